What follows belongs to an exercise in optimizing a design on an open flow for small area; a production flow would make more cautious choices.
At most, simulation tests tie the RTL to the original design; equivalence was not proved.
Order is by start time. A run may have started before the one above it ended, and the first run may already hold edits.
Not every run is shown, and edits may drop behaviour that the tests do not exercise.
Only the layout flow was run in runs 5, 6 and 10; the RTL was not checked for function there.
The clock input has no modelled driver; a real chip could not lean on it and would need a root buffer or a full tree.
No activity file was given, so power comes from the tool's default toggle rates.

$ cat flow/run.sh
#!/bin/bash
# synth_recipe.tcl (not shown) runs the flow's synth.tcl, then flattens the netlist and writes it again
# the make line also repeats each setting of config.mk as NAME=value (left out here)
make -C /OpenROAD-flow-scripts/flow DESIGN_CONFIG=/design/flow/config.mk WORK_HOME=/design/flow/orfs CLKGATE_MAP_FILE= SYNTH_SCRIPT=/design/flow/synth_recipe.tcl finish
$ cat flow/constraint.sdc
create_clock -name core_clock -period 12.0 [get_ports {clock}]
set_input_delay 2.4000 -clock core_clock [delete_from_list [all_inputs] [get_ports {clock}]]
set_output_delay 2.4000 -clock core_clock [all_outputs]
set_load 0.01 [all_outputs]
$ cat flow/config.mk
export PLATFORM = sky130hd
export DESIGN_NAME = my_chip
export DESIGN_NICKNAME = my_chip
export VERILOG_FILES = /design/flow/design.v
export SDC_FILE = /design/flow/constraint.sdc
export NUM_CORES = 4
export LEC_CHECK = 0
export CAP_MARGIN = 20
export CORE_MARGIN = 2
export CORE_UTILIZATION = 40
export SLEW_MARGIN = 20
$ cat flow/design.v
module huff_encoder (
	clk,
	reset,
	io_in,
	io_out
);
	input wire clk;
	input wire reset;
	input wire [11:0] io_in;
	output reg [11:0] io_out;
	reg [23:0] data_in;
	reg [8:0] freq_in;
	reg [1:0] count;
	reg [3:0] odd_idx;
	reg [3:0] even_idx;
	wire [56:0] initial_node;
	reg [2:0] state;
	reg [19:0] huff_tree [0:5];
	reg [56:0] in_huff_tree;
	reg [2:0] in_pad;
	wire [2:0] out_pad;
	wire [75:0] out_huff_tree;
	wire [18:0] merged_node;
	reg [8:0] encoded_value;
	reg [8:0] encoded_mask;
	reg done;
	reg [14:0] character;
	reg [2:0] encoded_value_h [0:5];
	reg [2:0] a;
	reg [2:0] b;
	reg [2:0] c;
	reg [2:0] encoded_value_l;
	reg [2:0] encoded_value_r;
	reg is_n_odd;
	freq_calc freq_calc_ins(
		.data_in(data_in),
		.freq_in(freq_in),
		.node(initial_node)
	);
	node_sorter node_sorter_ins(
		.clk(clk),
		.input_node(in_huff_tree[0+:57]),
		.input_pad(in_pad),
		.output_node(out_huff_tree[19+:57]),
		.output_pad(out_pad)
	);
	assign out_huff_tree[0+:19] = 19'b0;
	merge_nodes merge_nodes_ins(
		.min_node(out_huff_tree[57+:19]),
		.second_min_node(out_huff_tree[38+:19]),
		.merged_node(merged_node)
	);
	always @(posedge clk) begin : huffman_enc
		if (reset) begin
			state <= 3'b001;
			a <= 3'd0;
			b <= 3'b000;
			c <= 3'b000;
			done = 'b0;
			in_pad <= 3'b000;
			begin : sv2v_autoblock_1
				reg signed [31:0] i;
				for (i = 0; i < 3; i = i + 1)
					begin
						encoded_value[(2 - i) * 3+:3] = 'b0;
						encoded_mask[(2 - i) * 3+:3] = 'b0;
						in_huff_tree[((2 - i) * 19) + 18-:5] <= 'b0;
						in_huff_tree[((2 - i) * 19) + 13-:3] <= 'b0;
						in_huff_tree[((2 - i) * 19) + 10] <= 'b0;
						in_huff_tree[((2 - i) * 19) + 9-:5] <= 'b0;
						in_huff_tree[((2 - i) * 19) + 4-:5] <= 'b0;
						character[(2 - i) * 5+:5] = 'b0;
					end
			end
			begin : sv2v_autoblock_2
				reg signed [31:0] i;
				for (i = 0; i < 6; i = i + 1)
					begin
						encoded_value_h[i] = 'b0;
						huff_tree[i][19-:5] = 'b0;
						huff_tree[i][14] = 1'b0;
						huff_tree[i][3-:2] = 'b0;
						huff_tree[i][13-:5] = 'b0;
						huff_tree[i][8-:5] = 'b0;
						huff_tree[i][1-:2] = 'b0;
					end
			end
			encoded_value_l = 'b0;
			encoded_value_r = 'b0;
		end
		else
			case (state)
				3'b001: begin
					done = 'b0;
					io_out <= 'b0;
					a <= 'b0;
					b <= 'b0;
					if (io_in[11] == 1'b1) begin
						if (c < 3) begin
							data_in[(2 - c) * 8+:8] <= io_in[7:0];
							freq_in[(2 - c) * 3+:3] <= io_in[10:8];
						end
						c <= c + 1'b1;
					end
					state <= (c == 3 ? 3'b010 : 3'b001);
				end
				3'b010: begin
					count = 3;
					begin : sv2v_autoblock_3
						reg signed [31:0] i;
						for (i = 0; i < 3; i = i + 1)
							in_huff_tree[(2 - i) * 19+:19] <= initial_node[(2 - i) * 19+:19];
					end
					in_pad <= 3'b000;
					state <= 3'b011;
				end
				3'b011: state <= 3'b100;
				3'b100: begin
					in_huff_tree[38+:19] <= merged_node;
					in_huff_tree[0+:38] <= out_huff_tree[0+:38];
					in_pad <= {out_pad[2] | out_pad[1], out_pad[0], 1'b1};
					count = count - 1'b1;
					even_idx = count << 1'b1;
					odd_idx = even_idx + 1'b1;
					huff_tree[even_idx][19-:5] = out_huff_tree[75-:5];
					huff_tree[odd_idx][19-:5] = out_huff_tree[56-:5];
					huff_tree[even_idx][14] = out_huff_tree[67];
					huff_tree[odd_idx][14] = out_huff_tree[48];
					huff_tree[even_idx][13-:5] = out_huff_tree[66-:5];
					huff_tree[odd_idx][13-:5] = out_huff_tree[47-:5];
					huff_tree[even_idx][8-:5] = out_huff_tree[61-:5];
					huff_tree[odd_idx][8-:5] = out_huff_tree[42-:5];
					huff_tree[1][19-:5] = out_huff_tree[75-:5];
					huff_tree[1][14] = out_huff_tree[67];
					huff_tree[1][13-:5] = out_huff_tree[66-:5];
					huff_tree[1][8-:5] = out_huff_tree[61-:5];
					if (!(count[0] | count[1]))
						state <= 3'b101;
					else
						state <= 3'b011;
				end
				3'b101: begin
					begin : sv2v_autoblock_4
						reg signed [31:0] l;
						for (l = 5; l > 1; l = l - 1)
							begin : sv2v_autoblock_5
								reg signed [31:0] n;
								for (n = 1; n < 6; n = n + 1)
									if ((huff_tree[n][14] == 'b0) && ((huff_tree[n][13-:5] == huff_tree[l][19-:5]) || (huff_tree[n][8-:5] == huff_tree[l][19-:5])))
										huff_tree[l][3-:2] = n;
							end
					end
					begin : sv2v_autoblock_6
						reg signed [31:0] n;
						for (n = 2; n < 6; n = n + 1)
							huff_tree[n][1-:2] = huff_tree[huff_tree[n][3-:2]][1-:2] + 1'b1;
					end
					state <= 3'b110;
				end
				3'b110: begin
					begin : sv2v_autoblock_7
						reg signed [31:0] n;
						for (n = 2; n < 6; n = n + 1)
							begin
								encoded_value_l = encoded_value_h[huff_tree[n][3-:2]] << 1'b1;
								encoded_value_r = (encoded_value_h[huff_tree[n][3-:2]] << 1'b1) | 1'b1;
								is_n_odd = n[0];
								if (huff_tree[n][3-:2] != 1'b1)
									encoded_value_h[n] = (is_n_odd ? encoded_value_r : encoded_value_l);
								else if (huff_tree[n][3-:2] == 1'b1)
									encoded_value_h[n][0] = (is_n_odd ? 1'b1 : 1'b0);
							end
					end
					begin : sv2v_autoblock_8
						integer i;
						for (i = 0; i <= 2; i = i + 1)
							begin : sv2v_autoblock_9
								reg signed [31:0] n;
								for (n = 1; n < 6; n = n + 1)
									if ((huff_tree[n][19-:5] == data_in[((2 - i) * 8) + 3-:4]) && (huff_tree[n][14] == 'b1)) begin
										encoded_mask[(2 - i) * 3+:3] = (1'b1 << huff_tree[n][1-:2]) - 1'b1;
										encoded_value[(2 - i) * 3+:3] = encoded_value_h[n];
										character[(2 - i) * 5+:5] = huff_tree[n][19-:5];
									end
							end
					end
					state <= 3'b111;
				end
				3'b111: begin
					c <= 'b0;
					done = 1'b1;
					io_out[8:0] <= (b[0] == 1'b0 ? {done, 3'b011, (a > 2 ? 5'b00000 : character[(2 - a) * 5+:5])} : {done, 2'b00, encoded_mask[(2 - a) * 3+:3], encoded_value[(2 - a) * 3+:3]});
					b <= b + 1'b1;
					a <= (b[0] == 1'b1 ? a + 1 : a);
					state <= (a > 2 ? 3'b001 : 3'b111);
				end
				default: state <= 3'b001;
			endcase
	end
endmodule
module freq_calc (
	data_in,
	freq_in,
	node
);
	input wire [23:0] data_in;
	input wire [8:0] freq_in;
	output reg [56:0] node;
	always @(*) begin : sv2v_autoblock_1
		reg signed [31:0] i;
		for (i = 0; i < 3; i = i + 1)
			begin
				node[((2 - i) * 19) + 18-:5] = data_in[(2 - i) * 8+:8];
				node[((2 - i) * 19) + 13-:3] = freq_in[(2 - i) * 3+:3];
				node[((2 - i) * 19) + 9-:5] = 'b0;
				node[((2 - i) * 19) + 4-:5] = 'b0;
				node[((2 - i) * 19) + 10] = 1'b1;
			end
	end
endmodule
module node_sorter (
	clk,
	input_node,
	input_pad,
	output_node,
	output_pad
);
	input wire clk;
	input wire [56:0] input_node;
	input wire [2:0] input_pad;
	output reg [56:0] output_node;
	output reg [2:0] output_pad;
	reg [18:0] temp_node;
	reg [56:0] sort_tmp;
	reg [2:0] pad_tmp;
	always @(posedge clk) begin
		begin : sv2v_autoblock_1
			reg signed [31:0] i;
			for (i = 0; i < 3; i = i + 1)
				sort_tmp = input_node;
		end
		pad_tmp = input_pad;
		begin : sv2v_autoblock_2
			reg signed [31:0] j;
			for (j = 0; j < 2; j = j + 1)
				begin : sv2v_autoblock_3
					reg signed [31:0] k;
					for (k = 0; k < 2; k = k + 1)
						if (!(pad_tmp[2 - k] | pad_tmp[2 - (k + 1)]) && (((sort_tmp[((2 - k) * 19) + 13-:3] == sort_tmp[((2 - (k + 1)) * 19) + 13-:3]) && (sort_tmp[((2 - k) * 19) + 18-:5] > sort_tmp[((2 - (k + 1)) * 19) + 18-:5])) || (sort_tmp[((2 - k) * 19) + 13-:3] > sort_tmp[((2 - (k + 1)) * 19) + 13-:3]))) begin
							temp_node = sort_tmp[(2 - k) * 19+:19];
							sort_tmp[(2 - k) * 19+:19] = sort_tmp[(2 - (k + 1)) * 19+:19];
							sort_tmp[(2 - (k + 1)) * 19+:19] = temp_node;
							pad_tmp[2 - k] = 1'b0;
							pad_tmp[2 - (k + 1)] = 1'b0;
						end
				end
		end
		output_node <= sort_tmp;
		output_pad <= pad_tmp;
	end
endmodule
module merge_nodes (
	min_node,
	second_min_node,
	merged_node
);
	input wire [18:0] min_node;
	input wire [18:0] second_min_node;
	output wire [18:0] merged_node;
	assign merged_node[18-:5] = min_node[18-:5] + second_min_node[18-:5];
	assign merged_node[13-:3] = min_node[13-:3] + second_min_node[13-:3];
	assign merged_node[9-:5] = min_node[18-:5];
	assign merged_node[4-:5] = second_min_node[18-:5];
	assign merged_node[10] = 1'b0;
endmodule
`default_nettype none
module my_chip (
    input logic [11:0] io_in,  
    output logic [11:0] io_out,  
    input logic clock,
    input logic reset  
);
    huff_encoder DUT(.clk(clock), .reset(reset), .io_in(io_in), .io_out(io_out));  
endmodule
==> results of run 1 <==
-- stage by stage --
stage	cell area (µm²)	setup WS (ns)	hold WS, ns	instances	util (%)
after floorplan	19000	3.58	0.421	2306	-
after global placement	19200	1.75	0.399	2746	41.1
after detailed placement	19200	1.66	0.398	2746	41.1
after CTS	20300	1.60	0.403	2808	43.5
after global routing	20400	0.956	0.417	2809	43.5
final	20400	1.64	0.411	2809	43.5
-- cell usage after synthesis, types with 12 or more instances --
cell	count	area (µm²)
sky130_fd_sc_hd__nand2_1	265	995
sky130_fd_sc_hd__dfxtp_1	258	5160
sky130_fd_sc_hd__nor2_1	199	747
sky130_fd_sc_hd__a21oi_1	179	896
sky130_fd_sc_hd__xor2_1	161	1410
sky130_fd_sc_hd__clkbuf_1	120	450
sky130_fd_sc_hd__mux2i_1	105	1050
sky130_fd_sc_hd__xnor2_1	103	902
sky130_fd_sc_hd__nor3_1	73	365
sky130_fd_sc_hd__inv_1	72	270
sky130_fd_sc_hd__ha_1	67	838
sky130_fd_sc_hd__o22ai_1	67	419
sky130_fd_sc_hd__nand3_1	57	285
sky130_fd_sc_hd__buf_2	53	265
sky130_fd_sc_hd__o21ai_0	47	235
sky130_fd_sc_hd__mux2_2	46	518
sky130_fd_sc_hd__a22oi_1	34	255
sky130_fd_sc_hd__edfxtp_1	34	1020
sky130_fd_sc_hd__a211oi_1	31	233
sky130_fd_sc_hd__nor2b_1	26	163
sky130_fd_sc_hd__buf_1	22	82.6
sky130_fd_sc_hd__a221oi_1	21	184
sky130_fd_sc_hd__a22o_1	20	175
sky130_fd_sc_hd__o211ai_1	17	128
sky130_fd_sc_hd__buf_4	16	120
sky130_fd_sc_hd__nand2b_1	16	100
sky130_fd_sc_hd__a31oi_1	14	87.6
sky130_fd_sc_hd__nand4_1	12	75.1
sky130_fd_sc_hd__o21a_1	12	90.1
-- state kept, by name (all words and copies together), names as in the netlist --
register	flops
DUT.in_pad	3
DUT.node_sorter_ins.output_pad	3
DUT.character	15
DUT.encoded_value_h	10
DUT.huff_tree	96
DUT.state	3
DUT.data_in	15
DUT.io_out	8
DUT.freq_in	9
DUT.encoded_mask	9
DUT.b	1
DUT.encoded_value	9
DUT.c	3
DUT.in_huff_tree	46
DUT.a	3
DUT.count	2
DUT.node_sorter_ins.output_node	57
-- power groups by stage --
stage / Clock [mW] / Combinational, mW / Sequential, mW
detailed placement: 0 / 2.10 / 1.26
finish: 1.03 / 2.11 / 1.24
CTS: 1.06 / 2.11 / 1.24
global placement: 0 / 2.07 / 1.26
global route: 1.09 / 2.32 / 1.26
floorplan: 0 / 1.69 / 1.18
-- final cells by class --
type / instances / area (µm²) / area share, %
Clock buffer: 53 / 1040 / 5.13
Clock inverter: 9 / 68.8 / 0.338
Inverter: 75 / 282 / 1.38
Multi-Input combinational cell: 1718 / 11600 / 56.7
Sequential cell: 292 / 6190 / 30.4
Tap cell: 607 / 759 / 3.73
Timing Repair Buffer: 55 / 467 / 2.29
-- routing by layer --
metal,track usage (%),up-vias
met2,35.4,569
met3,2.39,117
met5,0,-
met1,29.8,7769
met4,8.04,0
li1,-,7769
-- worst register-to-register path: cells and delay by family (launching register included) --
kind | cells | cell delay (ns)
flip-flops | 1 | 0.32
AO/OA/AOI/OAI | 23 | 6.13
multiplexers | 3 | 1.17
buffers and inverters | 4 | 0.97
AND/OR/NAND/NOR | 4 | 0.55
adder cells (fa/ha/maj) | 4 | 1.16
-- path summary, 6_finish.rpt --
path	start	to	cells after the start
worst max register to register	DUT.in_huff_tree[34]	DUT.node_sorter_ins.output_node[10]	38
worst max-delay path	DUT.in_huff_tree[34]	DUT.node_sorter_ins.output_node[10]	38
worst min-delay path	DUT.in_pad[2]	DUT.node_sorter_ins.output_pad[2]	0
worst min register to register	DUT.in_pad[2]	DUT.node_sorter_ins.output_pad[2]	0
-- logic make-up (layout without fill, tap and decap cells) --
| family | after synthesis | count (layout) | share of synthesized area [%] |
|---|---|---|---|
| flops | 292 | 292 | 32.5 |
| other cells | 1 | 4 | 0.0197 |
| xor+xnor | 264 | 264 | 12.2 |
| mux | 157 | 157 | 8.89 |
| fa+ha+maj | 72 | 72 | 4.94 |
| buf+inv | 296 | 192 | 6.89 |
| simple gates | 709 | 709 | 17.0 |
| compound gates | 512 | 512 | 17.6 |
==> run notes, run 1 <==
- The flow ran to the end and the layout has no timing, DRC or antenna violations.
- The portion of total power attributed to combinational logic is roughly 48%.
- The routed design uses 25,300 µm of met2 wire.
- The internal power contribution is around 2.5 mW.
- Synthesis inferred ~290 register bits.
- After routing, the total negative slack on setup checks comes to 0 ns.
- The count of input and output buffers is 18.
- The uppermost signal routing layer after detailed routing is met4.
- The global-route wire length before repair is between 80,000 and 90,000 µm.
- During synthesis, Yosys emitted a total of 5 warnings.
- The sequential fraction of the synthesis area is 32.5%.
- The clock passes through at most 3 buffers.
- The worst slew slack as a fraction of its limit is between 10% and 20%.
- In this run the mean area of a mapped cell was roughly 8.3 µm².
- The floorplan step defined a core boundary enclosing roughly 47,000 µm².
- The count of pins over their slew limit came to 0.
- The clock net in this run drives a total of roughly 290 sinks.
- The netlist uses between 80 and 90 different library cells.
- The analysis attributes to net switching a power of roughly 1.9 mW.
- The number of DRC violations after detailed-routing iteration 0 is approximately 1,200.
- The category of the critical setup timing path is reg2reg.
- Using the TritonRoute via totals, the vias-per-cell ratio works out to 5.78.
- By instance count, the cell type seen most on the critical path is sky130_fd_sc_hd__o21a_1.
- The number of buffers inserted for hold repair after clock tree synthesis is 0.
- The residual antenna-violating net count after detailed routing is 0.
- After clock tree synthesis, the clock-pin slew on the worst setup and hold paths is around 0.060 ns.
- The dominant register cell in the synthesized netlist is sky130_fd_sc_hd__dfxtp_1.
- In the finished design, the share of the clock period the worst path needs comes to approximately 86%.
- On the critical path the largest part of the delay comes from compound AO/OA/AOI/OAI gates.
- The share of post-route cells with drive strength above 1 is ~8.0%.
- The per-cell routed wire length is ~20 µm.
- The library cells used most frequently in the layout, excluding fill and tap cells, are sky130_fd_sc_hd__nand2_1 (263), sky130_fd_sc_hd__dfxtp_1 (257), sky130_fd_sc_hd__nor2_1 (197), sky130_fd_sc_hd__a21oi_1 (179), sky130_fd_sc_hd__xor2_1 (161).
- Derived from the worst setup path, the maximum achievable clock frequency is 0.0965 GHz.
- The number of global-route vias before repair is approximately 15,000.
- Before antenna repair, the detailed router went through 6 iterations.
- The total of cells resized after clock tree synthesis is 0.
- For this run, the post-layout net count is around 2,300.
- Summed over all nets, the half-perimeter wirelength after detailed placement is around 38,000 µm.
- The layout has 4,512 filler cells.
- The net switching fraction of the power is roughly 42%.
- Setup violations remaining at the end of the flow were counted as 0.
- The transition time of the tightest slew-check pin is between 1 and 1.5 ns.
- The total length of routed met3 wires is around 3300 µm.
- STA classifies the critical path endpoint as a flip-flop.
- The maximum number of pins on one net before global-route repair is 86.
- The routed design has around 55,000 µm of wire.
- For this run, design rule violations remaining after detail routing come to 0.
- The number of enable flip-flop cells after synthesis is 34.
- Once the floorplan was initialized, standard cells occupied between 40% and 50% of the core.
- TritonCTS built the clock tree.
- The worst setup path is launched from a flip-flop.
- Of all nets on the critical path, the largest fanout is 31.
- In this run the worst hold path is classified as reg2reg.
- The clock period minus final worst setup slack is a little over 10 ns.
- The total die area is around 49,000 µm².
- IR analysis of the VDD net gives a maximum drop of approximately 500 µV.
- Row generation in the floorplan step produced 79 rows.
- At the worst endpoint, the arrival time is approximately 11 ns.
- Measured along the y axis, the die boundary spans approximately 220 µm.
- The H-tree depth is 2.
- Of all flip-flops after synthesis, the portion carrying an async set or reset was 0%.
- The sequential share of power is between 20% and 30%.
- The total vias in the final route is 16,200.
- The cell count after synthesis came out at approximately 2,300.
- The overall power after layout is 4.39 mW.
- The number of antenna violations at the first check in global routing is 0.
- For this run, the total global-route usage over all layers was measured as approximately 22%.
- The count of boundary I/O pins is 26.
- The relative area change from synthesis to final layout is 7.12%.
- The library cell used most frequently in the layout, excluding fill and tap cells, is sky130_fd_sc_hd__nand2_1.
- In this run the clock root is driven by a sky130_fd_sc_hd__clkbuf_16.
- The leakage component of the power is between 8 and 9 nW.
- The cell area that synthesis handed to floorplanning was approximately 19,000 µm².
- The clock network accounts for between 20% and 30% of the total power.
- The required time at the endpoint of the critical path is 12.47 ns.
- The number of clock buffers added by TritonCTS is 35.
- Setup repair after global routing left no endpoint under its margin.
- The later pin in the worst-skew pair is clocked with a latency of between 0.5 and 0.6 ns.
- The final global-route overflow total is 0.
- The number of setup buffers added after CTS is 0.
- The die is 222 µm wide.
- The met1 layer wirelength in the final routing is between 20,000 and 25,000 µm.
- The count of buffering cells on the critical path with inverters included is 4.
- The global placement routability congestion is 0.886.
- For this run, the slowest stage of the critical path takes 0.79 ns.
- The cell at the slowest stage of the critical path is sky130_fd_sc_hd__a21oi_1.
- The final antenna diode count is 0.
- The clock tree skew after final layout is between 0.02 and 0.025 ns.
- The slack of the worst reg-to-reg path is roughly 1.6 ns.
- Max-cap violations in this run came to 0.
- The total power divided by cell area is approximately 220 nW/µm².
- The final number of hold-violating endpoints is 0.
==> run 2, diff against run 1 <==
==> flow/design.v (replaced) <==
module huff_encoder (
	clk,
	reset,
	io_in,
	io_out
);
	input wire clk;
	input wire reset;
	input wire [11:0] io_in;
	output wire [11:0] io_out;
	reg [5:0] s0, s1, s2;    
	reg [4:0] cnt;           
	reg nsw;                 
	reg c2a;                 
	reg [1:0] lvl;           
	wire en = io_in[11];
	wire collect = (cnt < 5'd3) | (cnt == 5'd20);
	wire load = collect & en;
	wire rot = (cnt == 5'd3) | (cnt == 5'd4) | (cnt == 5'd5) | (cnt == 5'd15) | (cnt == 5'd17);
	always @(posedge clk)
		if (load | rot) begin
			s0 <= s1;
			s1 <= s2;
			s2 <= load ? {io_in[9:8], io_in[3:0]} : s0;
		end
	always @(posedge clk)
		if (reset)
			cnt <= 5'd0;
		else if (cnt == 5'd20)
			cnt <= {4'd0, en};
		else if (cnt < 5'd3)
			cnt <= cnt + {4'd0, en};
		else
			cnt <= cnt + 5'd1;
	wire [1:0] f0 = s0[5:4], f1 = s1[5:4], f2 = s2[5:4];
	wire [3:0] x0 = s0[3:0], x1 = s1[3:0], x2 = s2[3:0];
	wire eq1 = x0 == x1;
	wire eq2 = x0 == x2;
	wire xg1 = x0 > x1;
	wire xg2 = x0 > x2;
	wire gt1 = (f0 > f1) | ((f0 == f1) & xg1);
	wire gt2 = (f0 > f2) | ((f0 == f2) & xg2);
	wire c2 = gt1 & gt2 & ~eq1 & ~eq2;
	wire c12 = (f1 > f2) | ((f1 == f2) & (eq1 ? xg2 : ~xg1));
	wire med = eq1 ? (eq2 | ~(gt2 ^ c12)) : (eq2 ? (gt1 ^ c12) : (gt1 ^ gt2));
	wire [2:0] fs = f1 + f2;
	wire [4:0] xs = x1 + x2;
	wire term = ({1'b0, f0} > fs) | (({1'b0, f0} == fs) & (xs <= {1'b0, x0}));
	always @(posedge clk) begin
		if (cnt == 5'd3) begin
			nsw <= term;
			c2a <= c2;
		end else if ((cnt == 5'd4) | (cnt == 5'd5)) begin
			nsw <= nsw | term;
			c2a <= c2a | c2;
		end
	end
	wire dup = ~c2a;
	wire a1 = lvl[1];
	wire b2 = lvl[1] & lvl[0];
	always @(posedge clk)
		if (reset)
			lvl <= 2'd0;
		else if (cnt == 5'd19)
			case (lvl)
				2'd0: lvl <= 2'd1;
				2'd1: lvl <= (~nsw & dup) ? 2'd2 : 2'd1;
				2'd2: lvl <= (nsw & dup) ? 2'd3 : 2'd2;
				default: lvl <= 2'd3;
			endcase
	wire active = (cnt >= 5'd14) & (cnt <= 5'd20);
	wire charw = active & ~cnt[0];
	wire maskw = active & cnt[0];
	wire showc = charw & (cnt != 5'd20);
	wire [2:0] value = {nsw & (c2 ? b2 : a1), ~nsw & (~c2 | a1), c2 ? nsw : med};
	assign io_out[11:9] = 3'b000;
	assign io_out[8] = active;
	assign io_out[7] = 1'b0;
	assign io_out[6] = charw;
	assign io_out[5] = charw;
	assign io_out[4] = maskw & ~c2;
	assign io_out[3] = (showc & x0[3]) | maskw;
	assign io_out[2:0] = showc ? x0[2:0] : (maskw ? value : 3'b000);
endmodule
`default_nettype none
module my_chip (
    input logic [11:0] io_in,  
    output logic [11:0] io_out,  
    input logic clock,
    input logic reset  
);
    huff_encoder DUT(.clk(clock), .reset(reset), .io_in(io_in), .io_out(io_out));
endmodule
==> run 2 against run 1 <==
  * Worst setup slack improved by 5.2 ns
  * Area after synthesis fell by 89%
  * First-iteration DRC count fell by 93%
  * Final area down 88%
  * Sequential share of layout area up 0.51 points
  * Clock-buffer cell count decreased by 50
  * Non-clock buffer count down 38
  * Critical endpoint is now io_out[0]
  * Largest cell class unchanged
  * Largest power group is now sequential cells
==> run notes, run 2 <==
- Counting instances, the worst hold path has a depth of 0.
- After filler insertion, the fill cell instance count of the layout stands at 514.
- The worst hold path begins at DUT.s1[2].
- The reg-to-reg critical path startpoint is DUT.s1[0].
- The portion of total power attributed to combinational logic is approximately a third.
- From bottom edge to top edge, the die measures about 78 µm.
- The number of gates resized after CTS was 0.
- The gate count of the mapped netlist is around 220.
- The library cells used most frequently in the layout, excluding fill and tap cells, are sky130_fd_sc_hd__ha_1 (27), sky130_fd_sc_hd__inv_1 (26), sky130_fd_sc_hd__edfxtp_1 (20), sky130_fd_sc_hd__clkdlybuf4s50_1 (16).
- 0 antenna diodes ended up in the layout.
- Setup repair after global routing left no endpoint under its margin.
- Across the routed clock network, the largest skew measured is 0.00309 ns.
- The area used by multi-input combinational logic is 1260 µm².
- After clock tree synthesis, the flow added hold-fix buffers numbering 0.
- Setup violations remaining at the end of the flow were counted as 0.
- The maximum number of pins on one net before global-route repair is 19.
- The switching power is 88.3 µW.
- Clock tree synthesis selected as its root buffer the cell sky130_fd_sc_hd__clkbuf_8.
- The total number of yosys warnings is 1.
- The overall power after layout is 263 µW.
- At the pin with the least slew margin, the transition time is between 0.5 and 0.6 ns.
- The power share of the clock group is approximately a fifth.
- The mean area per synthesized cell is around 10 µm².
- The maximum ir drop on the vdd rail is 50.8 µV.
- Yosys attributes the largest share of cell area to sky130_fd_sc_hd__edfxtp_1 (28%), sky130_fd_sc_hd__ha_1 (16%), sky130_fd_sc_hd__dfxtp_1 (6.5%), sky130_fd_sc_hd__inv_1 (4.5%), sky130_fd_sc_hd__a21oi_1 (3.5%).
- The count of input and output buffers is 16.
- The number of antenna violations at the first check in global routing is 0.
- The final number of hold-violating endpoints is 0.
- The x dimension of the die is 77.6 µm.
- Relative to the synthesized area, the layout overhead comes to 10.6%.
- The number of global-route vias before repair is roughly 1,500.
- The count of pins over their slew limit is 0.
- The clock passes through at most 2 buffers.
- In this run, flip-flops and latches consume a little under half of the power.
- The biggest area contributor in the post-synthesis netlist is sky130_fd_sc_hd__edfxtp_1.
- The largest fanout of any net on the critical path is 5.
- The worst setup path is captured at an output port.
- The largest stage delay on the critical path is 0.53 ns.
- The run finished with no timing, DRC or antenna violations.
- The H-tree depth is 1.
- The per-cell routed wire length is about 14 µm.
- The worst setup path is launched from a flip-flop.
- After synthesis, flip-flops and latches occupy approximately a third of the total area.
- The later pin in the worst-skew pair is clocked with a latency of approximately 0.27 ns.
- In the synthesized netlist the async set-or-reset flop fraction comes to 0%.
- STA puts the critical path data required time at 9.60 ns.
- The signal on the critical path passes through ha_1, a21oi_1, a41oi_2, nand4_1, o31ai_1, a31o_1, clkdlybuf4s50_1.
- The final layout contains routed wiring with a total length of between 4000 and 5000 µm.
- Once placement completed, the tool counted placed cells totaling 295.
- TritonCTS built the clock tree.
- Setup slack on the worst reg-to-reg path comes out at between 9 and 10 ns.
- For the worst setup path, the data arrival time is around 2.7 ns.
- By instance count, the leading cell after synthesis is sky130_fd_sc_hd__ha_1.
- The initial utilization of the core area, before any placement, comes to between 40% and 50%.
- The pre-antenna-repair detailed-routing pass consisted of 4 iterations.
- Dividing total power by cell area gives a power density of between 100 and 150 nW/µm².
- The via-per-instance ratio is between 5 and 6.
- The worst register-to-register path ends at DUT.nsw.
- Hold is met by ~0.5 ns.
- After clock tree synthesis, the clock-pin slew on the worst setup and hold paths is approximately 0.1 ns.
- The total overflow left after global routing is 0.
- The global placement routability congestion is 0.760.
- The total DRC errors in the routed layout is 0.
- The non-filler instance count after layout is ~300.
- Buffers inserted during clock tree synthesis total 3.
- The post-route fraction of the period consumed by the critical path is between 40% and 50%.
- The combined global-route utilization of all metal layers is 14.9%.
- The net count of the finished layout is between 200 and 300.
- The cell area after technology mapping is ~2200 µm².
- The category of the critical setup timing path is reg2out.
- The path with the worst hold slack has its endpoint at DUT.s0[2].
- The dominant register cell in the synthesized netlist is sky130_fd_sc_hd__edfxtp_1.
- The leakage component of the power is just over 1 nW.
- The depth of the most critical reg-to-reg path is 11.
- The setup TNS after final layout is 0 ns.
- The number of rows created at floorplan is 26.
- The detailed router placed around 1,500 vias in this run.
- The count of boundary I/O pins is 26.
- The number of setup buffers added after CTS is 0.
- In the final layout, flip-flops and latches occupy roughly 740 µm².
- The clock period minus final worst setup slack is a little over 5 ns.
- On the critical path, the stage with the largest delay is an instance of sky130_fd_sc_hd__clkdlybuf4s50_1.
- Cells with a size suffix above 1 make up between 8 and 9% of the layout.
- In this run the biggest area consumer among cell types represents roughly 28% of the synthesized area.
- Headroom to the max-slew limit came out at between 60% and 70%.
- The half-perimeter wire length of the detailed placement result is ~3200 µm.
- The number of max-capacitance violations reported is 0.
- Once detail routing completed, the nets flagged for antenna violations numbered 0.
- The region available for standard cell placement spans around 5200 µm².
- The internal power of the cells totals 174 µW.
- The clock net in this run drives a total of 27 sinks.
- Based on the critical path, the design can be clocked at up to a little under 0.2 GHz.
- The number of enable flip-flop cells after synthesis is 20.
- Sorting the synthesized cells by how often they occur yields sky130_fd_sc_hd__ha_1 (27), sky130_fd_sc_hd__inv_1 (26), sky130_fd_sc_hd__edfxtp_1 (20), sky130_fd_sc_hd__a21oi_1 (15), sky130_fd_sc_hd__nor2_1 (15).
- The first global-routing pass estimated around 7200 µm of wire.
- The detailed router finished its first iteration with 84 violations.
- The die covers 6020 µm².
- The number of register bits inferred by synthesis is 27.
- The count of distinct cell types in the synthesized netlist is between 50 and 60.
- In this run the worst hold path is classified as reg2reg.
- The library cell used most frequently in the layout, excluding fill and tap cells, is sky130_fd_sc_hd__ha_1.
- The net switching fraction of the power is approximately 34%.
run 2: changes by cell type after synthesis, moves of 46 or more:
cell | previous run | this run
sky130_fd_sc_hd__a21oi_1 | 179 | 15
sky130_fd_sc_hd__buf_2 | 53 | 3
sky130_fd_sc_hd__clkbuf_1 | 120 | 0
sky130_fd_sc_hd__dfxtp_1 | 258 | 7
sky130_fd_sc_hd__inv_1 | 72 | 26
sky130_fd_sc_hd__mux2i_1 | 105 | 3
sky130_fd_sc_hd__nand2_1 | 265 | 8
sky130_fd_sc_hd__nand3_1 | 57 | 5
sky130_fd_sc_hd__nor2_1 | 199 | 15
sky130_fd_sc_hd__nor3_1 | 73 | 4
sky130_fd_sc_hd__o22ai_1 | 67 | 0
sky130_fd_sc_hd__xnor2_1 | 103 | 3
sky130_fd_sc_hd__xor2_1 | 161 | 2
run 2: critical path, delay by kind of cell (launching register included):
kind / cells / cell delay [ns]
AOI/OAI and AO/OA: 4 / 0.80
buffers and inverters: 1 / 0.53
DFF: 1 / 0.52
adders and majority gates: 1 / 0.38
and+or+nand+nor: 1 / 0.22
run 2: worst max-delay path by stage:
stage	endpoint	cells after the start	slack, ns	from
2_1_floorplan	io_out[0]	8	7.88	DUT.s2[5]
3_3_place_gp	io_out[0]	8	7.20	DUT.s0[1]
4_1_cts	io_out[0]	8	6.87	DUT.s0[1]
6_report	io_out[0]	7	6.87	DUT.s0[3]
5_1_grt	io_out[0]	8	6.63	DUT.s0[1]
3_5_place_dp	io_out[0]	7	7.17	DUT.s0[3]
run 2: power by group through the flow:
stage / Clock (mW) / Combinational [mW] / Sequential, mW
5_1_grt: 0.0581 / 0.101 / 0.124
4_1_cts: 0.0555 / 0.0881 / 0.122
2_1_floorplan: 0 / 0.0714 / 0.118
6_report: 0.0531 / 0.0880 / 0.121
3_3_place_gp: 0 / 0.0852 / 0.124
3_5_place_dp: 0 / 0.0875 / 0.124
run 2: per-layer routing:
metal  wire (µm)  part of all wire (%)  GRT usage, %  vias up
met5           0                     0             0        -
met1        2100                    52          21.5      719
met2        1810                    44          23.1       27
met3         106                   2.6          1.86        4
li1            -                     -             -      796
met4          59                   1.4          4.82        0
run 2: through the flow:
stage | util, % | worst slack, ns | area (µm²)
6_report | 46.3 | 6.87 | 2400
5_1_grt | 46.3 | 6.63 | 2400
4_1_cts | 46.3 | 6.87 | 2400
3_5_place_dp | 45.5 | 7.17 | 2350
3_3_place_gp | 45.5 | 7.20 | 2350
2_1_floorplan | - | 7.88 | 2180
run 2: cell families (layout without fill, tap and decap cells):
kind of cell | Yosys count | count (layout) | share of synthesized area, %
XOR/XNOR | 5 | 5 | 2.02
multiplexers | 10 | 10 | 5.02
AO/OA/AOI/OAI | 46 | 46 | 15.0
AND/OR/NAND/NOR | 61 | 61 | 17.5
other | 1 | 4 | 0.173
adder cells (fa/ha/maj) | 29 | 29 | 17.4
buffers and inverters | 38 | 47 | 8.66
flip-flops | 27 | 27 | 34.2
run 2: area by class of cell:
| type | instances | area share (%) |
|---|---|---|
| Multi-Input combinational cell | 155 | 52.5 |
| Timing Repair Buffer | 17 | 6.99 |
| Tap cell | 70 | 3.65 |
| Clock inverter | 1 | 0.209 |
| Sequential cell | 27 | 30.9 |
| Inverter | 26 | 4.07 |
| Clock buffer | 3 | 1.72 |
==> run 3, diff against run 2 <==
--- a/flow/design.v
+++ b/flow/design.v
@@ -16,7 +16,7 @@
 	wire en = io_in[11];
 	wire collect = (cnt < 5'd3) | (cnt == 5'd20);
 	wire load = collect & en;
-	wire rot = (cnt == 5'd3) | (cnt == 5'd4) | (cnt == 5'd5) | (cnt == 5'd15) | (cnt == 5'd17);
+	wire rot = ((cnt >= 5'd8) & (cnt <= 5'd13)) | (cnt == 5'd15) | (cnt == 5'd17);
 	always @(posedge clk)
 		if (load | rot) begin
 			s0 <= s1;
@@ -26,34 +26,59 @@
 	always @(posedge clk)
 		if (reset)
 			cnt <= 5'd0;
-		else if (cnt == 5'd20)
-			cnt <= {4'd0, en};
-		else if (cnt < 5'd3)
-			cnt <= cnt + {4'd0, en};
 		else
-			cnt <= cnt + 5'd1;
+			case (cnt)
+				5'd0: cnt <= en ? 5'd1 : 5'd0;
+				5'd1: cnt <= en ? 5'd2 : 5'd1;
+				5'd2: cnt <= en ? 5'd3 : 5'd2;
+				5'd3: cnt <= 5'd4;
+				5'd4: cnt <= 5'd5;
+				5'd5: cnt <= 5'd6;
+				5'd6: cnt <= 5'd7;
+				5'd7: cnt <= 5'd8;
+				5'd8: cnt <= 5'd9;
+				5'd9: cnt <= 5'd10;
+				5'd10: cnt <= 5'd11;
+				5'd11: cnt <= 5'd12;
+				5'd12: cnt <= 5'd13;
+				5'd13: cnt <= 5'd14;
+				5'd14: cnt <= 5'd15;
+				5'd15: cnt <= 5'd16;
+				5'd16: cnt <= 5'd17;
+				5'd17: cnt <= 5'd18;
+				5'd18: cnt <= 5'd19;
+				5'd19: cnt <= 5'd20;
+				5'd20: cnt <= en ? 5'd1 : 5'd0;
+				default: cnt <= 5'd0;
+			endcase
 	wire [1:0] f0 = s0[5:4], f1 = s1[5:4], f2 = s2[5:4];
 	wire [3:0] x0 = s0[3:0], x1 = s1[3:0], x2 = s2[3:0];
-	wire eq1 = x0 == x1;
-	wire eq2 = x0 == x2;
-	wire xg1 = x0 > x1;
-	wire xg2 = x0 > x2;
-	wire gt1 = (f0 > f1) | ((f0 == f1) & xg1);
-	wire gt2 = (f0 > f2) | ((f0 == f2) & xg2);
-	wire c2 = gt1 & gt2 & ~eq1 & ~eq2;
-	wire c12 = (f1 > f2) | ((f1 == f2) & (eq1 ? xg2 : ~xg1));
-	wire med = eq1 ? (eq2 | ~(gt2 ^ c12)) : (eq2 ? (gt1 ^ c12) : (gt1 ^ gt2));
-	wire [2:0] fs = f1 + f2;
+	function gt4(input [3:0] a, input [3:0] b);
+		gt4 = (a[3] & ~b[3]) | ((a[3] | ~b[3]) & ((a[2] & ~b[2]) | ((a[2] | ~b[2]) &
+		      ((a[1] & ~b[1]) | ((a[1] | ~b[1]) & a[0] & ~b[0])))));
+	endfunction
+	function gt2(input [1:0] a, input [1:0] b);
+		gt2 = (a[1] & ~b[1]) | ((a[1] | ~b[1]) & a[0] & ~b[0]);
+	endfunction
+	wire xg1 = gt4(x0, x1), xl1 = gt4(x1, x0);
+	wire xg2 = gt4(x0, x2), xl2 = gt4(x2, x0);
+	wire eq1 = ~xg1 & ~xl1;
+	wire eq2 = ~xg2 & ~xl2;
+	wire fg1 = gt2(f0, f1), fl1 = gt2(f1, f0);
+	wire fg2 = gt2(f0, f2), fl2 = gt2(f2, f0);
+	wire fg12 = gt2(f1, f2), fl12 = gt2(f2, f1);
+	wire gt1 = fg1 | (~fl1 & xg1);
+	wire gt2_ = fg2 | (~fl2 & xg2);
+	wire c2 = gt1 & gt2_ & ~eq1 & ~eq2;
+	wire c12 = fg12 | (~fl12 & (eq1 ? xg2 : xl1));
+	wire med = eq1 ? (eq2 | ~(gt2_ ^ c12)) : (eq2 ? (gt1 ^ c12) : (gt1 ^ gt2_));
+	wire f11 = (f1 == 2'd1) & (f2 == 2'd1);
+	wire fsum = (f0 == 2'd3) ? (((f1 == 2'd1) & (f2 == 2'd2)) | ((f1 == 2'd2) & (f2 == 2'd1))) : ((f0 == 2'd2) & f11);
 	wire [4:0] xs = x1 + x2;
-	wire term = ({1'b0, f0} > fs) | (({1'b0, f0} == fs) & (xs <= {1'b0, x0}));
+	wire term = ((f0 == 2'd3) & f11) | (fsum & (xs <= {1'b0, x0}));
 	always @(posedge clk) begin
-		if (cnt == 5'd3) begin
-			nsw <= term;
-			c2a <= c2;
-		end else if ((cnt == 5'd4) | (cnt == 5'd5)) begin
-			nsw <= nsw | term;
-			c2a <= c2a | c2;
-		end
+		nsw <= ~collect & (nsw | term);
+		c2a <= ~collect & (c2a | c2);
 	end
 	wire dup = ~c2a;
 	wire a1 = lvl[1];
==> flow/flow/run.sh (new file) <==
#!/bin/bash
# Standard ORFS layout with two changes:
#  - synthesis maps the logic with an area-oriented ABC script (flow/abc_area.script)
#    and without the adder extraction pass; registers are mapped as in the standard flow;
#  - ports are buffered with the smallest buffer cell.
set -euo pipefail
HERE=$(pwd)
cp -r "$FLOW_HOME/scripts" "$HERE/scripts_mod"
cp "$HERE/flow/abc_area.script" "$HERE/scripts_mod/abc_area.script"
bash standard.sh SCRIPTS_DIR="$HERE/scripts_mod" ABC_AREA=1 ADDER_MAP_FILE= synth > "$HERE/synth.log" 2>&1
bash standard.sh "BUFFER_PORTS_ARGS=-buffer_cell sky130_fd_sc_hd__buf_1" CTS_BUF_LIST=sky130_fd_sc_hd__clkbuf_16 CTS_CLUSTER_SIZE=30 CTS_CLUSTER_DIAMETER=200 finish > "$HERE/finish.log" 2>&1
==> flow/flow/abc_area.script (new file) <==
strash
&get -n
&deepsyn -T 60
&put
dch -f
map -a
strash
dch -f
map -a
topo
==> flow/standard.sh (new file) <==
#!/bin/bash
# synth_recipe.tcl (not shown) runs the flow's synth.tcl, then flattens the netlist and writes it again
# the make line also repeats each setting of config.mk as NAME=value (left out here)
make -C /OpenROAD-flow-scripts/flow DESIGN_CONFIG=/design/flow/config.mk WORK_HOME=/design/flow/orfs CLKGATE_MAP_FILE= SYNTH_SCRIPT=/design/flow/synth_recipe.tcl "${@:-finish}"
removed: flow/run.sh
==> run 3 against run 2 <==
  * Sequential power decreased by 3%
  * Clock skew rose by 0.0024 ns
  * Highest routed layer unchanged
  * First-iteration DRC count down 63%
  * Global-route usage grew 0.57 points
  * Worst setup slack got worse by 0.10 ns
  * Hold slack worse by 0.040 ns
  * Critical path type unchanged
  * Largest power group unchanged
  * Fmax is 1.9% lower
  * Synthesized cell count decreased by 18%
  * Largest cell class is now sequential cells
  * Non-clock buffer count did not move
  * Still clean
  * Sequential share of layout area grew 14 points
==> run notes, run 3 <==
- The flow ran to the end and the layout has no timing, DRC or antenna violations.
- Data arrives at the worst endpoint at about 2.8 ns.
- The number of rows created at floorplan is 21.
- Setup repair after global routing left no endpoint under its margin.
- In the global route stage, overall resource usage came out at 15.5%.
- Routability-driven placement finished with a final weighted congestion of 0.828.
- The count of nets after finishing is 211.
- The number of clock buffers added by TritonCTS is 3.
- The leakage component of the power is ~0.55 nW.
- In this run the tool buffered the top-level ports with 16 buffer cells.
- Along the worst path, the maximum fanout reaches 6.
- The total length of routed met3 wires is just over 90 µm.
- The post-route fraction of the period consumed by the critical path is between 40% and 50%.
- The number of register bits inferred by synthesis is 27.
- The residual antenna-violating net count after detailed routing is 0.
- After detailed routing, the number of remaining DRC violations is 0.
- Traced cell by cell, the critical path runs through clkinv_1, nand2_1, clkinv_1, a211oi_1, o21ai_0, o211ai_1, a21oi_1, o21bai_1, nor2_1, a21oi_1, o21ai_0, nor2_1, clkinv_1, o21ai_0, o32ai_1, buf_1.
- The master cell of the clock root buffer is sky130_fd_sc_hd__clkbuf_16.
- The met1 layer wirelength in the final routing is between 1000 and 1500 µm.
- The number of sinks handled by clock tree synthesis is 27.
- From synthesis to final layout, the design area changed by 11.2%.
- Hold repair after CTS inserted 0 buffers.
- The fill cell instance count of the final layout is 339.
- The overall power after layout is between 200 and 250 µW.
- Setup total negative slack on the finished layout was measured at 0 ns.
- The minimum setup slack after placement is roughly 7 ns.
- In this run the register-to-register setup slack is approximately 9.7 ns.
- Yosys mapped a number of flops with a built-in enable equal to 18.
- The total of cells resized after clock tree synthesis is 0.
- The maximum ir drop on the vdd rail is about 66 µV.
- The clock period minus final worst setup slack is 5.23 ns.
- The longest clock path from root to sink contains 2 buffers.
- After detailed routing, no signal wire sits above met4.
- The total power divided by cell area is 147 nW/µm².
- The maximum number of pins on one net before global-route repair is 19.
- Wires add up to between 2000 and 3000 µm.
- The HPWL after detailed placement is ~2300 µm.
- The share of post-route cells with drive strength above 1 is 2.04%.
- For this run, asynchronously set or reset flops after synthesis account for 0%.
- The x dimension of the die is 64.2 µm.
- The count of pins over their slew limit is 0.
- After routing the design area is 1610 µm².
- The final number of hold-violating endpoints is 0.
- The core region area is 3420 µm².
- The number of antenna violations at the first check in global routing is 0.
- The worst hold path was traced through 2 stages.
- The cell taking the most area after synthesis is sky130_fd_sc_hd__edfxtp_1.
- Summing over every cut layer, the via total after detailed routing is 1,241.
- In the layout the commonest cells are sky130_fd_sc_hd__clkinv_1 (31), sky130_fd_sc_hd__a21oi_1 (26), sky130_fd_sc_hd__nor2_1 (24), sky130_fd_sc_hd__nand2_1 (20), sky130_fd_sc_hd__edfxtp_1 (18).
- The non-filler instance count after layout is between 200 and 250.
- Across the run, the number of max-cap violations was 0.
- The cell area after placement is roughly 1500 µm².
- The kind of end point of the critical path is an output port.
- The area used by multi-input combinational logic is between 500 and 600 µm².
- The floorplan step defined a die boundary enclosing approximately 4000 µm².
- The clock tree skew after final layout is between 0.005 and 0.006 ns.
- The gate count of the mapped netlist is 179.
- The most common cell after layout, fill and taps aside is sky130_fd_sc_hd__clkinv_1.
- In the final routed layout, each cell accounts on average for 12.3 µm.
- After clock tree synthesis, the clock-pin slew on the worst setup and hold paths is 0.07 ns.
- After detailed placement, the design holds a cell count of roughly 240.
- For this run, the number of Yosys warnings is 1.
- The final worst setup slack is between 6 and 7 ns.
- The setup path with the least slack is of type reg2out.
- The worst hold-check path type is reg2reg.
- For this run, the detailed router's first-pass iteration total came to 6.
- Setup violations remaining at the end of the flow were counted as 0.
- For this configuration, the core starts out at a cell density of roughly 42%.
- The slowest stage of the critical path belongs to the cell sky130_fd_sc_hd__edfxtp_1.
- The first global-routing pass estimated 4890 µm of wire.
- For this run the aggregate overflow at the end of global routing stands at 0.
- The most numerous cell in the Yosys netlist is sky130_fd_sc_hd__clkinv_1.
- TritonCTS built the clock tree.
- The dominant register cell in the synthesized netlist is sky130_fd_sc_hd__edfxtp_1.
- The combined flip-flop and latch cell area is ~700 µm².
- In this run the count of I/O pins placed on the die edge is 26.
- The number of global-route vias before repair came to between 1,000 and 1,500.
- Dividing the detail-routed via count by the number of cells gives between 5 and 6.
- The number of setup buffers added after CTS is 0.
- The wire length on met2 is roughly 1500 µm.
- Yosys mapped the design onto 22 distinct sky130hd cell types.
- Of the synthesized area, sequential elements account for between 40% and 50%.
- The depth of the most critical reg-to-reg path is 13.
- The commonest cells after synthesis are sky130_fd_sc_hd__clkinv_1 (31), sky130_fd_sc_hd__a21oi_1 (26), sky130_fd_sc_hd__nor2_1 (24), sky130_fd_sc_hd__nand2_1 (20), sky130_fd_sc_hd__edfxtp_1 (18).
- The floorplan step set the die height to about 64 µm.
- The required time at the endpoint of the critical path is roughly 9.6 ns.
- The nature of the critical path startpoint is a flip-flop.
- The number of DRC violations after detailed-routing iteration 0 is 31.
- The largest single stage delay on the critical path is about 0.33 ns.
- After synthesis, the cell types taking the most area are sky130_fd_sc_hd__edfxtp_1 (37%), sky130_fd_sc_hd__dfxtp_1 (12%), sky130_fd_sc_hd__a21oi_1 (9.0%), sky130_fd_sc_hd__clkinv_1 (8.0%), sky130_fd_sc_hd__nor2_1 (6.2%).
- The maximum operating frequency is 0.191 GHz.
- The top cell type's share of synthesized area is ~37%.
- The clock latency reported for the late side of the worst-skew pair is 0.26 ns.
- In this run the cell area of the synthesized design comes to between 1000 and 1500 µm².
- The H-tree depth is 1.
- The final antenna diode count is 0.
- The mean area per synthesized cell is between 8 and 9 µm².
[run 3: changes by cell type after synthesis, moves of 7 or more]
cell	before	now
sky130_fd_sc_hd__a21oi_1	15	26
sky130_fd_sc_hd__clkinv_1	0	31
sky130_fd_sc_hd__o21ai_0	8	15
sky130_fd_sc_hd__nor2_1	15	24
sky130_fd_sc_hd__ha_1	27	0
sky130_fd_sc_hd__inv_1	26	0
sky130_fd_sc_hd__nand2_1	8	20
[run 3: power breakdown]
part	leakage (nW)	switching, mW	internal [mW]
Sequential	0.246	0.00665	0.110
Clock	0.0423	0.0301	0.0446
Combinational	0.264	0.0298	0.0150
[run 3: cell families after synthesis]
group	synth area share (%)
DFF	49.7
buffers and inverters	11.6
and+or+nand+nor	15.0
AOI/OAI and AO/OA	22.8
other	0.259
xor gates and xnor gates	0.604
[run 3: worst max-delay path: cells and delay by family, from the launching register on]
| family | cells | cell delay (ns) |
|---|---|---|
| buf+inv | 4 | 0.55 |
| flops | 1 | 0.33 |
| simple gates | 3 | 0.38 |
| compound gates | 9 | 1.33 |
[run 3: cell type report]
| cell class | count | area share [%] |
|---|---|---|
| Tap cell | 46 | 3.57 |
| Clock buffer | 3 | 4.65 |
| Multi-Input combinational cell | 117 | 35.5 |
| Timing Repair Buffer | 17 | 4.19 |
| Clock inverter | 1 | 0.233 |
| Inverter | 31 | 7.21 |
| Sequential cell | 27 | 44.7 |
[run 3: worst paths after layout]
| kind | start | to |
|---|---|---|
| hold reg to reg | DUT.c2a | DUT.c2a |
| setup reg to reg | DUT.s0[2] | DUT.c2a |
| setup / recovery | DUT.s0[2] | io_out[0] |
| hold / removal | DUT.c2a | DUT.c2a |
[run 3: metal layers]
metal / global-route usage, % / vias up
met5: 0 / -
met4: 6.38 / 0
met3: 2.11 / 4
met2: 27.2 / 30
met1: 18.9 / 561
li1: - / 646
[run 3: stage by stage]
step,hold slack [ns],util [%]
floorplan,0.435,-
global placement,0.453,44.9
detailed placement,0.451,44.9
CTS,0.462,47.2
global route,0.494,47.2
finish,0.460,47.2
==> run 4, diff against run 3 <==
--- a/flow/flow/run.sh
+++ b/flow/flow/run.sh
@@ -8,4 +8,4 @@
 cp -r "$FLOW_HOME/scripts" "$HERE/scripts_mod"
 cp "$HERE/flow/abc_area.script" "$HERE/scripts_mod/abc_area.script"
 bash standard.sh SCRIPTS_DIR="$HERE/scripts_mod" ABC_AREA=1 ADDER_MAP_FILE= synth > "$HERE/synth.log" 2>&1
-bash standard.sh "BUFFER_PORTS_ARGS=-buffer_cell sky130_fd_sc_hd__buf_1" CTS_BUF_LIST=sky130_fd_sc_hd__clkbuf_16 CTS_CLUSTER_SIZE=30 CTS_CLUSTER_DIAMETER=200 finish > "$HERE/finish.log" 2>&1
+bash standard.sh "BUFFER_PORTS_ARGS=-buffer_cell sky130_fd_sc_hd__buf_1" CTS_BUF_LIST=sky130_fd_sc_hd__clkbuf_8 finish > "$HERE/finish.log" 2>&1
==> run 4 against run 3 <==
  * Hold slack improved by 0.0034 ns
  * Global-route usage down 0.34 points
  * Sequential power hardly changed
  * Clock-buffer cell count did not move
  * Final cell count is the same
  * Synthesized cell count stayed put
  * Non-clock buffer count is the same
  * Utilization is 0.99 points lower
  * Worst setup slack worse by 0.022 ns
  * First-iteration DRC count down 29%
  * Largest power group unchanged
==> run notes, run 4 <==
- The run finished with no timing, DRC or antenna violations.
- Summed over all cells, the static leakage comes to 0.538 nW.
- Setup repair after global routing left no endpoint under its margin.
- The final setup violation count is 0.
- After clock tree synthesis, the flow added hold-fix buffers numbering 0.
- The total vias in the final route is roughly 1,200.
- In the final layout, flip-flops and latches occupy 721 µm².
- TritonCTS built the clock tree.
- Clock-pin slew was measured on the worst setup and hold paths at approximately 0.09 ns.
- The number of max-capacitance violations reported is 0.
- The count of pins over their slew limit was 0.
- The total power divided by cell area is approximately 130 nW/µm².
- The number of DRC violations after detailed-routing iteration 0 is 22.
- The clock latency reported for the late side of the worst-skew pair is about 0.26 ns.
- The clock period minus final worst setup slack is between 5 and 6 ns.
- The total number of yosys warnings is 1.
- The residual antenna-violating net count after detailed routing is 0.
- The half-perimeter wire length of the detailed placement result is roughly 2300 µm.
- Synthesis inferred 27 register bits.
- STA classifies the critical path startpoint as a flip-flop.
- Data on the critical path arrives at its endpoint at ~2.9 ns.
- The number of clock buffers added by TritonCTS is 3.
- The combined global-route utilization of all metal layers is 15.1%.
- The number of setup buffers added after CTS is 0.
- The category of the critical setup timing path is reg2out.
- Entering global routing, the biggest net connects 19 pins.
- The most numerous cell in the Yosys netlist is sky130_fd_sc_hd__clkinv_1.
- The maximum ir drop on the vdd rail is between 50 and 60 µV.
- The routed wire length is between 2000 and 3000 µm.
- Buffers placed on the I/O ports in this run total 16.
- The count of boundary I/O pins is 26.
- Sorting the synthesized cells by area gives the leading types as sky130_fd_sc_hd__edfxtp_1 (37%), sky130_fd_sc_hd__dfxtp_1 (12%), sky130_fd_sc_hd__a21oi_1 (9.0%), sky130_fd_sc_hd__clkinv_1 (8.0%), sky130_fd_sc_hd__nor2_1 (6.2%).
- In this run, distinct cell masters in the synthesized netlist total 22.
- In the routed layout, each cell is associated on average with a via count of a little over 5.
- The cell taking the most area after synthesis is sky130_fd_sc_hd__edfxtp_1.
- The x dimension of the die is 64.2 µm.
- For the final database, setup skew stands at 0.00194 ns.
- CTS built an H-tree with a depth of 1.
- The number of antenna violations at the first check in global routing is 0.
- The top cell type's share of synthesized area is a little under two fifths.
- The slack of the worst reg-to-reg path is between 9 and 10 ns.
- The maximum operating frequency is ~0.19 GHz.
- The number of global-route vias before repair came to 1,156.
- The relative area change from synthesis to final layout is 8.89%.
- The total die area is just over 4000 µm².
- After detailed routing, the average wire length per cell comes to roughly 12 µm.
- Synthesis produced approximately 180 cells.
- The first global-routing pass estimated 4890 µm of wire.
- Summing all multi-input logic gate instances after layout gives 572 µm².
- The min-delay analysis places its worst path in the category reg2reg.
- Clock tree synthesis found a total of 27 sinks.
- Of the cells placed in the final design, the portion with a size suffix greater than 1 is ~2%.
- The final number of hold-violating endpoints was 0.
- Leaving out fill and tap cells, the most frequent cell in the layout is sky130_fd_sc_hd__clkinv_1.
- STA puts the critical path data required time at between 9 and 10 ns.
- The commonest cells after synthesis are sky130_fd_sc_hd__clkinv_1 (31), sky130_fd_sc_hd__a21oi_1 (26), sky130_fd_sc_hd__nor2_1 (24), sky130_fd_sc_hd__nand2_1 (20), sky130_fd_sc_hd__edfxtp_1 (18).
- In the final design database the tool counted around 210 nets.
- The fill cell instance count of the final layout is 347.
- The final global-route overflow total is 0.
- The initial core utilization is a little over two fifths.
- The post-route fraction of the period consumed by the critical path is roughly 44%.
- Yosys mapped a number of flops with a built-in enable equal to 18.
- Leaving out fill and tap cells, the most frequent cells in the layout are sky130_fd_sc_hd__clkinv_1 (31), sky130_fd_sc_hd__a21oi_1 (26), sky130_fd_sc_hd__nor2_1 (24), sky130_fd_sc_hd__nand2_1 (20), sky130_fd_sc_hd__edfxtp_1 (18).
- The largest fanout of any net on the critical path is 6.
- In the synthesized netlist the dominant register cell turns out to be sky130_fd_sc_hd__edfxtp_1.
- After synthesis, the share of flip-flops with an asynchronous set or reset is 0%.
- After floorplanning, the core was divided into 21 placement rows.
- The sequential fraction of the synthesis area is 49.7%.
- The worst setup path is captured at an output port.
- The mean area per synthesized cell is ~8.1 µm².
- Gates resized during post-CTS repair numbered 0.
- For this run, design rule violations remaining after detail routing come to 0.
- The setup TNS after final layout is 0 ns.
- The number of buffers on the longest clock path is 2.
- Clock tree synthesis selected as its root buffer the cell sky130_fd_sc_hd__clkbuf_8.
- Cells fill 46.2% of the core in the end.
- The global placement routability congestion is 0.828.
- The floorplan step set the die height to ~64 µm.
- The detailed-router iteration count before antenna repair is 4.
- The cell area after technology mapping is roughly 1500 µm².
- The final antenna diode count is 0.
- The core region area is 3420 µm².
[run 4: cell counts after synthesis]
No cell type changed its count.
[run 4: report_power, final]
part           switching, mW  total, mW  internal [mW]
Sequential           0.00661      0.117          0.110
Combinational         0.0298     0.0448         0.0150
Clock                 0.0268     0.0497         0.0229
[run 4: cell families (layout without fill, tap and decap cells)]
family          after synthesis  count (layout)  synth area share [%]
compound gates               58              58                  22.8
simple gates                 54              54                  15.0
buf+inv                      38              52                  11.6
flops                        27              27                  49.7
other cells                   1               4                 0.259
xor+xnor                      1               1                 0.604
[run 4: layer usage]
metal	share of wire (%)	track usage, %
met1	44	19.0
met2	52	27.1
met3	2.8	2.11
met4	0.65	3.99
met5	0	0
[run 4: final timing paths]
check / from / to / cells past startpoint
worst max-delay path: DUT.s0[2] / io_out[0] / 16
worst min-delay path: DUT.c2a / DUT.c2a / 2
worst max register to register: DUT.s0[2] / DUT.c2a / 13
worst min register to register: DUT.c2a / DUT.c2a / 2
[run 4: layout make-up]
class	instances	share of cell area, %
flip-flops and latches	27	45.6
inverters	31	7.37
clock buffers	3	2.61
clock inverters	1	0.238
well taps	46	3.65
multi-input cells	117	36.2
repair buffers	17	4.28
[run 4: critical path, cell delays in order, from the launching register on]
cell,delay [ns]
sky130_fd_sc_hd__edfxtp_1,0.34
sky130_fd_sc_hd__clkinv_1,0.19
sky130_fd_sc_hd__nand2_1,0.12
sky130_fd_sc_hd__clkinv_1,0.09
sky130_fd_sc_hd__a211oi_1,0.26
sky130_fd_sc_hd__o21ai_0,0.15
sky130_fd_sc_hd__o211ai_1,0.13
sky130_fd_sc_hd__a21oi_1,0.06
sky130_fd_sc_hd__o21bai_1,0.21
sky130_fd_sc_hd__nor2_1,0.16
sky130_fd_sc_hd__a21oi_1,0.05
sky130_fd_sc_hd__o21ai_0,0.14
sky130_fd_sc_hd__nor2_1,0.10
sky130_fd_sc_hd__clkinv_1,0.09
sky130_fd_sc_hd__o21ai_0,0.07
sky130_fd_sc_hd__o32ai_1,0.26
sky130_fd_sc_hd__buf_1,0.19
[run 4: per-stage QoR]
stage	hold slack (ns)	cells	area (µm²)	total power, mW	setup slack, ns
final	0.463	242	1580	0.211	6.75
after global routing	0.498	242	1580	0.226	6.42
after CTS	0.466	242	1580	0.214	6.71
after detailed placement	0.451	238	1530	0.163	7.03
after global placement	0.453	238	1530	0.162	7.03
after floorplan	0.435	182	1460	0.153	7.51
==> run 5, diff against run 4 <==
--- a/flow/design.v
+++ b/flow/design.v
@@ -9,14 +9,20 @@
 	input wire [11:0] io_in;
 	output wire [11:0] io_out;
 	reg [5:0] s0, s1, s2;    
-	reg [4:0] cnt;           
+	reg [4:0] cnt;
 	reg nsw;                 
 	reg c2a;                 
 	reg [1:0] lvl;           
 	wire en = io_in[11];
-	wire collect = (cnt < 5'd3) | (cnt == 5'd20);
+	wire c012 = ~cnt[4] & ~(cnt[2] & (cnt[1] | cnt[0]));
+	wire w7 = cnt[4] & cnt[3] & cnt[2] & cnt[1];
+	wire collect = c012 | w7;
 	wire load = collect & en;
-	wire rot = ((cnt >= 5'd8) & (cnt <= 5'd13)) | (cnt == 5'd15) | (cnt == 5'd17);
+	wire active = cnt[4] & cnt[3];
+	wire charw = active & ~cnt[0];
+	wire maskw = active & cnt[0];
+	wire showc = charw & ~(cnt[2] & cnt[1]);
+	wire rot = maskw | (cnt[4] & ~cnt[3] & ~(cnt[2] & cnt[1]));
 	always @(posedge clk)
 		if (load | rot) begin
 			s0 <= s1;
@@ -25,32 +31,11 @@
 		end
 	always @(posedge clk)
 		if (reset)
-			cnt <= 5'd0;
+			cnt <= 5'd10;
+		else if (w7)
+			cnt <= {4'b0101, en};
 		else
-			case (cnt)
-				5'd0: cnt <= en ? 5'd1 : 5'd0;
-				5'd1: cnt <= en ? 5'd2 : 5'd1;
-				5'd2: cnt <= en ? 5'd3 : 5'd2;
-				5'd3: cnt <= 5'd4;
-				5'd4: cnt <= 5'd5;
-				5'd5: cnt <= 5'd6;
-				5'd6: cnt <= 5'd7;
-				5'd7: cnt <= 5'd8;
-				5'd8: cnt <= 5'd9;
-				5'd9: cnt <= 5'd10;
-				5'd10: cnt <= 5'd11;
-				5'd11: cnt <= 5'd12;
-				5'd12: cnt <= 5'd13;
-				5'd13: cnt <= 5'd14;
-				5'd14: cnt <= 5'd15;
-				5'd15: cnt <= 5'd16;
-				5'd16: cnt <= 5'd17;
-				5'd17: cnt <= 5'd18;
-				5'd18: cnt <= 5'd19;
-				5'd19: cnt <= 5'd20;
-				5'd20: cnt <= en ? 5'd1 : 5'd0;
-				default: cnt <= 5'd0;
-			endcase
+			cnt <= cnt + {4'd0, ~(c012 & ~en)};
 	wire [1:0] f0 = s0[5:4], f1 = s1[5:4], f2 = s2[5:4];
 	wire [3:0] x0 = s0[3:0], x1 = s1[3:0], x2 = s2[3:0];
 	function gt4(input [3:0] a, input [3:0] b);
@@ -71,7 +56,7 @@
 	wire gt2_ = fg2 | (~fl2 & xg2);
 	wire c2 = gt1 & gt2_ & ~eq1 & ~eq2;
 	wire c12 = fg12 | (~fl12 & (eq1 ? xg2 : xl1));
-	wire med = eq1 ? (eq2 | ~(gt2_ ^ c12)) : (eq2 ? (gt1 ^ c12) : (gt1 ^ gt2_));
+	wire med = (gt1 ^ gt2_) | (eq1 & ~(gt1 ^ c12)) | (eq2 & (gt2_ ^ c12));
 	wire f11 = (f1 == 2'd1) & (f2 == 2'd1);
 	wire fsum = (f0 == 2'd3) ? (((f1 == 2'd1) & (f2 == 2'd2)) | ((f1 == 2'd2) & (f2 == 2'd1))) : ((f0 == 2'd2) & f11);
 	wire [4:0] xs = x1 + x2;
@@ -86,17 +71,13 @@
 	always @(posedge clk)
 		if (reset)
 			lvl <= 2'd0;
-		else if (cnt == 5'd19)
+		else if (w7)
 			case (lvl)
 				2'd0: lvl <= 2'd1;
 				2'd1: lvl <= (~nsw & dup) ? 2'd2 : 2'd1;
 				2'd2: lvl <= (nsw & dup) ? 2'd3 : 2'd2;
 				default: lvl <= 2'd3;
 			endcase
-	wire active = (cnt >= 5'd14) & (cnt <= 5'd20);
-	wire charw = active & ~cnt[0];
-	wire maskw = active & cnt[0];
-	wire showc = charw & (cnt != 5'd20);
 	wire [2:0] value = {nsw & (c2 ? b2 : a1), ~nsw & (~c2 | a1), c2 ? nsw : med};
 	assign io_out[11:9] = 3'b000;
 	assign io_out[8] = active;
==> flow/flow/run.sh (replaced) <==
#!/bin/bash
# Standard ORFS layout with these changes:
#  - synthesis maps the logic with an area-oriented ABC script (flow/abc_area.script)
#    and without the adder extraction pass; registers are mapped as in the standard flow;
#  - ports are buffered with the smallest buffer cell;
#  - clock tree built from small clock buffers.
set -euo pipefail
HERE=$(pwd)
CTS="-sink_clustering_enable -repair_clock_nets -root_buf sky130_fd_sc_hd__clkbuf_8 -buf_list sky130_fd_sc_hd__clkbuf_8 -sink_clustering_size 30 -sink_clustering_max_diameter 500 -dont_use_dummy_load"
cp -r "$FLOW_HOME/scripts" "$HERE/scripts_mod"
cp "$HERE/flow/abc_area.script" "$HERE/scripts_mod/abc_area.script"
bash standard.sh SCRIPTS_DIR="$HERE/scripts_mod" ABC_AREA=1 ADDER_MAP_FILE= synth > "$HERE/synth.log" 2>&1
bash standard.sh "BUFFER_PORTS_ARGS=-buffer_cell sky130_fd_sc_hd__buf_1" "CTS_ARGS=$CTS" finish > "$HERE/finish.log" 2>&1
==> run 5 against run 4 <==
  * First-iteration DRC count increased by 100%
  * Register-to-register slack worse by 0.03 ns
  * Combinational power is 23% higher
  * Non-clock buffer count down 1
  * Critical path depth shrank 1
  * Wire length fell by 3.1%
  * Sequential share of layout area down 0.96 points
  * Hold slack got worse by 0.0016 ns
  * Global-route usage decreased by 0.15 points
  * Highest routed layer unchanged
==> run notes, run 5 <==
- The run finished with no timing, DRC or antenna violations.
- Timing would allow up to slightly below 0.2 GHz.
- From synthesis to final layout, the design area changed by 9.33%.
- The number of antenna violations at the first check in global routing is 0.
- The clock period minus final worst setup slack is just over 5 ns.
- After detailed routing, the number of vias per cell comes to 4.87.
- The clock transition at the registers of the reported paths is ~0.09 ns.
- The final global-route overflow total is 0.
- The minimum setup slack after placement is between 7 and 8 ns.
- The reg-to-reg critical path startpoint is DUT.s0[2].
- The dominant register cell in the synthesized netlist is sky130_fd_sc_hd__edfxtp_1.
- Routability-driven placement finished with a final weighted congestion of between 0.8 and 0.9.
- For the final database, setup skew stands at approximately 0.0052 ns.
- The leakage component of the power is around 0.56 nW.
- The total vias in the final route is roughly 1,200.
- STA classifies the critical path startpoint as a flip-flop.
- Of all nets on the critical path, the largest fanout is 4.
- The count of pins over their slew limit came to 0.
- The number of buffers inserted for hold repair after clock tree synthesis is 0.
- The core utilization of the finished layout is between 40 and 50%.
- Sorting the synthesized cells by how often they occur yields sky130_fd_sc_hd__clkinv_1 (34), sky130_fd_sc_hd__nor2_1 (29), sky130_fd_sc_hd__nand2_1 (28), sky130_fd_sc_hd__o21ai_0 (20), sky130_fd_sc_hd__edfxtp_1 (18).
- Dividing the detail-routed wire length by the instance count gives between 10 and 15 µm.
- The required time at the endpoint of the critical path is around 9.6 ns.
- The floorplan step defined a die boundary enclosing 4190 µm².
- The count of buffers added on input and output ports is 16.
- The number of DRC violations after detailed-routing iteration 0 is between 40 and 50.
- The total of cells resized after clock tree synthesis is 0.
- After layout, the worst setup slack is just under 7 ns.
- TritonCTS built the clock tree.
- The number of enable flip-flop cells after synthesis is 18.
- In the synthesized netlist the async set-or-reset flop fraction comes to 0%.
- Counting cells, the worst reg-to-reg path comes to 14.
- The cell taking the most area after synthesis is sky130_fd_sc_hd__edfxtp_1.
- The vertical die dimension is roughly 65 µm.
- Across all register-to-register paths, the minimum setup slack is 9.70 ns.
- The gate count of the mapped netlist is 186.
- The top cell type's share of synthesized area is a little over a third.
- The combined flip-flop and latch cell area is slightly above 700 µm².
- The maximum number of pins on one net before global-route repair is 19.
- The number of setup buffers added after CTS is 0.
- The clock latency reported for the late side of the worst-skew pair is 0.27 ns.
- Dividing the synthesized area by the synthesized cell count gives between 7 and 8 µm².
- The count of boundary I/O pins is 26.
- The worst slew slack as a fraction of its limit is between 50% and 60%.
- The depth of the worst hold-timing path is 2.
- The tool flagged a number of max-cap violations equal to 0.
- After the last flow step, the layout net total stands at 217.
- The sequential fraction of the synthesis area is 48.9%.
- The design draws roughly 230 µW.
- By instance count, the leading cell after synthesis is sky130_fd_sc_hd__clkinv_1.
- The master cell of the clock root buffer is sky130_fd_sc_hd__clkbuf_8.
- The number of rows created at floorplan is 22.
- The setup TNS after final layout is 0 ns.
- The fill cell instance count of the final layout is ~360.
- The half-perimeter wire length of the detailed placement result is around 2200 µm.
- In this run the worst hold path is classified as reg2reg.
- The combined global-route utilization of all metal layers is roughly 15%.
- Yosys attributes the largest share of cell area to sky130_fd_sc_hd__edfxtp_1 (37%), sky130_fd_sc_hd__dfxtp_1 (12%), sky130_fd_sc_hd__clkinv_1 (8.7%), sky130_fd_sc_hd__nor2_1 (7.4%), sky130_fd_sc_hd__nand2_1 (7.1%).
- The number of global-route vias before repair is ~1,100.
- The final number of hold-violating endpoints is 0.
- The routed wire length is between 2000 and 3000 µm.
- The setup path with the least slack is of type reg2out.
- In this run the number of H-tree levels came out at 1.
- The core region area is roughly 3600 µm².
- From left edge to right edge, the die measures around 65 µm.
- The final setup violation count is 0.
- For this run, design rule violations remaining after detail routing come to 0.
- The maximum ir drop on the vdd rail is ~81 µV.
- The count of distinct cell types in the synthesized netlist is 23.
- The area used by multi-input combinational logic is just over 600 µm².
- For this run, the number of Yosys warnings is 1.
- The most common cell after layout, fill and taps aside is sky130_fd_sc_hd__clkinv_1.
- The longest clock path from root to sink contains 2 buffers.
- Counting flops and latches in the post-synthesis netlist gives 27.
- The detailed-router iteration count before antenna repair is 5.
- The non-filler instance count after layout is between 200 and 250.
- The kind of end point of the critical path is an output port.
- The residual antenna-violating net count after detailed routing is 0.
- Clock tree synthesis inserted a total of 3 buffers.
- The number of sinks handled by clock tree synthesis is 27.
- The transition time of the tightest slew-check pin is between 0.6 and 0.7 ns.
- The cell area after technology mapping is between 1000 and 1500 µm².
- The global-route wire length before repair is around 4900 µm.
- For this configuration, the core starts out at a cell density of 40.9%.
- The data arrival time of the critical path is ~2.8 ns.
- Leaving out fill and tap cells, the most frequent cells in the layout are sky130_fd_sc_hd__clkinv_1 (34), sky130_fd_sc_hd__nor2_1 (29), sky130_fd_sc_hd__nand2_1 (28), sky130_fd_sc_hd__o21ai_0 (20), sky130_fd_sc_hd__edfxtp_1 (18).
- The startpoint identified for the worst hold timing path is DUT.c2a.
- Setup repair after global routing left no endpoint under its margin.
- The endpoint identified for the worst register-to-register timing path is DUT.c2a.
- In this run the power density over the cells is 140 nW/µm².
- The repair_antennas step left the layout with diodes totalling 0.
- The share of post-route cells with drive strength above 1 is between 2 and 2.5%.
- After layout, the worst path uses between 40% and 50% of the clock period.
- The number of placed cells counting well taps is between 200 and 250.
- The worst min-delay path endpoint is DUT.c2a.
## run 5: cell types whose count changed after synthesis, sizes merged, moves of 3 or more
cell,before,now
clkinv,31,34
nor2,24,29
a21oi,26,14
nand2,20,28
nand3,4,1
o21ai,15,20
## run 5: layout make-up
class	count	area share [%]
Sequential cell	27	44.7
Multi-Input combinational cell	121	37.4
Inverter	34	7.91
Timing Repair Buffer	16	3.72
Tap cell	48	3.72
Clock buffer	3	2.56
## run 5: critical path, stage by stage (launching register included)
cell,delay [ns]
sky130_fd_sc_hd__edfxtp_1,0.42
sky130_fd_sc_hd__clkinv_1,0.11
sky130_fd_sc_hd__o21ai_0,0.27
sky130_fd_sc_hd__clkinv_1,0.10
sky130_fd_sc_hd__nand2_1,0.07
sky130_fd_sc_hd__o221ai_1,0.12
sky130_fd_sc_hd__nand2_1,0.09
sky130_fd_sc_hd__clkinv_1,0.07
sky130_fd_sc_hd__a21oi_1,0.14
sky130_fd_sc_hd__a21oi_1,0.06
sky130_fd_sc_hd__maj3_1,0.35
sky130_fd_sc_hd__a211oi_1,0.17
sky130_fd_sc_hd__o21ai_0,0.13
sky130_fd_sc_hd__o311ai_0,0.11
sky130_fd_sc_hd__o21ai_0,0.16
sky130_fd_sc_hd__buf_1,0.15
## run 5: per-stage QoR
stage | cell area [µm²] | hold slack, ns
final | 1610 | 0.461
after global routing | 1610 | 0.500
after CTS | 1600 | 0.469
after detailed placement | 1560 | 0.457
after global placement | 1560 | 0.456
after floorplan | 1490 | 0.431
## run 5: logic make-up (layout without fill, tap and decap cells)
| group | Yosys count | in the layout | share of synthesized area (%) |
|---|---|---|---|
| and+or+nand+nor | 65 | 65 | 17.4 |
| AOI/OAI and AO/OA | 49 | 49 | 19.3 |
| buffers and inverters | 41 | 53 | 12.2 |
| DFF | 27 | 27 | 48.9 |
| adders and majority gates | 1 | 1 | 0.679 |
| other | 1 | 4 | 0.254 |
| xor gates and xnor gates | 1 | 1 | 0.594 |
| muxes | 1 | 1 | 0.763 |
## run 5: layer usage
layer	routed length (µm)	global-route usage, %	vias to the layer above
met1	1380	20.7	542
met5	0	0	-
li1	-	-	646
met3	124	3.13	5
met2	1300	23.5	20
met4	44	4.79	0
## run 5: worst max-delay path by stage
stage,from,to,cells after the start
3_3_place_gp,DUT.s2[2],io_out[0],15
2_1_floorplan,DUT.s2[2],io_out[1],15
6_report,DUT.s2[2],io_out[0],15
3_5_place_dp,DUT.s2[2],io_out[0],15
4_1_cts,DUT.s2[2],io_out[0],15
5_1_grt,DUT.s2[2],io_out[0],15
## run 5: report_power, final
part / internal (mW) / switching, mW / total [mW] / leakage (nW)
Clock: 0.0225 / 0.0270 / 0.0495 / 0.0216
Sequential: 0.113 / 0.00831 / 0.121 / 0.249
Combinational: 0.0185 / 0.0366 / 0.0551 / 0.287
==> run 6, diff against run 5 <==
--- a/flow/flow/run.sh
+++ b/flow/flow/run.sh
@@ -6,7 +6,7 @@
 #  - clock tree built from small clock buffers.
 set -euo pipefail
 HERE=$(pwd)
-CTS="-sink_clustering_enable -repair_clock_nets -root_buf sky130_fd_sc_hd__clkbuf_8 -buf_list sky130_fd_sc_hd__clkbuf_8 -sink_clustering_size 30 -sink_clustering_max_diameter 500 -dont_use_dummy_load"
+CTS="-repair_clock_nets -root_buf sky130_fd_sc_hd__clkbuf_16 -buf_list sky130_fd_sc_hd__clkbuf_16 -dont_use_dummy_load"
 cp -r "$FLOW_HOME/scripts" "$HERE/scripts_mod"
 cp "$HERE/flow/abc_area.script" "$HERE/scripts_mod/abc_area.script"
 bash standard.sh SCRIPTS_DIR="$HERE/scripts_mod" ABC_AREA=1 ADDER_MAP_FILE= synth > "$HERE/synth.log" 2>&1
==> run 6 against run 5 <==
  * Register-to-register slack about the same
  * Area after synthesis is the same
  * Final area up 2.1%
  * Total power increased by 11%
  * Wire length increased by 3.1%
  * Critical endpoint is now io_out[2]
==> run notes, run 6 <==
- The via-per-instance ratio is 4.96.
- Relative to the synthesized area, the layout overhead comes to 11.6%.
- The number of buffers inserted for hold repair after clock tree synthesis is 0.
- The combined global-route utilization of all metal layers is approximately 15%.
- The clock tree skew after final layout is 0.00159 ns.
- The biggest area contributor in the post-synthesis netlist is sky130_fd_sc_hd__edfxtp_1.
- For the worst-skew pair, the clock arrives at the later sink with an insertion delay of between 0.2 and 0.3 ns.
- Port buffering added 16 buffers.
- In the final design database the tool counted about 220 nets.
- The final antenna diode count is 0.
- The top cell type's share of synthesized area is 36.6%.
- The mean area per synthesized cell is between 7 and 8 µm².
- The number of setup buffers added after CTS is 0.
- The dominant register cell in the synthesized netlist is sky130_fd_sc_hd__edfxtp_1.
- The initial core utilization is 40.9%.
- At the pin with the least slew margin, the transition time is 0.679 ns.
- The library cell used most frequently in the layout, excluding fill and tap cells, is sky130_fd_sc_hd__clkinv_1.
- The kind of end point of the critical path is an output port.
- The final number of hold-violating endpoints was 0.
- The first global-routing pass estimated about 5000 µm of wire.
- The fill cell instance count of the final layout is 361.
- The master cell of the clock root buffer is sky130_fd_sc_hd__clkbuf_16.
- The total of cells resized after clock tree synthesis is 0.
- The global placement routability congestion is 0.835.
- For this block, the initial DRC count from the detailed router was between 40 and 50.
- The clock drives 27 sinks.
- After detailed routing, the number of remaining DRC violations is 0.
- The x dimension of the die is ~65 µm.
- The nature of the critical path startpoint is a flip-flop.
- The clock transition at the registers of the reported paths is around 0.06 ns.
- The clock buffer count from CTS is 3.
- The min-delay analysis places its worst path in the category reg2reg.
- Entering global routing, the biggest net connects 19 pins.
- For this run the aggregate overflow at the end of global routing stands at 0.
- The worst slew slack as a fraction of its limit is between 50% and 60%.
- The share of post-route cells with drive strength above 1 is about 2.5%.
- Detailed placement finished with a half-perimeter wire length of 2200 µm.
- The number of global-route vias before repair is roughly 1,100.
- STA puts the critical path data arrival time at 2.77 ns.
- The CTS tree is built.
- The final setup violation count is 0.
- The routed wire length is 2940 µm.
- The H-tree depth is 1.
- The vertical die dimension is ~65 µm.
- The total vias in the final route is between 1,000 and 1,500.
- Derived from the worst setup path, the maximum achievable clock frequency is just under 0.2 GHz.
- The per-cell routed wire length is roughly 12 µm.
- On the final layout, the worst hold slack is 0.459 ns.
- The run finished with no timing, DRC or antenna violations.
- The post-synthesis async set-or-reset flop share is 0%.
- The count of boundary I/O pins is 26.
- The sequential fraction of the synthesis area is 48.9%.
- The residual antenna-violating net count after detailed routing is 0.
- Setup repair after global routing left no endpoint under its margin.
- The uppermost signal routing layer after detailed routing is met4.
- The floorplan step defined a die boundary enclosing ~4200 µm².
- In this run the power density over the cells is approximately 150 nW/µm².
- The clock period minus final worst setup slack is approximately 5.2 ns.
- The largest fanout of any net on the critical path is 5.
- Leaving out fill and tap cells, the most frequent cells in the layout are sky130_fd_sc_hd__clkinv_1 (34), sky130_fd_sc_hd__nor2_1 (29), sky130_fd_sc_hd__nand2_1 (28), sky130_fd_sc_hd__o21ai_0 (20), sky130_fd_sc_hd__edfxtp_1 (18).
- The detailed-router iteration count before antenna repair is 4.
- For this run, the share of the core covered by cells in the final layout is between 40% and 50%.
- No sink is reached through more buffers than the 2 on the longest clock path.
- The wire length on met2 is between 1000 and 1500 µm.
- In the synthesized netlist, the cells that appear most often are sky130_fd_sc_hd__clkinv_1 (34), sky130_fd_sc_hd__nor2_1 (29), sky130_fd_sc_hd__nand2_1 (28), sky130_fd_sc_hd__o21ai_0 (20), sky130_fd_sc_hd__edfxtp_1 (18).
- The total length of routed met3 wires is between 100 and 150 µm.
- STA puts the critical path data required time at ~9.6 ns.
- The count of pins over their slew limit is 0.
- The number of register bits inferred by synthesis is 27.
- The minimum setup slack after placement is a little over 7 ns.
- Counting distinct cell types in the post-synthesis netlist gives 23.
- The initialized floorplan defines 22 standard-cell rows.
- After synthesis, the cell types taking the most area are sky130_fd_sc_hd__edfxtp_1 (37%), sky130_fd_sc_hd__dfxtp_1 (12%), sky130_fd_sc_hd__clkinv_1 (8.7%), sky130_fd_sc_hd__nor2_1 (7.4%), sky130_fd_sc_hd__nand2_1 (7.1%).
- The setup TNS after final layout is 0 ns.
- The number of max-capacitance violations reported is 0.
- The maximum ir drop on the vdd rail is 80.3 µV.
- In the finished design, the share of the clock period the worst path needs comes to a little over two fifths.
- For this run, the number of Yosys warnings is 1.
- The gate count of the mapped netlist is 186.
- The cell area after placement is 1560 µm².
- After routing the design area is ~1600 µm².
- The most numerous cell in the Yosys netlist is sky130_fd_sc_hd__clkinv_1.
- The total area inside the core boundary comes to 3610 µm².
- The number of enable flip-flop cells after synthesis is 18.
- The analysis attributes to cell leakage a power of around 0.57 nW.
- After synthesis the cells add up to 1480 µm².
- The number of antenna violations at the first check in global routing is 0.
- After detailed routing, the wire length on met1 is ~1400 µm.
- The category of the critical setup timing path is reg2out.
- The worst path meets setup with a little under 7 ns of slack.
==> run 6: cell counts after synthesis <==
No cell type changed its count.
==> run 6: layer usage <==
| layer | vias up | global-route usage (%) |
|---|---|---|
| met3 | 5 | 3.65 |
| met2 | 21 | 24.0 |
| met5 | - | 0 |
| met4 | 0 | 4.79 |
| met1 | 560 | 20.8 |
| li1 | 649 | - |
==> run 6: kinds of logic (layout without fill, tap and decap cells) <==
| kind of cell | Yosys count | after routing | share of synthesized area [%] |
|---|---|---|---|
| AO/OA/AOI/OAI | 49 | 49 | 19.3 |
| XOR/XNOR | 1 | 1 | 0.594 |
| adder cells (fa/ha/maj) | 1 | 1 | 0.679 |
| buffers and inverters | 41 | 53 | 12.2 |
| flip-flops | 27 | 27 | 48.9 |
| multiplexers | 1 | 1 | 0.763 |
| other | 1 | 4 | 0.254 |
| AND/OR/NAND/NOR | 65 | 65 | 17.4 |
==> run 6: final timing paths <==
kind              slack [ns]        end  cells past startpoint  startpoint
hold / removal          0.46    DUT.c2a                      2     DUT.c2a
hold reg to reg         0.46    DUT.c2a                      2     DUT.c2a
setup reg to reg        9.70    DUT.c2a                     14   DUT.s0[2]
setup / recovery        6.83  io_out[2]                     16   DUT.s0[2]
==> run 6: critical path, cell delays in order, from the launching register on <==
cell	delay (ns)
sky130_fd_sc_hd__edfxtp_1	0.35
sky130_fd_sc_hd__clkinv_1	0.17
sky130_fd_sc_hd__nand2_1	0.13
sky130_fd_sc_hd__clkinv_1	0.06
sky130_fd_sc_hd__nor2_1	0.18
sky130_fd_sc_hd__nand2_1	0.07
sky130_fd_sc_hd__o21ai_0	0.29
sky130_fd_sc_hd__nand2_1	0.09
sky130_fd_sc_hd__a21oi_1	0.15
sky130_fd_sc_hd__o21ai_0	0.11
sky130_fd_sc_hd__clkinv_1	0.07
sky130_fd_sc_hd__nand2_1	0.06
sky130_fd_sc_hd__nor3_1	0.22
sky130_fd_sc_hd__clkinv_1	0.15
sky130_fd_sc_hd__o211ai_1	0.17
sky130_fd_sc_hd__o22ai_1	0.10
sky130_fd_sc_hd__buf_1	0.13
==> run 6: power by group <==
group / switching (mW) / leakage, nW / total [mW] / internal, mW
logic: 0.0370 / 0.287 / 0.0555 / 0.0185
registers: 0.00847 / 0.249 / 0.122 / 0.113
clock network: 0.0303 / 0.0370 / 0.0745 / 0.0442
==> run 6: final cells by class <==
class	count	area, µm²	area share [%]
multi-input combinational	121	603	36.6
sequential	27	721	43.8
timing repair buffer	16	60.1	3.65
inverter	34	128	7.75
clock buffer	3	75.1	4.56
tap	48	60.1	3.65
==> run 6: stage by stage <==
step                instances  power, mW
global route              249      0.268
CTS                       249      0.251
finish                    249      0.252
floorplan                 189      0.165
global placement          246      0.178
detailed placement        246      0.178
==> run 7, diff against run 6 <==
--- a/flow/design.v
+++ b/flow/design.v
@@ -43,7 +43,7 @@
 		      ((a[1] & ~b[1]) | ((a[1] | ~b[1]) & a[0] & ~b[0])))));
 	endfunction
 	function gt2(input [1:0] a, input [1:0] b);
-		gt2 = (a[1] & ~b[1]) | ((a[1] | ~b[1]) & a[0] & ~b[0]);
+		gt2 = a[1] & (~b[1] | (a[0] & ~b[0]));
 	endfunction
 	wire xg1 = gt4(x0, x1), xl1 = gt4(x1, x0);
 	wire xg2 = gt4(x0, x2), xl2 = gt4(x2, x0);
@@ -57,10 +57,10 @@
 	wire c2 = gt1 & gt2_ & ~eq1 & ~eq2;
 	wire c12 = fg12 | (~fl12 & (eq1 ? xg2 : xl1));
 	wire med = (gt1 ^ gt2_) | (eq1 & ~(gt1 ^ c12)) | (eq2 & (gt2_ ^ c12));
-	wire f11 = (f1 == 2'd1) & (f2 == 2'd1);
-	wire fsum = (f0 == 2'd3) ? (((f1 == 2'd1) & (f2 == 2'd2)) | ((f1 == 2'd2) & (f2 == 2'd1))) : ((f0 == 2'd2) & f11);
+	wire f11 = ~f1[1] & ~f2[1];
+	wire fsum = f0[1] & (f0[0] ? ((~f1[1] & f2[1] & ~f2[0]) | (f1[1] & ~f1[0] & ~f2[1])) : f11);
 	wire [4:0] xs = x1 + x2;
-	wire term = ((f0 == 2'd3) & f11) | (fsum & (xs <= {1'b0, x0}));
+	wire term = (f0[1] & f0[0] & f11) | (fsum & (xs <= {1'b0, x0}));
 	always @(posedge clk) begin
 		nsw <= ~collect & (nsw | term);
 		c2a <= ~collect & (c2a | c2);
==> flow/flow/run.sh (replaced) <==
#!/bin/bash
# Standard ORFS layout (bash standard.sh) with these changes:
#  - synthesis: the ORFS synthesis script unchanged except for the logic
#    mapping step, which runs ABC with several area-oriented scripts
#    (flow/abc_multi.tcl) and keeps the smallest result, and with the adder
#    extraction pass skipped.  Flip-flops are mapped before that step, as in
#    the standard flow, so the registers are the standard synthesis's;
#  - ports are buffered with the smallest buffer cell;
#  - the clock tree is built from clkbuf_8 cells.
# Each tool's output goes to its own log in this folder.
set -euo pipefail
HERE=$(pwd)
CTS="-sink_clustering_enable -repair_clock_nets -buf_list sky130_fd_sc_hd__clkbuf_8"
cp -r "$FLOW_HOME/scripts" "$HERE/scripts_mod"
python3 - "$HERE/scripts_mod/synth.tcl" <<'PY'
import sys
p = sys.argv[1]
s = open(p).read()
old = "  log_cmd abc {*}$abc_args\n"
assert s.count(old) == 1
s = s.replace(old, "  source $::env(ABC_MULTI_TCL)\n")
open(p, "w").write(s)
PY
mkdir -p "$HERE/abc_multi"
for s in $(seq 1 16); do
  printf 'strash\n&get -n\n&deepsyn -T 10 -S %d\n&put\ndch -f\nmap -a\nstrash\ndch -f\nmap -a\n' "$s" > "$HERE/abc_multi/d10_$(printf %02d $s).abc"
done
for s in 1 2 3 4; do
  printf 'strash\n&get -n\n&deepsyn -T 30 -S %d\n&put\ndch -f\nmap -a\nstrash\ndch -f\nmap -a\n' "$s" > "$HERE/abc_multi/d30_$s.abc"
done
printf 'strash\nifraig\ndc2\ndch -f\nmap -a\nstrash\ndch -f\nmap -a\n' > "$HERE/abc_multi/m9.abc"
export ABC_MULTI_TCL="$HERE/flow/abc_multi.tcl"
export ABC_MULTI_DIR="$HERE/abc_multi"
bash standard.sh SCRIPTS_DIR="$HERE/scripts_mod" ABC_AREA=1 ADDER_MAP_FILE= synth > "$HERE/synth.log" 2>&1
bash standard.sh "BUFFER_PORTS_ARGS=-buffer_cell sky130_fd_sc_hd__buf_1" "CTS_ARGS=$CTS" finish > "$HERE/finish.log" 2>&1
==> flow/flow/abc_multi.tcl (new file) <==
# Multi-start logic mapping: run ABC once per script in $ABC_MULTI_DIR and
# keep the mapping with the smallest cell area.  Flip-flops are already
# mapped at this point and are not touched by ABC.
set my_abc_rest [lrange $abc_args 2 end]
design -save my_preabc
set my_best_area 1e30
set my_best_scr ""
foreach my_scr [lsort [glob $::env(ABC_MULTI_DIR)/*.abc]] {
  design -load my_preabc
  abc -script $my_scr {*}$my_abc_rest
  set my_f $::env(RESULTS_DIR)/abc_try.txt
  tee -q -o $my_f stat {*}$lib_args
  set my_fh [open $my_f r]
  set my_txt [read $my_fh]
  close $my_fh
  set my_a 1e30
  regexp {Chip area for module '[^']*': ([0-9.]+)} $my_txt -> my_a
  puts "ABC try [file tail $my_scr]: $my_a"
  if { $my_a < $my_best_area } {
    set my_best_area $my_a
    set my_best_scr $my_scr
    design -save my_best
  }
}
design -load my_best
puts "ABC best [file tail $my_best_scr]: $my_best_area"
removed: flow/flow/abc_area.script
==> run 7 against run 6 <==
  * Final area down 4.4%
  * Global-route usage is 1.1 points higher
  * Hold slack improved by 0.0054 ns
  * Critical endpoint is now io_out[0]
  * Sequential cell count unchanged
  * Synthesized cell count decreased by 5.4%
  * Largest cell class unchanged
  * Utilization up 0.78 points
  * Total power up 1.8%
  * Highest routed layer unchanged
  * Worst setup slack better by 0.14 ns
  * Critical path depth down 2
  * Non-clock buffer count unchanged
==> run notes, run 7 <==
- The flow ran to the end and the layout has no timing, DRC or antenna violations.
- Tracing the worst setup path back leads to its startpoint at DUT.s0[2].
- The final antenna diode count is 0.
- Clock-pin slew was measured on the worst setup and hold paths at roughly 0.090 ns.
- Sorting the synthesized cells by area gives the leading types as sky130_fd_sc_hd__edfxtp_1 (38%), sky130_fd_sc_hd__dfxtp_1 (13%), sky130_fd_sc_hd__a21oi_1 (8.0%), sky130_fd_sc_hd__clkinv_1 (7.9%), sky130_fd_sc_hd__o21ai_0 (6.3%).
- For this block, the initial DRC count from the detailed router was 62.
- The number of register bits inferred by synthesis is 27.
- The final number of hold-violating endpoints is 0.
- Setup repair after global routing left no endpoint under its margin.
- TritonCTS built the clock tree.
- The internal power contribution is 165 µW.
- The final instance area is between 1500 and 2000 µm².
- The nature of the critical path startpoint is a flip-flop.
- The depth of the worst hold-timing path is 0.
- The gate count of the mapped netlist is between 150 and 200.
- In this run the biggest area consumer among cell types represents between 30 and 40% of the synthesized area.
- For the worst setup path, the data required time is 9.60 ns.
- The number of antenna violations at the first check in global routing came to 0.
- The vertical die dimension is about 64 µm.
- The worst pin sits at a relative slew slack of 48.2%.
- The path class of the tightest hold or removal check is reg2reg.
- The number of max-capacitance violations reported is 0.
- Registers take between 700 and 800 µm².
- The total die area is around 4100 µm².
- The maximum number of pins on one net before global-route repair is 20.
- The number of different library cells used by synthesis comes to 19.
- The clock period minus final worst setup slack is 5.03 ns.
- The minimum setup slack after placement is around 7.3 ns.
- The count of pins over their slew limit came to 0.
- The number of cells on the worst reg-to-reg path is 7.
- The number of global-route vias before repair is about 1,200.
- The number of rows created at floorplan is 21.
- For this run, the register share of the synthesized area comes to between 50% and 60%.
- The maximum operating frequency is approximately 0.20 GHz.
- CTS saw 27 sinks.
- After the last flow step, the layout net total stands at approximately 210.
- The clock latency reported for the late side of the worst-skew pair is 0.27 ns.
- The number of enable flip-flop cells after synthesis is 18.
- Buffers inserted to repair hold after CTS numbered 0.
- The per-cell routed wire length is ~13 µm.
- The portion of total power attributed to combinational logic is between 20 and 30%.
- The post-route fraction of the period consumed by the critical path is between 40% and 50%.
- For the final database, setup skew stands at 0.00641 ns.
- The final setup violation count is 0.
- The total DRC errors in the routed layout is 0.
- The top cell types in the final layout, fill and taps aside, are sky130_fd_sc_hd__clkinv_1 (30), sky130_fd_sc_hd__a21oi_1 (23), sky130_fd_sc_hd__nand2_1 (22), sky130_fd_sc_hd__nor2_1 (21).
- The die is between 60 and 70 µm wide.
- The relative area change from synthesis to final layout is 9.97%.
- For this design the ratio of total power to cell area is between 150 and 200 nW/µm².
- In this run, post-CTS repair resized a total of 0 instances.
- The sequential share of power is 51.4%.
- The number of setup buffers added after CTS is 0.
- The leakage component of the power is 0.518 nW.
- The beginning of the worst hold path is DUT.s1[2].
- In this run the critical register-to-register path is captured at DUT.s2[5].
- Summed over all instances, the cell type with the most area after synthesis is sky130_fd_sc_hd__edfxtp_1.
- The root buffer cell chosen for the clock tree is sky130_fd_sc_hd__clkbuf_8.
- Across all hold checks on the routed design, the worst slack comes to about 0.46 ns.
- The kind of end point of the critical path is an output port.
- The transition time of the tightest slew-check pin is just under 0.8 ns.
- The largest fanout of any net on the critical path is 4.
- The number of clock buffers added by TritonCTS is 3.
- The global placement routability congestion is around 0.86.
- The most used flip-flop cell after synthesis is sky130_fd_sc_hd__edfxtp_1.
- The mean area per synthesized cell is between 8 and 9 µm².
- Cells with a size suffix above 1 make up between 2 and 3% of the layout.
- The most numerous cell in the Yosys netlist is sky130_fd_sc_hd__clkinv_1.
- For this design the top-level I/O count stands at 26.
- Once detail routing completed, the nets flagged for antenna violations numbered 0.
- In this run the critical register-to-register path is launched from DUT.cnt[3].
- For this block, the via count after detailed routing is between 1,000 and 1,500.
- Summing all placed instances gives a cell area of between 1500 and 2000 µm².
- At the end of the flow the core is filled with cells to between 40% and 50%.
- In this run the cell area of the synthesized design comes to roughly 1400 µm².
- Counting instances in the post-synthesis netlist gives the leading cell types as sky130_fd_sc_hd__clkinv_1 (30), sky130_fd_sc_hd__a21oi_1 (23), sky130_fd_sc_hd__nand2_1 (22), sky130_fd_sc_hd__nor2_1 (21).
- The core region is ~3400 µm².
- The first global-routing pass estimated around 5300 µm of wire.
- The net switching fraction of the power is 35.6%.
- The setup TNS after final layout is 0 ns.
- The worst hold path terminates at DUT.s0[2].
- The half-perimeter wire length of the detailed placement result is ~2300 µm.
- The detailed-router iteration count before antenna repair is 4.
- The number of buffers on the longest clock path is 2.
- The post-synthesis async set-or-reset flop share is 0%.
- Data on the critical path arrives at its endpoint at ~2.6 ns.
- The count of buffers added on input and output ports is 16.
- The library cell used most frequently in the layout, excluding fill and tap cells, is sky130_fd_sc_hd__clkinv_1.
- The area used by multi-input combinational logic is about 570 µm².
- The slack of the worst reg-to-reg path is between 9 and 10 ns.
- The combined global-route utilization of all metal layers is about 16%.
- The category of the critical setup timing path is reg2out.
- Wires add up to around 3000 µm.
- After layout, the worst setup slack is between 6 and 7 ns.
- Using the TritonRoute via totals, the vias-per-cell ratio works out to between 5 and 6.
- Summed over all layers, the global routing overflow is 0.
- IR analysis of the VDD net gives a maximum drop of a little under 80 µV.
- The power share of the clock group is approximately a fifth.
- The H-tree depth is 1.
- The initial core utilization is between 40% and 50%.
- The switching power is a little over 90 µW.
- For this run, the number of Yosys warnings is 1.
- The fill cell instance count of the final layout is 350.
==> run 7: final cells by class <==
cell class	count	area share (%)
flip-flops and latches	27	45.8
multi-input cells	115	36.5
inverters	30	7.15
repair buffers	16	3.82
well taps	46	3.66
clock buffers	3	2.62
clock inverters	1	0.477
==> run 7: worst max path at each step <==
stage	endpoint	slack, ns	cells after the start
detailed placement	io_out[0]	7.32	14
CTS	io_out[0]	6.97	14
finish	io_out[0]	6.97	14
global route	io_out[0]	6.75	14
global placement	io_out[0]	7.42	14
floorplan	io_out[0]	7.82	13
==> run 7: metrics by stage <==
stage               instances  total power [mW]
detailed placement        234             0.203
finish                    238             0.256
CTS                       238             0.256
global placement          234             0.200
floorplan                 179             0.185
global route              238             0.275
==> run 7: worst max-delay path: stages, from the launching register on <==
cell and delay [ns]:
sky130_fd_sc_hd__edfxtp_1 0.43, sky130_fd_sc_hd__nand2_1 0.14, sky130_fd_sc_hd__o21ai_0 0.10, sky130_fd_sc_hd__a21oi_1 0.13, sky130_fd_sc_hd__clkinv_1 0.07, sky130_fd_sc_hd__a21oi_1 0.29
sky130_fd_sc_hd__a21oi_1 0.10, sky130_fd_sc_hd__a21oi_1 0.16, sky130_fd_sc_hd__o22ai_1 0.13, sky130_fd_sc_hd__nand2_1 0.13, sky130_fd_sc_hd__clkinv_1 0.11, sky130_fd_sc_hd__a21oi_1 0.14
sky130_fd_sc_hd__o311ai_0 0.13, sky130_fd_sc_hd__o21ai_0 0.13, sky130_fd_sc_hd__buf_1 0.18
==> run 7: cells by family after synthesis <==
| group | share of synthesized area, % |
|---|---|
| simple gates | 16.0 |
| compound gates | 21.9 |
| buf+inv | 11.5 |
| flops | 50.3 |
| other cells | 0.262 |
==> run 7: metal layers <==
| metal | global-route usage, % | routed length, µm | up-vias |
|---|---|---|---|
| met5 | 0 | 0 | - |
| met4 | 5.43 | 37 | 0 |
| met3 | 2.29 | 146 | 5 |
| met2 | 27.1 | 1410 | 38 |
| met1 | 22.0 | 1410 | 563 |
| li1 | - | - | 635 |
==> run 7: power by group through the flow <==
stage,combinational [mW],clock [mW],sequential (mW)
floorplan,0.0551,0,0.130
global placement,0.0669,0,0.133
detailed placement,0.0690,0,0.134
CTS,0.0700,0.0545,0.132
global route,0.0819,0.0588,0.134
finish,0.0713,0.0532,0.132
==> run 8, diff against run 7 <==
--- a/flow/flow/run.sh
+++ b/flow/flow/run.sh
@@ -6,11 +6,14 @@
 #    extraction pass skipped.  Flip-flops are mapped before that step, as in
 #    the standard flow, so the registers are the standard synthesis's;
 #  - ports are buffered with the smallest buffer cell;
-#  - the clock tree is built from clkbuf_8 cells.
+#  - the clock tree: after CTS, the root buffer alone, resized, drives every
+#    flip-flop (flow/clock1.tcl), so all registers see the same clock arrival;
+#  - repair aims at the library's slew and capacitance limits (no extra margin).
 # Each tool's output goes to its own log in this folder.
 set -euo pipefail
 HERE=$(pwd)
-CTS="-sink_clustering_enable -repair_clock_nets -buf_list sky130_fd_sc_hd__clkbuf_8"
+CTS="-sink_clustering_enable -repair_clock_nets -buf_list sky130_fd_sc_hd__clkbuf_8 -dont_use_dummy_load"
+MARGINS="SLEW_MARGIN=0 CAP_MARGIN=0"
 cp -r "$FLOW_HOME/scripts" "$HERE/scripts_mod"
 python3 - "$HERE/scripts_mod/synth.tcl" <<'PY'
 import sys
@@ -32,4 +35,7 @@
 export ABC_MULTI_TCL="$HERE/flow/abc_multi.tcl"
 export ABC_MULTI_DIR="$HERE/abc_multi"
 bash standard.sh SCRIPTS_DIR="$HERE/scripts_mod" ABC_AREA=1 ADDER_MAP_FILE= synth > "$HERE/synth.log" 2>&1
-bash standard.sh "BUFFER_PORTS_ARGS=-buffer_cell sky130_fd_sc_hd__buf_1" "CTS_ARGS=$CTS" finish > "$HERE/finish.log" 2>&1
+bash standard.sh $MARGINS "BUFFER_PORTS_ARGS=-buffer_cell sky130_fd_sc_hd__buf_1" "CTS_ARGS=$CTS" cts > "$HERE/cts.log" 2>&1
+RESULTS="$HERE/orfs/results/sky130hd/my_chip/base" CLOCK_ROOT_CELL=sky130_fd_sc_hd__buf_12 \
+  openroad -no_init -exit "$HERE/flow/clock1.tcl" > "$HERE/clock1.log" 2>&1
+bash standard.sh $MARGINS "BUFFER_PORTS_ARGS=-buffer_cell sky130_fd_sc_hd__buf_1" "CTS_ARGS=$CTS" finish > "$HERE/finish.log" 2>&1
==> flow/flow/clock1.tcl (new file) <==
# Replace the clock tree TritonCTS built (a root buffer and two leaf buffers)
# with the root buffer alone, resized to $CLOCK_ROOT_CELL, driving every
# flip-flop clock pin.  All registers keep the same clock arrival.
set plat $::env(FLOW_HOME)/platforms/sky130hd
read_lef $plat/lef/sky130_fd_sc_hd.tlef
read_lef $plat/lef/sky130_fd_sc_hd_merged.lef
read_liberty $plat/lib/sky130_fd_sc_hd__tt_025C_1v80.lib
set res $::env(RESULTS)
read_db $res/4_cts.odb
read_sdc $res/4_cts.sdc
source $plat/setRC.tcl
set block [ord::get_db_block]
set root [$block findInst clkbuf_0_clock]
if { $root == "NULL" } { error "no clock root buffer" }
set rootnet [[$root findITerm X] getNet]
foreach inst [$block getInsts] {
  set n [$inst getName]
  if { [string match clkbuf_* $n] && $inst != $root } {
    set onet [[$inst findITerm X] getNet]
    foreach it [$onet getITerms] {
      if { [$it getInst] != $inst } {
        $it disconnect
        $it connect $rootnet
      }
    }
    foreach it [$inst getITerms] { $it disconnect }
    odb::dbInst_destroy $inst
    odb::dbNet_destroy $onet
    puts "removed clock buffer $n"
  } elseif { [string match clkload* $n] } {
    foreach it [$inst getITerms] { $it disconnect }
    odb::dbInst_destroy $inst
    puts "removed dummy clock load $n"
  }
}
$root swapMaster [[ord::get_db] findMaster $::env(CLOCK_ROOT_CELL)]
detailed_placement
check_placement
set_propagated_clock [all_clocks]
estimate_parasitics -placement
set mx 0
foreach p [get_pins -hier */CLK] {
  set s [get_property $p slew_max]
  if { $s > $mx } { set mx $s }
}
puts "max clock pin slew (placement estimate): $mx"
report_clock_skew
report_worst_slack -max
report_worst_slack -min
write_db $res/4_cts.odb
==> run 8 against run 7 <==
  * First-iteration DRC count grew to 2.6 times the previous value
  * Global-route usage is 2.1 points higher
  * Fmax is 2.1% higher
  * Clock power is 31% lower
  * Final area is 2.5% lower
  * Register-to-register slack worse by 0.09 ns
  * Combinational power is 1% lower
  * Synthesized cell count stayed put
  * Sequential share of layout area is 1.2 points higher
  * Non-clock buffer count stayed put
  * Area after synthesis stayed put
  * Sequential cell count stayed put
  * Critical path type unchanged
  * Largest cell class unchanged
  * Highest routed layer unchanged
==> run notes, run 8 <==
- The flow ran to the end and the layout has no timing, DRC or antenna violations.
- The post-synthesis async set-or-reset flop share is 0%.
- In the final design database the tool counted 205 nets.
- Once the floorplan was initialized, standard cells occupied 42.2% of the core.
- The maximum operating frequency is 0.203 GHz.
- Once detailed placement completed, the half-perimeter wirelength came to 2250 µm.
- The detailed router finished its first iteration with between 150 and 200 violations.
- For this run, the number of Yosys warnings is 1.
- The tool flagged a number of max-cap violations equal to 0.
- For the worst flop-to-flop path, the logic depth is 6.
- The most numerous cell in the Yosys netlist is sky130_fd_sc_hd__clkinv_1.
- The relative area change from synthesis to final layout is 7.17%.
- After synthesis, the most frequently instantiated cells are sky130_fd_sc_hd__clkinv_1 (30), sky130_fd_sc_hd__a21oi_1 (23), sky130_fd_sc_hd__nand2_1 (22), sky130_fd_sc_hd__nor2_1 (21).
- The count of pins over their slew limit is 0.
- Routability-driven placement finished with a final weighted congestion of around 0.86.
- The x dimension of the die is between 60 and 70 µm.
- The count of input and output buffers is 16.
- Across all layers, the routed design uses 1,276 vias.
- The global-route wire length before repair is approximately 5200 µm.
- The worst setup path is launched from a flip-flop.
- On the final layout, the worst clock skew is between 0.006 and 0.007 ns.
- The data arrival time of the critical path is roughly 2.5 ns.
- The post-route worst hold slack is approximately 0.47 ns.
- Synthesis handed over a netlist of around 180 instances.
- The routed wire length is 3020 µm.
- The total of cells resized after clock tree synthesis is 0.
- The setup TNS after final layout is 0 ns.
- The clock period could shrink to approximately 4.9 ns.
- For this run, the share of the core covered by cells in the final layout is a little under half.
- The number of register bits inferred by synthesis is 27.
- The number of global-route vias before repair is approximately 1,200.
- The number of antenna violations at the first check in global routing is 0.
- The residual antenna-violating net count after detailed routing is 0.
- In this run the static leakage power is between 0.5 and 0.6 nW.
- For this design the ratio of total power to cell area is about 160 nW/µm².
- The via-per-instance ratio is about 5.4.
- The most common cell after layout, fill and taps aside is sky130_fd_sc_hd__clkinv_1.
- The mean area per synthesized cell is 8.13 µm².
- The final number of hold-violating endpoints was 0.
- Cells with a size suffix above 1 make up under 10% of the layout.
- The number of placed cells counting well taps is between 200 and 250.
- Among all flip-flop cells after synthesis, the most frequent one is sky130_fd_sc_hd__edfxtp_1.
- The tree built by TritonCTS fans out to 27 sinks.
- The core region area is 3390 µm².
- The number of rows created at floorplan is 21.
- The kind of end point of the critical path is an output port.
- The synthesized design contains 18 enable-type register cells.
- STA puts the critical path data required time at ~9.6 ns.
- The post-route fraction of the period consumed by the critical path is 41.1%.
- Setup repair after global routing left no endpoint under its margin.
- Excluding fillers, the count of instances in the completed layout stands at about 240.
- The depth of the worst hold-timing path is 0.
- Of the synthesized area, sequential elements account for 50.3%.
- The total DRC errors in the routed layout is 0.
- The number of setup buffers added after CTS is 0.
- The count of boundary I/O pins is 26.
- The design draws 239 µW.
- The largest total area in the synthesized netlist belongs to sky130_fd_sc_hd__edfxtp_1.
- The synthesized design devotes to its leading area cell type between 30% and 40% of total area.
- The number of buffers inserted for hold repair after clock tree synthesis is 0.
- The die covers roughly 4100 µm².
- The critical path in this run is classified as reg2out.
- The clock latency reported for the late side of the worst-skew pair is between 0.1 and 0.15 ns.
- Entering global routing, the biggest net connects 28 pins.
- In the layout the commonest cells are sky130_fd_sc_hd__clkinv_1 (30), sky130_fd_sc_hd__a21oi_1 (23), sky130_fd_sc_hd__nand2_1 (22), sky130_fd_sc_hd__nor2_1 (21).
- After synthesis, the cell types taking the most area are sky130_fd_sc_hd__edfxtp_1 (38%), sky130_fd_sc_hd__dfxtp_1 (13%), sky130_fd_sc_hd__a21oi_1 (8.0%), sky130_fd_sc_hd__clkinv_1 (7.9%), sky130_fd_sc_hd__o21ai_0 (6.3%).
- The final setup violation count is 0.
- In this run the tightest slew margin relative to its limit is a little over a quarter.
- The repair_antennas step left the layout with diodes totalling 0.
- The detailed-router iteration count before antenna repair is 4.
- The transition time of the tightest slew-check pin is roughly 1.1 ns.
- Across the VDD grid, the largest voltage drop is approximately 65 µV.
- Counting the fill cells in the layout gives 351.
- The vertical die dimension is ~64 µm.
- The count of distinct cell types in the synthesized netlist is 19.
- In this run the worst path has a maximum fanout of 4.
- The cell area after technology mapping is around 1400 µm².
- The path class of the tightest hold or removal check is reg2reg.
- The clock transition at the registers of the reported paths is around 0.11 ns.
- The final global-route overflow total is 0.
- For this run, the total global-route usage over all layers was measured as 18.5%.
- The per-cell routed wire length is roughly 13 µm.
[run 8: cell type report]
| class | instances | area [µm²] | area share (%) |
|---|---|---|---|
| sequential | 27 | 721 | 47.0 |
| multi-input combinational | 115 | 563 | 36.7 |
| inverter | 30 | 113 | 7.34 |
| timing repair buffer | 16 | 60.1 | 3.92 |
| tap | 46 | 57.6 | 3.75 |
| clock buffer | 1 | 20.0 | 1.31 |
[run 8: per-layer routing]
metal  track usage (%)  routed length, µm  up-vias  part of all wire, %
met5                 0                  0        -                    0
met4              4.62                 46        0                  1.5
met3              1.76                207        7                  6.8
met2              30.2               1380       47                   46
met1              26.2               1390      589                   46
li1                  -                  -      633                    -
[run 8: final timing paths]
kind                   start   endpoint  slack (ns)
setup / recovery   DUT.s0[2]  io_out[0]        7.07
setup reg to reg  DUT.cnt[3]  DUT.s0[1]        9.76
hold / removal     DUT.s1[2]  DUT.s0[2]        0.47
hold reg to reg    DUT.s1[2]  DUT.s0[2]        0.47
[run 8: critical path, stage by stage, from the launching register on]
cell and delay [ns]:
sky130_fd_sc_hd__edfxtp_1 0.44, sky130_fd_sc_hd__nand2_1 0.14, sky130_fd_sc_hd__o21ai_0 0.10, sky130_fd_sc_hd__a21oi_1 0.13, sky130_fd_sc_hd__clkinv_1 0.07, sky130_fd_sc_hd__a21oi_1 0.30
sky130_fd_sc_hd__a21oi_1 0.10, sky130_fd_sc_hd__a21oi_1 0.17, sky130_fd_sc_hd__o22ai_1 0.13, sky130_fd_sc_hd__nand2_1 0.13, sky130_fd_sc_hd__clkinv_1 0.11, sky130_fd_sc_hd__a21oi_1 0.14
sky130_fd_sc_hd__o311ai_0 0.13, sky130_fd_sc_hd__o21ai_0 0.14, sky130_fd_sc_hd__buf_1 0.18
[run 8: where the power goes]
part	leakage (nW)	internal (mW)	switching [mW]
logic	0.244	0.0222	0.0481
clock network	0.00940	0.0136	0.0232
registers	0.249	0.119	0.0127
total	0.503	0.155	0.0841
[run 8: logic make-up after synthesis]
| family | Yosys count | share of synthesized area (%) |
|---|---|---|
| DFF | 27 | 50.3 |
| AOI/OAI and AO/OA | 55 | 21.9 |
| and+or+nand+nor | 56 | 16.0 |
| other | 1 | 0.262 |
| buffers and inverters | 37 | 11.5 |
[run 8: metrics by stage]
stage	worst slack (ns)	area, µm²
after CTS	6.98	1560
after detailed placement	7.32	1510
after global placement	7.42	1510
final	7.07	1530
after global routing	6.87	1530
after floorplan	7.82	1440
==> run 9, diff against run 8 <==
--- a/flow/flow/run.sh
+++ b/flow/flow/run.sh
@@ -13,7 +13,7 @@
 set -euo pipefail
 HERE=$(pwd)
 CTS="-sink_clustering_enable -repair_clock_nets -buf_list sky130_fd_sc_hd__clkbuf_8 -dont_use_dummy_load"
-MARGINS="SLEW_MARGIN=0 CAP_MARGIN=0"
+MARGINS="SLEW_MARGIN=0 CAP_MARGIN=0 SKIP_REPAIR_TIE_FANOUT=1"
 cp -r "$FLOW_HOME/scripts" "$HERE/scripts_mod"
 python3 - "$HERE/scripts_mod/synth.tcl" <<'PY'
 import sys
==> run 9 against run 8 <==
  * Still clean
  * Clock skew shrank 0.0045 ns
  * Fmax rose by 1.9%
  * Clock power about the same
  * Final area is 0.73% lower
  * Critical path depth unchanged
  * Utilization decreased by 0.33 points
  * Sequential power about the same
  * Final cell count decreased by 1.3%
  * Combinational power down 3%
  * Hold slack gained 0.030 ns
  * Critical path type unchanged
==> run notes, run 9 <==
- The flow ran to the end and the layout has no timing, DRC or antenna violations.
- The final number of hold-violating endpoints is 0.
- The count of pins over their slew limit is 0.
- The number of global-route vias before repair came to roughly 1,000.
- Data on the critical path arrives at its endpoint at approximately 2.4 ns.
- The library cells used most frequently in the layout, excluding fill and tap cells, are sky130_fd_sc_hd__clkinv_1 (30), sky130_fd_sc_hd__a21oi_1 (23), sky130_fd_sc_hd__nand2_1 (22), sky130_fd_sc_hd__nor2_1 (21).
- Summing all flip-flop and latch instances after layout gives between 700 and 800 µm².
- The vertical die dimension is around 64 µm.
- The post-route worst hold slack is slightly below 0.5 ns.
- The transition time of the tightest slew-check pin is roughly 1.1 ns.
- From synthesis to final layout, the design area changed by 6.38%.
- For this design, the CTS-stage hold fixing added 0 buffers.
- The count of nets after finishing is just over 200.
- The cell taking the most area after synthesis is sky130_fd_sc_hd__edfxtp_1.
- The x dimension of the die is approximately 64 µm.
- The count of cells in the finished layout, fillers not included, comes to 232.
- The top cell type's share of synthesized area is a little under two fifths.
- Sequential elements use about half of the synthesized area.
- For this design, the slowest cell found on the critical path is sky130_fd_sc_hd__edfxtp_1.
- The number of setup buffers added after CTS is 0.
- The cell area after technology mapping is 1430 µm².
- Per report_power, the combinational group accounts for a little under 30% of the total.
- The mean area per synthesized cell is 8.13 µm².
- The residual antenna-violating net count after detailed routing is 0.
- The count of input and output buffers is 16.
- Max-cap violations in this run came to 0.
- Walking the worst path, the cells encountered are clkinv_1, o21ai_0, a21oi_1, clkinv_1, a21oi_1, a21oi_1, a21oi_1, o22ai_1, nand2_1, clkinv_1, a21oi_1, o311ai_0, o21ai_0, buf_1.
- Cell internal power was estimated by the tool at roughly 150 µW.
- Setup violations remaining at the end of the flow were counted as 0.
- The number of register bits inferred by synthesis is 27.
- The number of rows created at floorplan is 21.
- Routability-driven placement finished with a final weighted congestion of 0.804.
- Headroom to the max-slew limit came out at between 20% and 30%.
- The clock period minus final worst setup slack is approximately 4.8 ns.
- The count of distinct cell types in the synthesized netlist is 19.
- Of all nets on the critical path, the largest fanout is 5.
- The initial core utilization is approximately 42%.
- The most numerous cell on the critical path is sky130_fd_sc_hd__a21oi_1.
- Power spread over the standard cell area amounts to around 160 nW/µm².
- The via-per-instance ratio is 5.36.
- The total die area is just over 4000 µm².
- Signal routing reaches up to met4.
- The total length of routed met3 wires is 142 µm.
- The routed design uses approximately 1400 µm of met2 wire.
- The total of cells resized after clock tree synthesis is 0.
- The largest stage delay on the critical path is 0.43 ns.
- The setup path with the least slack is of type reg2out.
- In the post-synthesis netlist, the biggest area contributors are sky130_fd_sc_hd__edfxtp_1 (38%), sky130_fd_sc_hd__dfxtp_1 (13%), sky130_fd_sc_hd__a21oi_1 (8.0%), sky130_fd_sc_hd__clkinv_1 (7.9%), sky130_fd_sc_hd__o21ai_0 (6.3%).
- The number of DRC violations after detailed-routing iteration 0 is 96.
- The met1 layer wirelength in the final routing is 1360 µm.
- Wires add up to ~2900 µm.
- The clock transition at the registers of the reported paths is 0.11 ns.
- The post-route fraction of the period consumed by the critical path is between 40% and 50%.
- The power share of the clock group is between 15 and 20%.
- The number of placed cells counting well taps is approximately 230.
- Clock latency on the worst-skew pair, taken at its later pin, is 0.14 ns.
- The combined global-route utilization of all metal layers is 16.5%.
- For the worst setup path, the data required time is about 9.6 ns.
- Pin placement for this block handled 26 I/O pins.
- The number of enable flip-flop cells after synthesis is 18.
- Setup repair after global routing left no endpoint under its margin.
- The total DRC errors in the routed layout is 0.
- The region available for standard cell placement spans 3390 µm².
- After synthesis, the share of flip-flops with an asynchronous set or reset is 0%.
- The most numerous cell in the Yosys netlist is sky130_fd_sc_hd__clkinv_1.
- Once detailed placement completed, the half-perimeter wirelength came to approximately 2100 µm.
- STA classifies the critical path endpoint as an output port.
- For the final routed database, the setup TNS stands at 0 ns.
- The gate count of the mapped netlist is 176.
- The net switching fraction of the power is a little over a third.
- The final antenna diode count is 0.
- Ranked by instance count, the synthesized netlist is headed by sky130_fd_sc_hd__clkinv_1 (30), sky130_fd_sc_hd__a21oi_1 (23), sky130_fd_sc_hd__nand2_1 (22), sky130_fd_sc_hd__nor2_1 (21).
- Between clock sinks in the finished design, the worst skew comes to about 0.0017 ns.
- The global-route wire length before repair is about 4600 µm.
- Counting the fill cells in the layout gives between 300 and 400.
- The number of antenna violations at the first check in global routing is 0.
- In this run the static leakage power is 0.493 nW.
- The most common cell after layout, fill and taps aside is sky130_fd_sc_hd__clkinv_1.
- The final global-route overflow total is 0.
- The total number of yosys warnings is 1.
- The maximum number of pins on one net before global-route repair is 28.
- The maximum operating frequency is about 0.21 GHz.
- For this design, the sink count on the clock tree is 27.
- The analysis attributes to net switching a power of between 80 and 90 µW.
- The worst hold-check path type is reg2reg.
- The dominant register cell in the synthesized netlist is sky130_fd_sc_hd__edfxtp_1.
- Dividing the detail-routed wire length by the instance count gives around 12 µm.
- The detailed-router iteration count before antenna repair is 7.
- The post-route netlist has under 10% of its cells at a drive strength greater than 1.
- The routed layout has around 1,200 vias.
- The maximum ir drop on the vdd rail is ~71 µV.
- The sequential share of power is a little under three fifths.
- The worst setup path is launched from a flip-flop.
- The multi-input combinational cells in the finished layout cover a total of about 550 µm².
-- run 9: worst max-delay path, delay by kind of cell (launching register included) --
family,cells,cell delay [ns]
compound gates,9,1.24
buf+inv,4,0.51
flops,1,0.43
simple gates,1,0.12
-- run 9: area by class of cell --
type / count / share of cell area [%]
Clock buffer: 1 / 1.31
Inverter: 30 / 7.40
Multi-Input combinational cell: 112 / 36.2
Sequential cell: 27 / 47.3
Tap cell: 46 / 3.78
Timing Repair Buffer: 16 / 3.94
-- run 9: path summary, 6_finish.rpt --
kind                                 start   endpoint  slack [ns]  cells past startpoint
worst max register to register  DUT.cnt[3]  DUT.s0[1]        9.73                      6
worst min-delay path             DUT.s1[2]  DUT.s0[2]        0.50                      0
worst min register to register   DUT.s1[2]  DUT.s0[2]        0.50                      0
worst max-delay path             DUT.s0[1]  io_out[0]        7.17                     14
-- run 9: per-stage QoR --
step | utilization, % | power (mW) | cell area, µm² | setup slack (ns)
6_report | 44.9 | 0.237 | 1520 | 7.17
5_1_grt | 44.9 | 0.254 | 1520 | 6.90
4_1_cts | 45.6 | 0.250 | 1540 | 7.05
3_5_place_dp | 44.3 | 0.202 | 1500 | 7.38
3_3_place_gp | 44.3 | 0.200 | 1500 | 7.38
2_1_floorplan | - | 0.185 | 1430 | 7.82
-- run 9: cells by family after synthesis --
group	after synthesis	share of synthesized area [%]
and+or+nand+nor	56	16.0
AOI/OAI and AO/OA	55	21.9
DFF	27	50.3
other	1	0.262
buffers and inverters	37	11.5
-- run 9: per-layer routing --
layer / vias to the layer above / track usage [%]
met1: 559 / 24.7
met5: - / 0
met4: 0 / 2.72
li1: 632 / -
met2: 46 / 26.0
met3: 6 / 1.58
-- run 9: power groups by stage --
stage	Clock [mW]	Combinational (mW)	Sequential (mW)
5_1_grt	0.0408	0.0791	0.134
3_5_place_dp	0	0.0677	0.134
6_report	0.0371	0.0686	0.132
2_1_floorplan	0	0.0551	0.130
3_3_place_gp	0	0.0671	0.133
4_1_cts	0.0504	0.0682	0.132
==> run 10, diff against run 9 <==
--- a/flow/design.v
+++ b/flow/design.v
@@ -9,7 +9,8 @@
 	input wire [11:0] io_in;
 	output wire [11:0] io_out;
 	reg [5:0] s0, s1, s2;    
-	reg [4:0] cnt;
+	reg [4:0] cq;
+	wire [4:0] cnt = ~cq;    
 	reg nsw;                 
 	reg c2a;                 
 	reg [1:0] lvl;           
@@ -27,16 +28,16 @@
 		if (load | rot) begin
 			s0 <= s1;
 			s1 <= s2;
-			s2 <= load ? {io_in[9:8], io_in[3:0]} : s0;
+			s2 <= load ? {~io_in[9:8], io_in[3:0]} : s0;
 		end
 	always @(posedge clk)
 		if (reset)
-			cnt <= 5'd10;
+			cq <= ~5'd10;
 		else if (w7)
-			cnt <= {4'b0101, en};
+			cq <= ~{4'b0101, en};
 		else
-			cnt <= cnt + {4'd0, ~(c012 & ~en)};
-	wire [1:0] f0 = s0[5:4], f1 = s1[5:4], f2 = s2[5:4];
+			cq <= ~(cnt + {4'd0, ~(c012 & ~en)});
+	wire [1:0] f0 = ~s0[5:4], f1 = ~s1[5:4], f2 = ~s2[5:4];
 	wire [3:0] x0 = s0[3:0], x1 = s1[3:0], x2 = s2[3:0];
 	function gt4(input [3:0] a, input [3:0] b);
 		gt4 = (a[3] & ~b[3]) | ((a[3] | ~b[3]) & ((a[2] & ~b[2]) | ((a[2] | ~b[2]) &
--- a/flow/flow/run.sh
+++ b/flow/flow/run.sh
@@ -25,7 +25,7 @@
 open(p, "w").write(s)
 PY
 mkdir -p "$HERE/abc_multi"
-for s in $(seq 1 16); do
+for s in $(seq 1 24); do
   printf 'strash\n&get -n\n&deepsyn -T 10 -S %d\n&put\ndch -f\nmap -a\nstrash\ndch -f\nmap -a\n' "$s" > "$HERE/abc_multi/d10_$(printf %02d $s).abc"
 done
 for s in 1 2 3 4; do
==> run 10 against run 9 <==
  * Still clean
  * Synthesized cell count up 0.57%
  * Via count up 1.4%
  * Sequential cell count unchanged
  * Area after synthesis up 0.61%
  * First-iteration DRC count down 48%
  * Fmax down 5.7%
  * Global-route usage up 1.2 points
  * Critical path type unchanged
  * Critical endpoint unchanged
  * Largest power group unchanged
==> run notes, run 10 <==
- After synthesis, the netlist uses 24 different library cells.
- The final number of hold-violating endpoints is 0.
- The top cell type by area accounts for between 30 and 40% of the synthesized area.
- The setup TNS after final layout is 0 ns.
- The worst path uses 42.7% of the clock period.
- The cell at the slowest stage of the critical path is sky130_fd_sc_hd__nor4_1.
- The maximum number of pins on one net before global-route repair is 28.
- Across the VDD grid, the largest voltage drop is approximately 63 µV.
- Summed over all layers, the global routing overflow is 0.
- The cell area after placement is between 1500 and 2000 µm².
- For this configuration, the core starts out at a cell density of between 40% and 50%.
- The combined global-route utilization of all metal layers is between 10% and 20%.
- The detailed-router iteration count before antenna repair is 5.
- Once the clock tree was built, the setup fixing pass inserted 0 buffers.
- By area the synthesized netlist is led by sky130_fd_sc_hd__edfxtp_1 (38%), sky130_fd_sc_hd__dfxtp_1 (13%), sky130_fd_sc_hd__clkinv_1 (7.3%), sky130_fd_sc_hd__nor2_1 (7.3%), sky130_fd_sc_hd__nand2_1 (6.3%).
- The flow ran to the end and the layout has no timing, DRC or antenna violations.
- The total die area is a little over 4000 µm².
- Static timing analysis puts the maximum clock frequency at 0.195 GHz.
- In the synthesized netlist, the cells that appear most often are sky130_fd_sc_hd__clkinv_1 (28), sky130_fd_sc_hd__nor2_1 (28), sky130_fd_sc_hd__nand2_1 (24), sky130_fd_sc_hd__edfxtp_1 (18).
- The count of boundary I/O pins is 26.
- The critical path goes through clkinv_1, nor2_1, nor3_1, a221oi_1, o22ai_1, nor4_1, nor2_1, a22oi_1, o211ai_1, o311ai_0, o21ai_0, buf_1.
- The count of input and output buffers is 16.
- The via-per-instance ratio is between 5 and 6.
- The total vias in the final route is ~1,300.
- The data arrival time of the critical path is 2.73 ns.
- The number of global-route vias before repair is between 1,000 and 1,500.
- The number of DRC violations after detailed-routing iteration 0 is 50.
- In the layout the commonest cells are sky130_fd_sc_hd__nor2_1 (28), sky130_fd_sc_hd__clkinv_1 (28), sky130_fd_sc_hd__nand2_1 (24), sky130_fd_sc_hd__edfxtp_1 (18), sky130_fd_sc_hd__buf_1 (16).
- Max-cap violations in this run came to 0.
- After synthesis the cells add up to 1440 µm².
- The layout has 355 filler cells.
- The worst hold-check path type is reg2reg.
- The count of nets after finishing is 204.
- The post-synthesis async set-or-reset flop share is 0%.
- The required time at the endpoint of the critical path is roughly 9.6 ns.
- The analysis attributes to cell leakage a power of between 0.5 and 0.6 nW.
- The dominant register cell in the synthesized netlist is sky130_fd_sc_hd__edfxtp_1.
- At the later pin of the worst-skew pair, clock insertion delay measures between 0.1 and 0.15 ns.
- Measured along the y axis, the die boundary spans roughly 64 µm.
- The routing usage on met2 is a little under a third.
- The count of buffering cells on the critical path with inverters included is 2.
- The worst setup path is of the reg2out kind.
- The total DRC errors in the routed layout is 0.
- The met3 routing resource usage after global routing is ~2.1%.
- Sequential cells were found to cover between 50% and 60% of the synthesized design area.
- In this run the tightest slew margin relative to its limit is approximately 62%.
- The final setup violation count is 0.
- The routed wire length is approximately 3000 µm.
- The area used by multi-input combinational logic is 562 µm².
- The first global-routing pass estimated 5040 µm of wire.
- The largest single stage delay on the critical path is about 0.46 ns.
- The cell taking the most area after synthesis is sky130_fd_sc_hd__edfxtp_1.
- The nature of the critical path startpoint is a flip-flop.
- The clock transition at the registers of the reported paths is around 0.10 ns.
- After synthesis the netlist holds a flip-flop and latch count of 27.
- In this design, the critical path's most frequently occurring cell is sky130_fd_sc_hd__nor2_1.
- The core region area is ~3400 µm².
- The clock period minus final worst setup slack is approximately 5.1 ns.
- Global routing consumed, on the met1 layer, between 20% and 30% of the routing resources.
- The worst setup path is captured at an output port.
- The overall power after layout is roughly 200 µW.
- The core utilization of the finished layout is between 40% and 50%.
- The number of rows created at floorplan is 21.
- The count of pins over their slew limit came to 0.
- The clock tree skew after final layout is slightly above 0.005 ns.
- The total number of yosys warnings is 1.
- The global routing stage identified its most utilized layer as met2.
- The transition time of the tightest slew-check pin is ~0.56 ns.
- Cells with a size suffix above 1 make up around 1.6% of the layout.
- Synthesis handed over a netlist of approximately 180 instances.
- Summing all non-filler instances in the final layout gives an area of around 1500 µm².
- In this run, post-CTS repair resized a total of 0 instances.
- Grouping stages by cell kind, the critical path spends the most delay in compound AO/OA/AOI/OAI gates.
- Dividing the detail-routed wire length by the instance count gives between 10 and 15 µm.
- CTS saw 27 sinks.
- Hold repair after CTS inserted 0 buffers.
- Along the worst path, the maximum fanout reaches 4.
- Measured along the x axis, the die boundary spans ~64 µm.
- The final antenna diode count is 0.
- Setup repair after global routing left no endpoint under its margin.
- The number of antenna violations at the first check in global routing is 0.
- Relative to the synthesized area, the layout overhead comes to 6.43%.
- The number of enable flip-flop cells after synthesis is 18.
- The combined flip-flop and latch cell area is 721 µm².
- Once detail routing completed, the nets flagged for antenna violations numbered 0.
- The mean area per synthesized cell is 8.14 µm².
- At the end of routability-driven placement, the weighted congestion stood at just over 0.8.
- Power spread over the standard cell area amounts to around 130 nW/µm².
- Summed over all nets, the half-perimeter wirelength after detailed placement is about 2300 µm.
## run 10: cell types whose count changed after synthesis, sizes merged, moves of 3 or more
cell,previous run,this run
a22oi,0,4
a21oi,23,15
o21ai,18,15
nor3,6,2
nor2,21,28
## run 10: path summary, 6_finish.rpt
check,cells after the start,endpoint,slack (ns),start
worst max-delay path,12,io_out[0],6.87,DUT.s2[1]
worst min-delay path,2,DUT.c2a,0.47,DUT.c2a
worst max register to register,8,DUT.s1[4],9.70,DUT.cq[1]
worst min register to register,2,DUT.c2a,0.47,DUT.c2a
## run 10: layer usage
layer  vias to the layer above  wire [µm]  share of wire [%]
li1                        625          -                  -
met1                       578       1360                 44
met2                        47       1480                 48
met3                        11        167                5.4
met4                         0         62                2.0
met5                         -          0                  0
## run 10: kinds of logic after synthesis
logic type	Yosys count	share of synthesized area [%]
other cells	1	0.260
buf+inv	35	10.9
compound gates	50	20.7
flops	27	50.0
simple gates	64	18.1
## run 10: cell type report
type / count / area share (%)
sequential: 27 / 47.0
timing repair buffer: 17 / 4.41
clock buffer: 1 / 1.31
multi-input combinational: 115 / 36.7
tap: 46 / 3.76
inverter: 28 / 6.86
## run 10: worst min-delay path, delay by kind of cell (launching register included)
| family | cells | cell delay (ns) |
|---|---|---|
| AO/OA/AOI/OAI | 1 | 0.05 |
| buffers and inverters | 1 | 0.05 |
| flip-flops | 1 | 0.32 |
## run 10: report_power, final
group	total [mW]	internal (mW)	switching, mW
clock network	0.0360	0.0136	0.0224
registers	0.118	0.110	0.00836
logic	0.0437	0.0147	0.0289
## run 10: through the flow
step	worst slack, ns	hold slack (ns)	std cells
floorplan	7.68	0.435	177
global placement	7.29	0.449	233
detailed placement	7.07	0.456	233
CTS	6.76	0.469	236
global route	6.56	0.494	234
finish	6.87	0.466	234
==> run 11, diff against run 10 <==
--- a/flow/design.v
+++ b/flow/design.v
@@ -9,8 +9,7 @@
 	input wire [11:0] io_in;
 	output wire [11:0] io_out;
 	reg [5:0] s0, s1, s2;    
-	reg [4:0] cq;
-	wire [4:0] cnt = ~cq;    
+	reg [4:0] cnt;
 	reg nsw;                 
 	reg c2a;                 
 	reg [1:0] lvl;           
@@ -28,16 +27,16 @@
 		if (load | rot) begin
 			s0 <= s1;
 			s1 <= s2;
-			s2 <= load ? {~io_in[9:8], io_in[3:0]} : s0;
+			s2 <= load ? {io_in[9:8], io_in[3:0]} : s0;
 		end
 	always @(posedge clk)
 		if (reset)
-			cq <= ~5'd10;
+			cnt <= 5'd10;
 		else if (w7)
-			cq <= ~{4'b0101, en};
+			cnt <= {4'b0101, en};
 		else
-			cq <= ~(cnt + {4'd0, ~(c012 & ~en)});
-	wire [1:0] f0 = ~s0[5:4], f1 = ~s1[5:4], f2 = ~s2[5:4];
+			cnt <= cnt + {4'd0, ~(c012 & ~en)};
+	wire [1:0] f0 = s0[5:4], f1 = s1[5:4], f2 = s2[5:4];
 	wire [3:0] x0 = s0[3:0], x1 = s1[3:0], x2 = s2[3:0];
 	function gt4(input [3:0] a, input [3:0] b);
 		gt4 = (a[3] & ~b[3]) | ((a[3] | ~b[3]) & ((a[2] & ~b[2]) | ((a[2] | ~b[2]) &
--- a/flow/flow/run.sh
+++ b/flow/flow/run.sh
@@ -25,10 +25,10 @@
 open(p, "w").write(s)
 PY
 mkdir -p "$HERE/abc_multi"
-for s in $(seq 1 24); do
+for s in $(seq 1 32); do
   printf 'strash\n&get -n\n&deepsyn -T 10 -S %d\n&put\ndch -f\nmap -a\nstrash\ndch -f\nmap -a\n' "$s" > "$HERE/abc_multi/d10_$(printf %02d $s).abc"
 done
-for s in 1 2 3 4; do
+for s in 1 2 3 4 5 6; do
   printf 'strash\n&get -n\n&deepsyn -T 30 -S %d\n&put\ndch -f\nmap -a\nstrash\ndch -f\nmap -a\n' "$s" > "$HERE/abc_multi/d30_$s.abc"
 done
 printf 'strash\nifraig\ndc2\ndch -f\nmap -a\nstrash\ndch -f\nmap -a\n' > "$HERE/abc_multi/m9.abc"
==> run 11 against run 10 <==
  * Worst setup slack improved by 0.59 ns
  * Area after synthesis decreased by 1.2%
  * Clock power is 3% higher
  * Sequential share of layout area increased by 0.78 points
  * Sequential cell count unchanged
  * Sequential power rose by 8%
  * Register-to-register slack got worse by 0.56 ns
  * Critical path type unchanged
==> run notes, run 11 <==
- The detailed-router iteration count before antenna repair is 5.
- The number of max-capacitance violations reported is 0.
- The number of placed cells counting well taps is 226.
- The number of global-route vias before repair is about 1,200.
- Yosys instantiated no cell more often than sky130_fd_sc_hd__nand2_1.
- The initial core utilization is 42.3%.
- For the worst setup path, the data required time is 9.60 ns.
- Walking the worst path, the cells encountered are clkinv_1, nor2_1, nor2_1, o2111ai_1, clkinv_1, o21ai_0, a41oi_1, a21oi_1, o21ai_0, o22ai_1, buf_1.
- In the routed design, unresolved DRC markers number 0.
- The cell at the slowest stage of the critical path is sky130_fd_sc_hd__o21ai_0.
- The count of distinct cell types in the synthesized netlist is 24.
- Ranked by instance count, the synthesized netlist is headed by sky130_fd_sc_hd__nand2_1 (25), sky130_fd_sc_hd__clkinv_1 (24), sky130_fd_sc_hd__o21ai_0 (23), sky130_fd_sc_hd__edfxtp_1 (18), sky130_fd_sc_hd__nor2_1 (18).
- The run finished with no timing, DRC or antenna violations.
- The count of nets left with antenna violations once routing finished came out at 0.
- The fill cell instance count of the final layout is roughly 380.
- The total die area is around 4000 µm².
- Counting flops with an async set or reset pin after synthesis yields a share of 0%.
- The nature of the critical path startpoint is a flip-flop.
- After detailed routing, the average wire length per cell comes to ~13 µm.
- Setup slack on the worst reg-to-reg path comes out at roughly 9.1 ns.
- The non-filler instance count after layout is 227.
- The number of enable flip-flop cells after synthesis is 18.
- The count of pins over their slew limit is 0.
- The final number of hold-violating endpoints is 0.
- The region available for standard cell placement spans approximately 3400 µm².
- The leakage component of the power is ~0.5 nW.
- The vertical die dimension is around 64 µm.
- The cell area after technology mapping is 1420 µm².
- Wires add up to between 2000 and 3000 µm.
- The number of sinks handled by clock tree synthesis is 27.
- Along the worst path, the maximum fanout reaches 6.
- Leaving out fill and tap cells, the most frequent cell in the layout is sky130_fd_sc_hd__nand2_1.
- The worst reg2reg path endpoint is DUT.s0[5].
- In the final layout, the share of cells above drive strength 1 is under 10%.
- Summed over all layers, the global routing overflow is 0.
- The global-route wire length before repair is 4770 µm.
- The beginning of the worst hold path is DUT.c2a.
- The worst hold-check path type is reg2reg.
- The gate count of the mapped netlist is roughly 170.
- The net count of the finished layout is a little under 200.
- Averaged over all synthesized cells, the footprint is 8.32 µm².
- Entering global routing, the biggest net connects 28 pins.
- The maximum ir drop on the vdd rail is roughly 77 µV.
- Buffers added to address setup during post-CTS repair amount to 0.
- The count of boundary I/O pins is 26.
- The total power divided by cell area is about 150 nW/µm².
- Across all layers, the routed design uses about 1,200 vias.
- The worst min-delay path endpoint is DUT.c2a.
- For this run, the number of Yosys warnings is 1.
- The count of input and output buffers is 16.
- The minimum setup slack after placement is between 7 and 8 ns.
- The top cell type by area accounts for a little under two fifths of the synthesized area.
- Measured on the finished design, the core utilization comes to about 45%.
- The depth of the most critical reg-to-reg path is 8.
- After detailed placement, the total cell area comes to around 1500 µm².
- The number of DRC violations after detailed-routing iteration 0 is 55.
- The maximum operating frequency is about 0.22 GHz.
- The number of antenna violations at the first check in global routing is 0.
- The setup TNS after final layout is 0 ns.
- Setup repair after global routing left no endpoint under its margin.
- STA classifies the critical path endpoint as an output port.
- Summed over all nets, the half-perimeter wirelength after detailed placement is around 2200 µm.
- For the worst-skew pair, the clock arrives at the later sink with an insertion delay of about 0.14 ns.
- The worst slew slack as a fraction of its limit is around 48%.
- Relative to the synthesized area, the layout overhead comes to 5.98%.
- The sequential fraction of the synthesis area is ~51%.
- With fillers left out, the area of the finished cells amounts to ~1500 µm².
- Hold repair after CTS inserted 0 buffers.
- Once the clock tree was built, the resizer swapped 0 gates to a different size.
- The post-route fraction of the period consumed by the critical path is between 30% and 40%.
- The number of register bits inferred by synthesis is 27.
- Clock-pin slew was measured on the worst setup and hold paths at 0.11 ns.
- The depth of the worst hold-timing path is 2.
- At the pin with the least slew margin, the transition time is 0.777 ns.
- The worst setup path is of the reg2out kind.
- The final setup violation count is 0.
- Leaving out fill and tap cells, the most frequent cells in the layout are sky130_fd_sc_hd__nand2_1 (25), sky130_fd_sc_hd__clkinv_1 (24), sky130_fd_sc_hd__o21ai_0 (23), sky130_fd_sc_hd__edfxtp_1 (18), sky130_fd_sc_hd__nor2_1 (18).
- Counting both buffers and inverters, the worst setup path holds a total of 3.
- The data arrival time of the critical path is around 2.1 ns.
- The reg-to-reg critical path startpoint is DUT.cnt[4].
- In the post-route analysis, the smallest setup slack over all paths is between 7 and 8 ns.
- At the end of routability-driven placement, the weighted congestion stood at about 0.87.
- The floorplan step set the die width to about 64 µm.
- Summing internal, switching and leakage power gives about 230 µW.
- The gate family responsible for the most delay along the worst path is compound AO/OA/AOI/OAI gates.
- The cell taking the most area after synthesis is sky130_fd_sc_hd__edfxtp_1.
- Global routing used roughly 17% of the available tracks.
- On the final layout, the worst hold slack is approximately 0.49 ns.
- After synthesis, the cell types taking the most area are sky130_fd_sc_hd__edfxtp_1 (38%), sky130_fd_sc_hd__dfxtp_1 (13%), sky130_fd_sc_hd__o21ai_0 (8.1%), sky130_fd_sc_hd__nand2_1 (6.6%), sky130_fd_sc_hd__clkinv_1 (6.3%).
- The largest stage delay on the critical path is 0.38 ns.
- Counting I/O delays and the setup requirement, the final critical path takes about 4.5 ns.
- For this run, the leading register cell type out of synthesis is sky130_fd_sc_hd__edfxtp_1.
- Clock skew on the completed layout was measured at about 0.002 ns.
- 0 antenna diodes ended up in the layout.
- The via-per-instance ratio is around 5.4.
- The initialized floorplan defines 21 standard-cell rows.
-- run 11: changes by cell type after synthesis, sizes merged, moves of 4 or more --
| cell | delta |
|---|---|
| clkinv | -4 |
| nor2 | -10 |
| nor3 | +6 |
| o21ai | +8 |
-- run 11: report_power, final --
part | internal [mW] | switching [mW] | total [mW]
clock | 0.0136 | 0.0236 | 0.0372
sequential | 0.117 | 0.0109 | 0.128
combinational | 0.0213 | 0.0423 | 0.0635
total | 0.152 | 0.0768 | 0.229
-- run 11: logic make-up after synthesis --
group	synth area share, %
buffers and inverters	10.0
AO/OA/AOI/OAI	21.3
XOR/XNOR	1.23
other	0.264
AND/OR/NAND/NOR	16.5
flip-flops	50.7
-- run 11: worst min-delay path, stage by stage (launching register included) --
cell	delay [ns]
sky130_fd_sc_hd__dfxtp_1	0.33
sky130_fd_sc_hd__clkinv_1	0.06
sky130_fd_sc_hd__a21oi_1	0.07
-- run 11: area by class of cell --
| type | instances | area, µm² | area share, % |
|---|---|---|---|
| Inverter | 24 | 90.1 | 5.98 |
| Tap cell | 46 | 57.6 | 3.82 |
| Multi-Input combinational cell | 113 | 559 | 37.1 |
| Clock buffer | 1 | 20.0 | 1.33 |
| Timing Repair Buffer | 16 | 60.1 | 3.98 |
| Sequential cell | 27 | 721 | 47.8 |
-- run 11: per-layer routing --
layer	vias up	global-route usage, %	wire, µm
li1	610	-	-
met1	577	21.8	1190
met2	40	30.3	1460
met4	0	3.26	48
met3	9	1.96	154
met5	-	0	0
-- run 11: worst max-delay path by stage --
stage               from         to  slack (ns)  depth (start not counted)
2_1_floorplan  DUT.s0[2]  io_out[0]        8.02                         10
3_3_place_gp   DUT.s0[2]  io_out[0]        7.64                         11
3_5_place_dp   DUT.s0[2]  io_out[0]        7.62                         11
4_1_cts        DUT.s0[2]  io_out[0]        7.31                         11
5_1_grt        DUT.s0[2]  io_out[0]        7.21                         11
6_report       DUT.s0[2]  io_out[0]        7.46                         11

[static timing again, ports no longer ideal]
Ports are ideal in the flow. The routed layouts listed here were re-timed in OpenROAD.
Step 1 (the two cells are an assumption about what drives the block):
set clk [get_ports {clock}]
set_driving_cell -lib_cell sky130_fd_sc_hd__clkbuf_16 $clk
set_driving_cell -lib_cell sky130_fd_sc_hd__buf_2 [delete_from_list [all_inputs] $clk]
Step 2, shift: input delay + t, output delay - t, t = (earliest + latest rising clock arrival at the registers) / 2. This alone moves slack from input paths to output paths.
Three values: no drivers, after step 1, after step 2; two values: the first two.
run | shift t [ns] | setup slack, ns | hold WS [ns] | latest minus earliest clock arrival (ns) | worst register clock-pin slew, ns
run 1 | 0.591 | 1.640 / 1.640 / 1.640 | 0.411 / 0.411 / 0.411 | 0.025 / 0.025 | 0.06 / 0.06
run 2 | 0.299 | 6.872 / 6.845 / 7.144 | 0.499 / 0.499 / 0.499 | 0.004 / 0.004 | 0.10 / 0.10
run 3 | 0.288 | 6.770 / 6.740 / 7.028 | 0.460 / 0.460 / 0.460 | 0.005 / 0.005 | 0.07 / 0.07
run 4 | 0.287 | 6.748 / 6.724 / 7.011 | 0.463 / 0.463 / 0.463 | 0.002 / 0.002 | 0.09 / 0.09
run 5 | 0.292 | 6.808 / 6.785 / 7.078 | 0.461 / 0.461 / 0.461 | 0.005 / 0.005 | 0.09 / 0.09
run 6 | 0.286 | 6.829 / 6.800 / 7.087 | 0.459 / 0.459 / 0.459 | 0.002 / 0.001 | 0.06 / 0.06
run 7 | 0.297 | 6.968 / 6.942 / 7.239 | 0.464 / 0.464 / 0.464 | 0.006 / 0.007 | 0.10 / 0.10
run 8 | 0.170 | 7.073 / 7.041 / 7.211 | 0.467 / 0.466 / 0.466 | 0.007 / 0.007 | 0.11 / 0.11
run 9 | 0.170 | 7.166 / 7.134 / 7.304 | 0.497 / 0.497 / 0.497 | 0.002 / 0.002 | 0.11 / 0.11
run 10 | 0.168 | 6.871 / 6.838 / 7.006 | 0.466 / 0.466 / 0.466 | 0.005 / 0.006 | 0.10 / 0.10
run 11 | 0.169 | 7.456 / 7.425 / 7.594 | 0.491 / 0.491 / 0.491 | 0.002 / 0.002 | 0.11 / 0.11
After both steps every run listed still meets setup and hold.
